This is an optimization exercise on Yosys and OpenROAD, whose aim is small area and a short achievable clock period, not a production implementation.
In this exercise RTL edits were held to simulation tests only and were not proved equivalent to the original.
Order is by start time. A run may have started before the one above it ended, and the first run may already hold edits.
Some runs may be left out. An edit can pass the tests and still lose a function that they never use.

[design.v]
module multihead_attention #(
    parameter HEADS = 1,   
    parameter DIM = 4      
)(
    input clk,
    input reset,
    input [HEADS*DIM*32-1:0] query,
    input [HEADS*DIM*32-1:0] key,
    input [HEADS*DIM*32-1:0] value,
    output reg [HEADS*DIM*32-1:0] attention_output
);
    reg [31:0] scores [0:HEADS-1][0:DIM-1];
    reg [31:0] sum [0:HEADS-1];
    reg [31:0] weighted;
    reg [HEADS*DIM*32-1:0] next_output;
    integer i, j;
    always @* begin
        next_output = {HEADS*DIM*32{1'b0}};
        for (i = 0; i < HEADS; i = i + 1) begin
            sum[i] = 0;
            for (j = 0; j < DIM; j = j + 1) begin
                scores[i][j] = query[(i*DIM+j)*32 +: 32] * key[(i*DIM+j)*32 +: 32];  
                sum[i] = sum[i] + scores[i][j];
            end
            for (j = 0; j < DIM; j = j + 1) begin
                weighted = scores[i][j] * value[(i*DIM+j)*32 +: 32];
                next_output[(i*DIM+j)*32 +: 32] = (sum[i] == 32'd0) ? 32'd0 : weighted / sum[i];  
            end
        end
    end
    always @(posedge clk or posedge reset) begin
        if (reset)
            attention_output <= {HEADS*DIM*32{1'b0}};
        else
            attention_output <= next_output;
    end
endmodule
[run.sh]
#!/bin/bash
# synth_recipe.tcl (not shown) runs the flow's synth.tcl, then flattens the netlist and writes it again
# the make line also repeats each setting of config.mk as NAME=value (left out here)
make -C /OpenROAD-flow-scripts/flow DESIGN_CONFIG=/design/flow/config.mk WORK_HOME=/design/flow/orfs CLKGATE_MAP_FILE= SYNTH_SCRIPT=/design/flow/synth_recipe.tcl finish
[config.mk]
export PLATFORM = sky130hd
export DESIGN_NAME = multihead_attention
export DESIGN_NICKNAME = multihead_attention
export VERILOG_FILES = /design/flow/design.v
export SDC_FILE = /design/flow/constraint.sdc
export NUM_CORES = 4
export LEC_CHECK = 0
export CAP_MARGIN = 20
export CORE_MARGIN = 2
export CORE_UTILIZATION = 40
export SLEW_MARGIN = 20
[constraint.sdc]
create_clock -name core_clock -period 170.0 [get_ports {clk}]
set_input_delay 34.0000 -clock core_clock [delete_from_list [all_inputs] [get_ports {clk}]]
set_output_delay 34.0000 -clock core_clock [all_outputs]
set_load 0.01 [all_outputs]
==> run summary, run 1 <==
Layout Area Growth over Synthesis - 7.13%
sequential area share after synthesis - 0.0137
initial antenna violation count - 134
# fillers - 59.2k
max frequency - 6.24 MHz
largest net degree at the start of global routing - 77
Top Registers - attention_output (128)
# Max-Cap Violations - 0
largest register by flop count - attention_output
total CTS buffers - 25
Hold/Removal Path Class - in -> async
synth warn - 3
Mapped Cells - 29.7k
Synth Register Bits - 128
first-pass GRT wire length - 1290 mm
DR WL/cell - 22.4 µm
Worst Path Required - 170420 ps
largest cells by area after synthesis - fa_1 29%, ha_1 17%, inv_1 7.2%, nand2_1 6.4%, and2_1 3.9%
RePlAce Congestion - 0.955
EDFF count, synth - 0
vias in the first global route - 214k
final hold violations - 0
actual slew at the worst max-slew pin - 1350 ps
Die Width - 767 µm
share of the synthesized area in the top cell type - 0.286
GRT Overall Usage - 0.281
hold slack - 33910 ps
I/O pin cnt - 514
CTS Hold Bufs - 0
CTS tree - yes
crit path max-delay cell type - clkdlybuf4s50_1
Detail Placement HPWL - 672 mm
Primary FF master, synth - dfrtp_1
worst-path fanout max - 40
Final Setup Violations - 0
Routed Antenna Nets - 0
core area - 581000 µm²
top post-synthesis cells by count - 4443 x inv_1, 3997 x nand2_1, 3326 x fa_1
1st-pass router iterations - 8
Tmin final - 160240 ps
Clock transition at path regs - 60 ps
unrepaired setup endpoints after global routing - false
post-synthesis cell area - 233000 µm²
CTS max path bufs - 3
Slew headroom - 0.0987
htree depth - 4
most common cell in the netlist - inv_1
Unique masters post-synth - 107
total grt overflow - 0
Starting Density - 0.401
Vias - 212k
startpoint types - input port
clk sinks - 128
Root Driver - clkbuf_16
crit-path most repeated cell - o21a_1
Site Rows - 280
final setup TNS - 0 ps
asr flop ratio synth - 1.00
area of the die - 589000 µm²
Max Slew Vio Count - 0
Post-Route WL - 842 mm
postcts setup bufs - 0
worst setup path class - in -> reg
most area-hungry cell type in the Yosys netlist - fa_1
Final period util - 0.943
DRT iter0 DRCs - 16.3k
WP data arrival - 160660 ps
Mean Syn Cell Area - 7.84 µm²
CTS resizes - 0
vias per cell - 5.64
status - finished clean
layout cells sized above 1 - 0.0509
Layout Nets - 36.5k
Die Y - 767 µm
DRC viols - 0
CP Capture Type - flip-flop
port bufs - 513
max reg flops - 128
crit-path max cell delay - 1030 ps
stage by stage:
step                setup slack (ps)  instances  utilization  instance area [µm²]
floorplan                      30170      29720            -               233000
global placement               11630      37336        0.428               249000
detailed placement             10880      37337        0.428               249000
CTS                            11040      37370        0.429               249000
global route                     278      37467        0.430               250000
finish                          9760      37519        0.430               250000
cells in the final DEF (no fill, tap or decap), drive strengths merged, types with 486 or more instances in the layout:
| master | synthesis | layout |
|---|---|---|
| a21o | 537 | 537 |
| a21oi | 1115 | 1115 |
| and2 | 1468 | 1468 |
| buf | 106 | 553 |
| clkdlybuf4s50 | 0 | 499 |
| fa | 3326 | 3326 |
| ha | 3131 | 3131 |
| inv | 4445 | 4445 |
| mux2 | 494 | 494 |
| nand2 | 3997 | 3997 |
| nor2 | 1888 | 1888 |
| nor3 | 965 | 965 |
| o21a | 913 | 913 |
| o21ai | 958 | 958 |
| xnor2 | 1030 | 1030 |
| xor2 | 486 | 486 |
cell type report:
cell class                      instances  area (µm²)  share of cell area
Clock buffer                           29         671             0.00269
Sequential cell                       128        3200              0.0128
Multi-Input combinational cell      23956      210000               0.840
Inverter                             4446       16700              0.0670
Tap cell                             7755        9700              0.0389
Antenna cell                          149         373             0.00149
Timing Repair Buffer                 1052        9110              0.0365
Clock inverter                          4        45.0            0.000180
per-layer routing:
metal  global-route usage  wire, µm  up-vias
met3               0.0487     68800     1476
met5             0.000325       251        -
met2                0.443    371000     8008
li1                     -         -    97448
met1                0.378    358000   104732
met4                0.124     43200       42
final timing paths:
check | startpoint | cells after the start | endpoint
min in group core_clock | value[5] | 9 | attention_output[31]
hold / removal | reset | 2 | attention_output[72]
max in group asynchronous | reset | 3 | attention_output[123]
setup / recovery | key[9] | 497 | attention_output[0]
worst max-delay path, delay by kind of cell:
| family | cells | cell delay [ps] |
|---|---|---|
| AO/OA/AOI/OAI | 338 | 77210 |
| XOR/XNOR | 12 | 4270 |
| adder cells (fa/ha/maj) | 49 | 18530 |
| buffers and inverters | 21 | 5880 |
| multiplexers | 9 | 3670 |
| AND/OR/NAND/NOR | 68 | 16870 |
kinds of logic after synthesis:
family	count (synthesis)	share of synthesized area
compound gates	5071	0.145
xor+xnor	1552	0.0605
fa+ha+maj	6457	0.454
buf+inv	5636	0.0910
flops	128	0.0137
mux	608	0.0288
simple gates	10268	0.207
Power of run 1 is not shown: default switching activity piles up to over one toggle a cycle in this logic, so the estimate is an artifact.
--- run 2: outline of the changes from run 1 ---
design.v: 37 -> 8438 lines; modules unchanged: 0
  multihead_attention: edited, 37 -> 37 lines
  mul32lo: new, 1353 lines, not shown
  mul32lo_b: new, 896 lines, not shown
  sum4: new, 340 lines
  udiv32: new, 5385 lines, shown in part
  dprep: new, 404 lines, not shown
  bpp_c: new, 5 lines
  fa_c: new, 6 lines
  ha_c: new, 6 lines
  hai_c: new, 6 lines
==> module multihead_attention as of run 2 <==
module multihead_attention #(
    parameter HEADS = 1,
    parameter DIM = 4
)(
    input clk,
    input reset,
    input [HEADS*DIM*32-1:0] query,
    input [HEADS*DIM*32-1:0] key,
    input [HEADS*DIM*32-1:0] value,
    output reg [HEADS*DIM*32-1:0] attention_output
);
    wire [31:0] s0, s1, s2, s3, w0, w1, w2, w3, sum, q0, q1, q2, q3;
    mul32lo m0 (.a(query[31:0]),   .b(key[31:0]),   .y(s0));
    mul32lo m1 (.a(query[63:32]),  .b(key[63:32]),  .y(s1));
    mul32lo m2 (.a(query[95:64]),  .b(key[95:64]),  .y(s2));
    mul32lo m3 (.a(query[127:96]), .b(key[127:96]), .y(s3));
    sum4 ad (.a(s0), .b(s1), .c(s2), .d(s3), .y(sum));
    mul32lo_b m4 (.a(s0), .b(value[31:0]),   .y(w0));
    mul32lo_b m5 (.a(s1), .b(value[63:32]),  .y(w1));
    mul32lo_b m6 (.a(s2), .b(value[95:64]),  .y(w2));
    mul32lo_b m7 (.a(s3), .b(value[127:96]), .y(w3));
    wire [31:0] m1n;
    wire [32:0] m2n;
    wire [33:0] m3n;
    wire [47:0] fit;
    dprep dp (.d(sum), .m1n(m1n), .m2n(m2n), .m3n(m3n), .fit(fit));
    udiv32 d0 (.n(w0), .m1n(m1n), .m2n(m2n), .m3n(m3n), .fit(fit), .q(q0));
    udiv32 d1 (.n(w1), .m1n(m1n), .m2n(m2n), .m3n(m3n), .fit(fit), .q(q1));
    udiv32 d2 (.n(w2), .m1n(m1n), .m2n(m2n), .m3n(m3n), .fit(fit), .q(q2));
    udiv32 d3 (.n(w3), .m1n(m1n), .m2n(m2n), .m3n(m3n), .fit(fit), .q(q3));
    always @(posedge clk or posedge reset) begin
        if (reset)
            attention_output <= {HEADS*DIM*32{1'b0}};
        else
            attention_output <= {q3, q2, q1, q0};
    end
endmodule
==> module sum4 as of run 2 <==
module sum4 (a, b, c, d, y);
    input [31:0] a;
    input [31:0] b;
    input [31:0] c;
    input [31:0] d;
    output [31:0] y;
    wire c1, c2, c4, c5, c7, c8, c10, c11, c13, c14, c16, c17, c19, c20, c22, c23;
    wire c25, c26, c28, c29, c31, c32, c34, c35, c37, c38, c40, c41, c43, c44, c46, c47;
    wire c49, c50, c52, c53, c55, c56, c58, c59, c61, c62, c64, c65, c67, c68, c70, c71;
    wire c73, c74, c76, c77, c79, c80, c82, c83, c85, c86, c88, c89, c91, c92, c94, c95;
    wire c97, c98, c100, c101, c103, c104, c106, c107, c109, c110, c112, c113, c115, c116, c118, c119;
    wire c121, c122, c124, c125, c127, c128, c130, c131, c133, c134, c136, c137, c139, c140, c142, c143;
    wire c145, c146, c148, c149, c151, c152, c154, c155, c157, c158, c160, c161, c163, c164, c166, c167;
    wire c169, c170, c172, c173, c175, c176, c178, c179, c181, c182, c184, c185, c187, c188, c190, c191;
    wire c193, c194, c196, c197, c199, c200, c202, c203, c205, c206, c208, c209, c211, c212, c214, c215;
    wire c217, c218, c220, c221, c223, c224, c226, c227, c229, c230, c232, c233, c235, c236, c238, c239;
    wire c241, c242, c244, c245, c247, c248, c250, c251, c253, c254, c256, c257, c259, c260, c262, c263;
    wire c265, c266, c268, c269, c271, c272, c274, c275, c277, c278, c280, c281, c283, c284, c286, c287;
    wire n289, n290, n291, n292, n293, n294, n295, n296, n297, n298, n299, n300, n301, n302, n303, n304;
    wire n305, n306, n307, n308, n309, n310, n311, n312, n313, n314, n315, n316, n317, n318, n319, n320;
    wire n321, n322, n323, n324, n325, n326, n327, n328, n329, n330, n331, n332, n333, n334, n335, n336;
    wire n337, n338, n339, n340, n341, n342, n343, n344, n345, n346, n347, n348, n349, n350, n351, n352;
    wire n353, n354, n355, n356, n357, n358, n359, n360, n361, n362, n363, n364, n365, n366, n367, n368;
    wire n369, n370, n371, n372, n373, n374, n375, n376, n377, n378, n379, n380, n381, n382, n383, n384;
    wire n385, n386, n387, n388, n389, n390, n391, n392, n393, n394, n395, n396, n397, n398, n399, n400;
    wire n401, n402, n403, n404, n405, n406, n407, n408, n409, n410, n411, n412, n413, n414, n415, n416;
    wire n417, n418, n419, n420, n421, n422, n423, n424, n425, n426, n427, n428, n429, n430, n431, n432;
    wire n433, n434, n435, n436, n437, n438, n439, n440, n441, n442, n443, n444, n445, n446, n447, n448;
    wire n449, n450, n451, n452, n453, n454, n455, n456, n457, n458, n459, n460, n461, n462, n463, n464;
    wire n465, n466, n467, n468, n469;
    ha_c u3 (.a(a[0]), .b(b[0]), .s(c1), .co(c2));
    fa_c u6 (.a(a[1]), .b(b[1]), .c(c[1]), .s(c4), .co(c5));
    fa_c u9 (.a(a[2]), .b(b[2]), .c(c[2]), .s(c7), .co(c8));
    fa_c u12 (.a(a[3]), .b(b[3]), .c(c[3]), .s(c10), .co(c11));
    fa_c u15 (.a(a[4]), .b(b[4]), .c(c[4]), .s(c13), .co(c14));
    fa_c u18 (.a(a[5]), .b(b[5]), .c(c[5]), .s(c16), .co(c17));
    fa_c u21 (.a(a[6]), .b(b[6]), .c(c[6]), .s(c19), .co(c20));
    fa_c u24 (.a(a[7]), .b(b[7]), .c(c[7]), .s(c22), .co(c23));
    fa_c u27 (.a(a[8]), .b(b[8]), .c(c[8]), .s(c25), .co(c26));
    fa_c u30 (.a(a[9]), .b(b[9]), .c(c[9]), .s(c28), .co(c29));
    fa_c u33 (.a(a[10]), .b(b[10]), .c(c[10]), .s(c31), .co(c32));
    fa_c u36 (.a(a[11]), .b(b[11]), .c(c[11]), .s(c34), .co(c35));
    fa_c u39 (.a(a[12]), .b(b[12]), .c(c[12]), .s(c37), .co(c38));
    fa_c u42 (.a(a[13]), .b(b[13]), .c(c[13]), .s(c40), .co(c41));
    fa_c u45 (.a(a[14]), .b(b[14]), .c(c[14]), .s(c43), .co(c44));
    fa_c u48 (.a(a[15]), .b(b[15]), .c(c[15]), .s(c46), .co(c47));
    fa_c u51 (.a(a[16]), .b(b[16]), .c(c[16]), .s(c49), .co(c50));
    fa_c u54 (.a(a[17]), .b(b[17]), .c(c[17]), .s(c52), .co(c53));
    fa_c u57 (.a(a[18]), .b(b[18]), .c(c[18]), .s(c55), .co(c56));
    fa_c u60 (.a(a[19]), .b(b[19]), .c(c[19]), .s(c58), .co(c59));
    fa_c u63 (.a(a[20]), .b(b[20]), .c(c[20]), .s(c61), .co(c62));
    fa_c u66 (.a(a[21]), .b(b[21]), .c(c[21]), .s(c64), .co(c65));
    fa_c u69 (.a(a[22]), .b(b[22]), .c(c[22]), .s(c67), .co(c68));
    fa_c u72 (.a(a[23]), .b(b[23]), .c(c[23]), .s(c70), .co(c71));
    fa_c u75 (.a(a[24]), .b(b[24]), .c(c[24]), .s(c73), .co(c74));
    fa_c u78 (.a(a[25]), .b(b[25]), .c(c[25]), .s(c76), .co(c77));
    fa_c u81 (.a(a[26]), .b(b[26]), .c(c[26]), .s(c79), .co(c80));
    fa_c u84 (.a(a[27]), .b(b[27]), .c(c[27]), .s(c82), .co(c83));
    fa_c u87 (.a(a[28]), .b(b[28]), .c(c[28]), .s(c85), .co(c86));
    fa_c u90 (.a(a[29]), .b(b[29]), .c(c[29]), .s(c88), .co(c89));
    fa_c u93 (.a(a[30]), .b(b[30]), .c(c[30]), .s(c91), .co(c92));
    fa_c u96 (.a(a[31]), .b(b[31]), .c(c[31]), .s(c94), .co(c95));
    ha_c u99 (.a(c1), .b(c[0]), .s(c97), .co(c98));
    fa_c u102 (.a(c2), .b(c4), .c(d[1]), .s(c100), .co(c101));
    fa_c u105 (.a(c5), .b(c7), .c(d[2]), .s(c103), .co(c104));
    fa_c u108 (.a(c8), .b(c10), .c(d[3]), .s(c106), .co(c107));
    fa_c u111 (.a(c11), .b(c13), .c(d[4]), .s(c109), .co(c110));
    fa_c u114 (.a(c14), .b(c16), .c(d[5]), .s(c112), .co(c113));
    fa_c u117 (.a(c17), .b(c19), .c(d[6]), .s(c115), .co(c116));
    fa_c u120 (.a(c20), .b(c22), .c(d[7]), .s(c118), .co(c119));
    fa_c u123 (.a(c23), .b(c25), .c(d[8]), .s(c121), .co(c122));
    fa_c u126 (.a(c26), .b(c28), .c(d[9]), .s(c124), .co(c125));
    fa_c u129 (.a(c29), .b(c31), .c(d[10]), .s(c127), .co(c128));
    fa_c u132 (.a(c32), .b(c34), .c(d[11]), .s(c130), .co(c131));
    fa_c u135 (.a(c35), .b(c37), .c(d[12]), .s(c133), .co(c134));
    fa_c u138 (.a(c38), .b(c40), .c(d[13]), .s(c136), .co(c137));
    fa_c u141 (.a(c41), .b(c43), .c(d[14]), .s(c139), .co(c140));
    fa_c u144 (.a(c44), .b(c46), .c(d[15]), .s(c142), .co(c143));
    fa_c u147 (.a(c47), .b(c49), .c(d[16]), .s(c145), .co(c146));
    fa_c u150 (.a(c50), .b(c52), .c(d[17]), .s(c148), .co(c149));
    fa_c u153 (.a(c53), .b(c55), .c(d[18]), .s(c151), .co(c152));
    fa_c u156 (.a(c56), .b(c58), .c(d[19]), .s(c154), .co(c155));
    fa_c u159 (.a(c59), .b(c61), .c(d[20]), .s(c157), .co(c158));
    fa_c u162 (.a(c62), .b(c64), .c(d[21]), .s(c160), .co(c161));
    fa_c u165 (.a(c65), .b(c67), .c(d[22]), .s(c163), .co(c164));
    fa_c u168 (.a(c68), .b(c70), .c(d[23]), .s(c166), .co(c167));
    fa_c u171 (.a(c71), .b(c73), .c(d[24]), .s(c169), .co(c170));
    fa_c u174 (.a(c74), .b(c76), .c(d[25]), .s(c172), .co(c173));
    fa_c u177 (.a(c77), .b(c79), .c(d[26]), .s(c175), .co(c176));
    fa_c u180 (.a(c80), .b(c82), .c(d[27]), .s(c178), .co(c179));
    fa_c u183 (.a(c83), .b(c85), .c(d[28]), .s(c181), .co(c182));
    fa_c u186 (.a(c86), .b(c88), .c(d[29]), .s(c184), .co(c185));
    fa_c u189 (.a(c89), .b(c91), .c(d[30]), .s(c187), .co(c188));
    fa_c u192 (.a(c92), .b(c94), .c(d[31]), .s(c190), .co(c191));
    ha_c u195 (.a(c97), .b(d[0]), .s(c193), .co(c194));
    ha_c u198 (.a(c98), .b(c100), .s(c196), .co(c197));
    ha_c u201 (.a(c101), .b(c103), .s(c199), .co(c200));
    ha_c u204 (.a(c104), .b(c106), .s(c202), .co(c203));
    ha_c u207 (.a(c107), .b(c109), .s(c205), .co(c206));
    ha_c u210 (.a(c110), .b(c112), .s(c208), .co(c209));
    ha_c u213 (.a(c113), .b(c115), .s(c211), .co(c212));
    ha_c u216 (.a(c116), .b(c118), .s(c214), .co(c215));
    ha_c u219 (.a(c119), .b(c121), .s(c217), .co(c218));
    ha_c u222 (.a(c122), .b(c124), .s(c220), .co(c221));
    ha_c u225 (.a(c125), .b(c127), .s(c223), .co(c224));
    ha_c u228 (.a(c128), .b(c130), .s(c226), .co(c227));
    ha_c u231 (.a(c131), .b(c133), .s(c229), .co(c230));
    ha_c u234 (.a(c134), .b(c136), .s(c232), .co(c233));
    ha_c u237 (.a(c137), .b(c139), .s(c235), .co(c236));
    ha_c u240 (.a(c140), .b(c142), .s(c238), .co(c239));
    ha_c u243 (.a(c143), .b(c145), .s(c241), .co(c242));
    ha_c u246 (.a(c146), .b(c148), .s(c244), .co(c245));
    ha_c u249 (.a(c149), .b(c151), .s(c247), .co(c248));
    ha_c u252 (.a(c152), .b(c154), .s(c250), .co(c251));
    ha_c u255 (.a(c155), .b(c157), .s(c253), .co(c254));
    ha_c u258 (.a(c158), .b(c160), .s(c256), .co(c257));
    ha_c u261 (.a(c161), .b(c163), .s(c259), .co(c260));
    ha_c u264 (.a(c164), .b(c166), .s(c262), .co(c263));
    ha_c u267 (.a(c167), .b(c169), .s(c265), .co(c266));
    ha_c u270 (.a(c170), .b(c172), .s(c268), .co(c269));
    ha_c u273 (.a(c173), .b(c175), .s(c271), .co(c272));
    ha_c u276 (.a(c176), .b(c178), .s(c274), .co(c275));
    ha_c u279 (.a(c179), .b(c181), .s(c277), .co(c278));
    ha_c u282 (.a(c182), .b(c184), .s(c280), .co(c281));
    ha_c u285 (.a(c185), .b(c187), .s(c283), .co(c284));
    ha_c u288 (.a(c188), .b(c190), .s(c286), .co(c287));
    assign n289 = c197 | (c196 & c194);
    assign n290 = c196 & c193;
    assign n291 = c203 | (c202 & c200);
    assign n292 = c202 & c199;
    assign n293 = c209 | (c208 & c206);
    assign n294 = c208 & c205;
    assign n295 = c215 | (c214 & c212);
    assign n296 = c214 & c211;
    assign n297 = c221 | (c220 & c218);
    assign n298 = c220 & c217;
    assign n299 = c227 | (c226 & c224);
    assign n300 = c226 & c223;
    assign n301 = c233 | (c232 & c230);
    assign n302 = c232 & c229;
    assign n303 = c239 | (c238 & c236);
    assign n304 = c238 & c235;
    assign n305 = c245 | (c244 & c242);
    assign n306 = c244 & c241;
    assign n307 = c251 | (c250 & c248);
    assign n308 = c250 & c247;
    assign n309 = c257 | (c256 & c254);
    assign n310 = c256 & c253;
    assign n311 = c263 | (c262 & c260);
    assign n312 = c262 & c259;
    assign n313 = c269 | (c268 & c266);
    assign n314 = c268 & c265;
    assign n315 = c275 | (c274 & c272);
    assign n316 = c274 & c271;
    assign n317 = c281 | (c280 & c278);
    assign n318 = c280 & c277;
    assign n319 = c200 | (c199 & n289);
    assign n320 = c199 & n290;
    assign n321 = n291 | (n292 & n289);
    assign n322 = n292 & n290;
    assign n323 = c212 | (c211 & n293);
    assign n324 = c211 & n294;
    assign n325 = n295 | (n296 & n293);
    assign n326 = n296 & n294;
    assign n327 = c224 | (c223 & n297);
    assign n328 = c223 & n298;
    assign n329 = n299 | (n300 & n297);
    assign n330 = n300 & n298;
    assign n331 = c236 | (c235 & n301);
    assign n332 = c235 & n302;
    assign n333 = n303 | (n304 & n301);
    assign n334 = n304 & n302;
    assign n335 = c248 | (c247 & n305);
    assign n336 = c247 & n306;
    assign n337 = n307 | (n308 & n305);
    assign n338 = n308 & n306;
    assign n339 = c260 | (c259 & n309);
    assign n340 = c259 & n310;
    assign n341 = n311 | (n312 & n309);
    assign n342 = n312 & n310;
    assign n343 = c272 | (c271 & n313);
    assign n344 = c271 & n314;
    assign n345 = n315 | (n316 & n313);
    assign n346 = n316 & n314;
    assign n347 = c284 | (c283 & n317);
    assign n348 = c283 & n318;
    assign n349 = c206 | (c205 & n321);
    assign n350 = c205 & n322;
    assign n351 = n293 | (n294 & n321);
    assign n352 = n294 & n322;
    assign n353 = n323 | (n324 & n321);
    assign n354 = n324 & n322;
    assign n355 = n325 | (n326 & n321);
    assign n356 = n326 & n322;
    assign n357 = c230 | (c229 & n329);
    assign n358 = c229 & n330;
    assign n359 = n301 | (n302 & n329);
    assign n360 = n302 & n330;
    assign n361 = n331 | (n332 & n329);
    assign n362 = n332 & n330;
    assign n363 = n333 | (n334 & n329);
    assign n364 = n334 & n330;
    assign n365 = c254 | (c253 & n337);
    assign n366 = c253 & n338;
    assign n367 = n309 | (n310 & n337);
    assign n368 = n310 & n338;
    assign n369 = n339 | (n340 & n337);
    assign n370 = n340 & n338;
    assign n371 = n341 | (n342 & n337);
    assign n372 = n342 & n338;
    assign n373 = c278 | (c277 & n345);
    assign n374 = c277 & n346;
    assign n375 = n317 | (n318 & n345);
    assign n376 = n318 & n346;
    assign n377 = n347 | (n348 & n345);
    assign n378 = n348 & n346;
    assign n379 = c218 | (c217 & n355);
    assign n380 = c217 & n356;
    assign n381 = n297 | (n298 & n355);
    assign n382 = n298 & n356;
    assign n383 = n327 | (n328 & n355);
    assign n384 = n328 & n356;
    assign n385 = n329 | (n330 & n355);
    assign n386 = n330 & n356;
    assign n387 = n357 | (n358 & n355);
    assign n388 = n358 & n356;
    assign n389 = n359 | (n360 & n355);
    assign n390 = n360 & n356;
    assign n391 = n361 | (n362 & n355);
    assign n392 = n362 & n356;
    assign n393 = n363 | (n364 & n355);
    assign n394 = n364 & n356;
    assign n395 = c266 | (c265 & n371);
    assign n396 = c265 & n372;
    assign n397 = n313 | (n314 & n371);
    assign n398 = n314 & n372;
    assign n399 = n343 | (n344 & n371);
    assign n400 = n344 & n372;
    assign n401 = n345 | (n346 & n371);
    assign n402 = n346 & n372;
    assign n403 = n373 | (n374 & n371);
    assign n404 = n374 & n372;
    assign n405 = n375 | (n376 & n371);
    assign n406 = n376 & n372;
    assign n407 = n377 | (n378 & n371);
    assign n408 = n378 & n372;
    assign n409 = c242 | (c241 & n393);
    assign n410 = c241 & n394;
    assign n411 = n305 | (n306 & n393);
    assign n412 = n306 & n394;
    assign n413 = n335 | (n336 & n393);
    assign n414 = n336 & n394;
    assign n415 = n337 | (n338 & n393);
    assign n416 = n338 & n394;
    assign n417 = n365 | (n366 & n393);
    assign n418 = n366 & n394;
    assign n419 = n367 | (n368 & n393);
    assign n420 = n368 & n394;
    assign n421 = n369 | (n370 & n393);
    assign n422 = n370 & n394;
    assign n423 = n371 | (n372 & n393);
    assign n424 = n372 & n394;
    assign n425 = n395 | (n396 & n393);
    assign n426 = n396 & n394;
    assign n427 = n397 | (n398 & n393);
    assign n428 = n398 & n394;
    assign n429 = n399 | (n400 & n393);
    assign n430 = n400 & n394;
    assign n431 = n401 | (n402 & n393);
    assign n432 = n402 & n394;
    assign n433 = n403 | (n404 & n393);
    assign n434 = n404 & n394;
    assign n435 = n405 | (n406 & n393);
    assign n436 = n406 & n394;
    assign n437 = n407 | (n408 & n393);
    assign n438 = n408 & n394;
    assign n439 = c196 ^ c194;
    assign n440 = c199 ^ n289;
    assign n441 = c202 ^ n319;
    assign n442 = c205 ^ n321;
    assign n443 = c208 ^ n349;
    assign n444 = c211 ^ n351;
    assign n445 = c214 ^ n353;
    assign n446 = c217 ^ n355;
    assign n447 = c220 ^ n379;
    assign n448 = c223 ^ n381;
    assign n449 = c226 ^ n383;
    assign n450 = c229 ^ n385;
    assign n451 = c232 ^ n387;
    assign n452 = c235 ^ n389;
    assign n453 = c238 ^ n391;
    assign n454 = c241 ^ n393;
    assign n455 = c244 ^ n409;
    assign n456 = c247 ^ n411;
    assign n457 = c250 ^ n413;
    assign n458 = c253 ^ n415;
    assign n459 = c256 ^ n417;
    assign n460 = c259 ^ n419;
    assign n461 = c262 ^ n421;
    assign n462 = c265 ^ n423;
    assign n463 = c268 ^ n425;
    assign n464 = c271 ^ n427;
    assign n465 = c274 ^ n429;
    assign n466 = c277 ^ n431;
    assign n467 = c280 ^ n433;
    assign n468 = c283 ^ n435;
    assign n469 = c286 ^ n437;
    assign y[0] = c193;
    assign y[1] = n439;
    assign y[2] = n440;
    assign y[3] = n441;
    assign y[4] = n442;
    assign y[5] = n443;
    assign y[6] = n444;
    assign y[7] = n445;
    assign y[8] = n446;
    assign y[9] = n447;
    assign y[10] = n448;
    assign y[11] = n449;
    assign y[12] = n450;
    assign y[13] = n451;
    assign y[14] = n452;
    assign y[15] = n453;
    assign y[16] = n454;
    assign y[17] = n455;
    assign y[18] = n456;
    assign y[19] = n457;
    assign y[20] = n458;
    assign y[21] = n459;
    assign y[22] = n460;
    assign y[23] = n461;
    assign y[24] = n462;
    assign y[25] = n463;
    assign y[26] = n464;
    assign y[27] = n465;
    assign y[28] = n466;
    assign y[29] = n467;
    assign y[30] = n468;
    assign y[31] = n469;
endmodule
==> module udiv32 as of run 2, first 22 of 5385 lines <==
module udiv32 (n, m1n, m2n, m3n, fit, q);
    input [31:0] n;
    input [31:0] m1n;
    input [32:0] m2n;
    input [33:0] m3n;
    input [47:0] fit;
    output [31:0] q;
    wire c1, c2, c4, c5, n7, n8, n9, n10, n11, ge1_12, n13, c14, c15, n17, n18, n19;
    wire n20, n21, ge2_22, c23, c24, c26, c27, n29, n30, n31, n32, n33, ge3_34, s0_35, s1_36, s2_37;
    wire n38, n39, c40, c41, c43, c44, c46, c47, c49, c50, n52, n53, n54, n55, n56, n57;
    wire n58, n59, n60, n61, n62, n63, n64, ge1_65, n66, c67, c68, c70, c71, c73, c74, n76;
    wire n77, n78, n79, n80, n81, n82, n83, n84, n85, n86, n87, n88, ge2_89, c90, c91, c93;
    wire c94, c96, c97, c99, c100, n102, n103, n104, n105, n106, n107, n108, n109, n110, n111, n112;
    wire n113, n114, ge3_115, s0_116, s1_117, s2_118, n119, n120, n121, n122, c123, c124, c126, c127, c129, c130;
    wire c132, c133, c135, c136, c138, c139, n141, n142, n143, n144, n145, n146, n147, n148, n149, n150;
    wire n151, n152, n153, n154, n155, n156, n157, n158, n159, n160, n161, ge1_162, n163, c164, c165, c167;
    wire c168, c170, c171, c173, c174, c176, c177, n179, n180, n181, n182, n183, n184, n185, n186, n187;
    wire n188, n189, n190, n191, n192, n193, n194, n195, n196, n197, n198, n199, ge2_200, c201, c202, c204;
    wire c205, c207, c208, c210, c211, c213, c214, c216, c217, n219, n220, n221, n222, n223, n224, n225;
    wire n226, n227, n228, n229, n230, n231, n232, n233, n234, n235, n236, n237, n238, n239, ge3_240, s0_241;
    wire s1_242, s2_243, n244, n245, n246, n247, n248, n249, c250, c251, c253, c254, c256, c257, c259, c260;
    wire c262, c263, c265, c266, c268, c269, c271, c272, n274, n275, n276, n277, n278, n279, n280, n281;
==> module bpp_c as of run 2 <==
module bpp_c (one, two, neg, x1, x0, y);
    input one, two, neg, x1, x0;
    output y;
    assign y = ~(((one & x1) | (two & x0)) ^ neg);
endmodule
==> module fa_c as of run 2 <==
module fa_c (a, b, c, s, co);
    input a, b, c;
    output s, co;
    assign s = a ^ b ^ c;
    assign co = (a & b) | (a & c) | (b & c);
endmodule
==> module ha_c as of run 2 <==
module ha_c (a, b, s, co);
    input a, b;
    output s, co;
    assign s = a ^ b;
    assign co = a & b;
endmodule
==> module hai_c as of run 2 <==
module hai_c (a, b, s, co);
    input a, b;
    output s, co;
    assign s = ~(a ^ b);
    assign co = a | b;
endmodule
--- a/config.mk
+++ b/config.mk
@@ -5,7 +5,11 @@
 export SDC_FILE = /design/flow/constraint.sdc
 export NUM_CORES = 4
 export LEC_CHECK = 0
+export ABC_AREA = 1
 export CAP_MARGIN = 20
 export CORE_MARGIN = 2
 export CORE_UTILIZATION = 40
+export CTS_CLUSTER_DIAMETER = 60
+export CTS_CLUSTER_SIZE = 10
 export SLEW_MARGIN = 20
+export SYNTH_HIERARCHICAL = 1
==> run summary, run 2 <==
status - finished clean
Mean Syn Cell Area - 6.56 µm²
largest net degree at the start of global routing - 91
1st-pass router iterations - 10
Final Setup Violations - 0
DRC viols - 0
max frequency - 11.7 MHz
core area - 654000 µm²
postcts setup bufs - 0
Worst path depth - 284
delay-heaviest family, CP - simple AND/OR/NAND/NOR gates
first-pass GRT wire length - 1570 mm
Layout Nets - 47.9k
RePlAce Congestion - 0.959
largest register by flop count - attention_output
port bufs - 513
Layout Area Growth over Synthesis - 6.50%
DRT iter0 DRCs - 20.9k
htree depth - 4
Hold/Removal Path Class - in -> async
clk sinks - 128
worst setup path class - in -> reg
I/O pin cnt - 514
Setup crit end - attention_output[32]
Clock transition at path regs - 80 ps
crit-path most repeated cell - nand2_1
Worst Path Required - 170530 ps
crit-path max cell delay - 1060 ps
Bufs and invs on worst path - 15
crit path max-delay cell type - clkdlybuf4s50_1
Final period util - 0.504
# Max-Cap Violations - 0
Vias - 266k
CTS max path bufs - 3
total grt overflow - 0
final setup TNS - 0 ps
Final WS setup - 84350 ps
max reg flops - 128
dpl ws - 84210 ps
WP data arrival - 86190 ps
CTS tree - yes
vias in the first global route - 258k
Slew headroom - 0.188
Max Slew Vio Count - 0
area of the die - 663000 µm²
total CTS buffers - 25
Die Width - 814 µm
Mapped Cells - 40.0k
initial antenna violation count - 125
# fillers - 67.9k
most frequent cells in the layout - 14.1k x nand2_1, 5028 x inv_1, 4517 x ha_1, 2965 x nor2_1, 2642 x fa_1
Starting Density - 0.402
CP Capture Type - flip-flop
Root Driver - clkbuf_16
final hold violations - 0
unrepaired setup endpoints after global routing - false
layout cells sized above 1 - 0.0715
worst-path fanout max - 24
synth warn - 7
Die Y - 814 µm
actual slew at the worst max-slew pin - 1210 ps
Routed Antenna Nets - 0
CTS resizes - 0
post-synthesis cell area - 263000 µm²
CTS Hold Bufs - 0
most common cell after layout, fill and taps aside - nand2_1
GRT Overall Usage - 0.306
Worst Setup SP - query[47]
Post-Route WL - 1040 mm
Site Rows - 297
Top Registers - attention_output (128)
startpoint types - input port
Detail Placement HPWL - 813 mm
Tmin final - 85650 ps
DR WL/cell - 21.2 µm
vias per cell - 5.42
[run 2: per-stage QoR]
stage / instance area [µm²] / hold WS (ps) / cells / utilization
global route: 280000 / 33830 / 49059 / 0.428
floorplan: 263000 / 34350 / 40046 / -
detailed placement: 279000 / 34520 / 48987 / 0.426
CTS: 280000 / 33800 / 49020 / 0.427
finish: 280000 / 33770 / 49080 / 0.428
global placement: 279000 / 34520 / 48987 / 0.426
[run 2: layer usage]
metal / GRT usage / vias up / share of wire
met2: 0.505 / 10116 / 0.45
met4: 0.163 / 64 / 0.064
met3: 0.0502 / 2357 / 0.080
met5: 0 / - / 0.00044
li1: - / 127664 / -
met1: 0.382 / 125669 / 0.41
[run 2: worst min-delay path by stage]
| stage | slack [ps] | end | from |
|---|---|---|---|
| floorplan | 34350 | attention_output[0] | attention_output[0] |
| global placement | 34520 | attention_output[85] | reset |
| detailed placement | 34520 | attention_output[84] | reset |
| CTS | 33800 | attention_output[85] | reset |
| global route | 33830 | attention_output[85] | reset |
| finish | 33770 | attention_output[85] | reset |
[run 2: layout make-up]
| class | instances | area [µm²] | area share |
|---|---|---|---|
| Tap cell | 8671 | 10800 | 0.0388 |
| Antenna cell | 59 | 148 | 0.000528 |
| Sequential cell | 128 | 3200 | 0.0115 |
| Clock inverter | 2 | 35.0 | 0.000125 |
| Multi-Input combinational cell | 33939 | 236000 | 0.843 |
| Clock buffer | 31 | 678 | 0.00242 |
| Inverter | 5171 | 19600 | 0.0700 |
| Timing Repair Buffer | 1079 | 9390 | 0.0336 |
Power of run 2 is left out for the same reason.
==> run 3, diff against run 2 <==
--- a/config.mk
+++ b/config.mk
@@ -8,8 +8,9 @@
 export ABC_AREA = 1
 export CAP_MARGIN = 20
 export CORE_MARGIN = 2
-export CORE_UTILIZATION = 40
+export CORE_UTILIZATION = 55
 export CTS_CLUSTER_DIAMETER = 60
 export CTS_CLUSTER_SIZE = 10
+export PLACE_DENSITY = 0.7
 export SLEW_MARGIN = 20
 export SYNTH_HIERARCHICAL = 1
==> run summary, run 3 <==
post-synthesis cell area - 263000 µm²
crit-path most repeated cell - nand2_1
initial antenna violation count - 84
total grt overflow - 0
max frequency - 11.7 MHz
Top Registers - attention_output (128)
Max Slew Vio Count - 0
max reg flops - 128
Worst Path Required - 170500 ps
port bufs - 513
Routed Antenna Nets - 0
GRT Overall Usage - 0.401
final setup TNS - 0 ps
Layout Area Growth over Synthesis - 5.25%
I/O pin cnt - 514
actual slew at the worst max-slew pin - 1260 ps
Tmin final - 85120 ps
crit-path max cell delay - 1150 ps
synth warn - 7
Mean Syn Cell Area - 6.56 µm²
# fillers - 45.9k
Post-Route WL - 987 mm
Detail Placement HPWL - 769 mm
Util after Layout - 0.582
1st-pass router iterations - 8
largest register by flop count - attention_output
Die Width - 695 µm
Root Driver - clkbuf_16
WP data arrival - 85620 ps
Vias - 268k
CP Capture Type - flip-flop
Layout Nets - 47.9k
Site Rows - 253
total CTS buffers - 25
CTS tree - yes
Worst Setup SP - query[110]
first-pass GRT wire length - 1500 mm
Die Y - 695 µm
htree depth - 4
status - finished clean
layout cells sized above 1 - 0.0705
DRT iter0 DRCs - 23.6k
most common cell after layout, fill and taps aside - nand2_1
CTS max path bufs - 3
delay-heaviest family, CP - simple AND/OR/NAND/NOR gates
Starting Density - 0.553
Mapped Cells - 40.0k
area of the die - 483000 µm²
startpoint types - input port
most frequent cells in the layout - 14.1k x nand2_1, 5027 x inv_1, 4518 x ha_1, 2965 x nor2_1, 2642 x fa_1
Hold/Removal Path Class - in -> async
postcts setup bufs - 0
largest net degree at the start of global routing - 77
Final WS setup - 84880 ps
Reg area - 3200 µm²
DP Cell Count - 46.7k
RePlAce Congestion - 1.00
worst-path fanout max - 30
Final period util - 0.501
crit path max-delay cell type - clkdlybuf4s50_1
Worst path depth - 289
Slew headroom - 0.152
clk sinks - 128
dpl ws - 85310 ps
worst setup path class - in -> reg
Bufs and invs on worst path - 18
CTS resizes - 0
Final Setup Violations - 0
# Max-Cap Violations - 0
vias per cell - 5.73
unrepaired setup endpoints after global routing - false
core area - 475000 µm²
Clock transition at path regs - 90 ps
Multi-input gate area - 236000 µm²
DRC viols - 0
Cell Count, Final, Fillers Out - 46.7k
DR WL/cell - 21.1 µm
vias in the first global route - 258k
final hold violations - 0
CTS Hold Bufs - 0
## run 3: layer usage
| layer | global-route usage | wire [µm] | vias up |
|---|---|---|---|
| met5 | 0 | 257 | - |
| met4 | 0.274 | 79400 | 40 |
| met3 | 0.0827 | 96700 | 3018 |
| met2 | 0.642 | 432000 | 11847 |
| met1 | 0.486 | 379000 | 125406 |
| li1 | - | - | 127597 |
## run 3: cell type report
| class | instances | area share |
|---|---|---|
| Multi-Input combinational cell | 33939 | 0.853 |
| Inverter | 5171 | 0.0708 |
| Timing Repair Buffer | 1044 | 0.0328 |
| Tap cell | 6375 | 0.0289 |
| Sequential cell | 128 | 0.0116 |
| Clock buffer | 31 | 0.00256 |
| Antenna cell | 47 | 0.000426 |
| Clock inverter | 2 | 0.0000498 |
## run 3: metrics by stage
step | hold WS [ps] | cell area, µm²
floorplan | 34350 | 263000
global placement | 34570 | 275000
detailed placement | 34610 | 275000
CTS | 33930 | 276000
global route | 33980 | 276000
finish | 33920 | 276000
## run 3: worst max path at each step
stage | endpoint
after global placement | attention_output[32]
after detailed placement | attention_output[32]
after floorplan | attention_output[0]
after global routing | attention_output[32]
final | attention_output[96]
after CTS | attention_output[32]
Power of run 3 is left out for the same reason.
==> run 4, diff against run 3 <==
==> flow/run.sh (new file) <==
#!/bin/bash
set -uo pipefail
MARGIN=${MARGIN:-91}
bash standard.sh synth > synth.log 2>&1 || { tail -50 synth.log; exit 1; }
bash standard.sh SETUP_SLACK_MARGIN=$MARGIN SKIP_GATE_CLONING=1 SKIP_PIN_SWAP=1 finish > layout.log 2>&1 || { tail -50 layout.log; exit 1; }
tail -5 layout.log
==> standard.sh (new file) <==
#!/bin/bash
# synth_recipe.tcl (not shown) runs the flow's synth.tcl, then flattens the netlist and writes it again
# the make line also repeats each setting of config.mk as NAME=value (left out here)
make -C /OpenROAD-flow-scripts/flow DESIGN_CONFIG=/design/flow/config.mk WORK_HOME=/design/flow/orfs CLKGATE_MAP_FILE= SYNTH_SCRIPT=/design/flow/synth_recipe.tcl "${@:-finish}"
removed: run.sh
==> run summary, run 4 <==
Final period util - 0.452
total CTS buffers - 25
synth warn - 7
DRT iter0 DRCs - 23.9k
Hold/Removal Path Class - in -> async
first-pass GRT wire length - 1510 mm
Detail Placement HPWL - 769 mm
largest register by flop count - attention_output
Final Setup Violations - 0
Max Slew Vio Count - 0
crit-path max cell delay - 630 ps
Die Y - 695 µm
worst-path fanout max - 16
htree depth - 4
final setup TNS - 0 ps
1st-pass router iterations - 7
Mapped Cells - 40.0k
Layout Area Growth over Synthesis - 10.3%
port bufs - 513
Tmin final - 76850 ps
I/O pin cnt - 514
Site Rows - 253
vias in the first global route - 259k
initial antenna violation count - 80
area of the die - 483000 µm²
vias per cell - 5.74
Routed Antenna Nets - 0
Worst Path Required - 170500 ps
actual slew at the worst max-slew pin - 1200 ps
core area - 475000 µm²
Die Width - 695 µm
crit path max-delay cell type - fa_1
DR WL/cell - 21.3 µm
Clock transition at path regs - 90 ps
max frequency - 13.0 MHz
Top Registers - attention_output (128)
largest net degree at the start of global routing - 77
Mean Syn Cell Area - 6.56 µm²
CP Capture Type - flip-flop
unrepaired setup endpoints after global routing - false
most frequent cells in the layout - 13.9k x nand2_1, 4978 x inv_1, 4362 x ha_1, 2931 x nor2_1, 2619 x fa_1
post-synthesis cell area - 263000 µm²
final hold violations - 0
Post-Route WL - 1010 mm
Starting Density - 0.553
total grt overflow - 0
max reg flops - 128
# fillers - 44.6k
Layout Nets - 48.7k
most common cell after layout, fill and taps aside - nand2_1
worst setup path class - in -> reg
CTS tree - yes
Vias - 273k
GRT Overall Usage - 0.403
layout cells sized above 1 - 0.106
status - finished clean
CTS max path bufs - 3
Slew headroom - 0.196
WP data arrival - 77350 ps
Root Driver - clkbuf_16
startpoint types - input port
CTS Hold Bufs - 0
# Max-Cap Violations - 0
crit-path most repeated cell - nand2_1
clk sinks - 128
RePlAce Congestion - 1.00
DRC viols - 0
[run 4: changes by cell type in the layout (fill, tap and decap cells not counted), sizes merged, moves of 6 or more]
cell,change
dlygate4sd2,+11
dlymetal6s2s,+16
clkinvlp,+41
buf,+824
clkbuf,+45
clkdlybuf4s50,-63
inv,-46
clkdlybuf4s15,+6
[run 4: path summary, 6_finish.rpt]
| check | cells after the start | slack (ps) | end | start |
|---|---|---|---|---|
| worst max-delay path | 282 | 93150 | attention_output[96] | key[99] |
| worst min-delay path | 2 | 33920 | attention_output[78] | reset |
| max in group asynchronous | 4 | 134040 | attention_output[102] | reset |
| min in group core_clock | 18 | 35410 | attention_output[63] | value[33] |
[run 4: final cells by class]
type	instances	area, µm²	area share
multi-input combinational	33939	241000	0.833
sequential	128	3200	0.0111
inverter	5171	19900	0.0686
clock inverter	2	13.8	0.0000475
clock buffer	31	708	0.00244
antenna	49	123	0.000423
tap	6375	7980	0.0275
timing repair buffer	1883	16600	0.0574
[run 4: worst max-delay path, delay by kind of cell]
kind,cells,cell delay [ps]
simple gates,161,16170
compound gates,56,9460
fa+ha+maj,33,12460
xor+xnor,1,100
buf+inv,31,5040
[run 4: metal layers]
| metal | GRT usage | share of wire | wire length [µm] |
|---|---|---|---|
| met1 | 0.488 | 0.38 | 381000 |
| met2 | 0.642 | 0.44 | 442000 |
| met3 | 0.0844 | 0.10 | 103000 |
| met4 | 0.280 | 0.085 | 86400 |
| met5 | 0 | 0.00025 | 252 |
[run 4: stage by stage]
step,hold WS (ps),cells,setup slack [ps],cell area [µm²],utilization
5_1_grt,33980,47547,90450,290000,0.610
3_3_place_gp,34570,46654,85390,275000,0.580
2_1_floorplan,34350,40046,98480,263000,-
6_report,33920,47578,93150,290000,0.610
3_5_place_dp,34610,46654,85310,275000,0.580
4_1_cts,33930,46841,90990,279000,0.586
[run 4: repair_timing]
item / CTS / global route
pin swaps: 0 / 0
setup buffers: 154 / 685
setup endpoints to repair: 16 / 16
resized for setup: 321 / 1105
Power of run 4 is left out for the same reason.
## Run 5: large edit since run 4, in outline
design.v: 8438 -> 8884 lines; modules unchanged: 6
  mul32lo: edited, 1353 -> 1353 lines
  mul32lo_b: edited, 896 -> 1353 lines, shown in part
  removed: bpp_c, hai_c
==> module mul32lo, changes in run 5 <==
@@ -637,44 +637,44 @@
     assign pp526 = ~(a[0] & b[30]);
     assign pp527 = ~(a[1] & b[30]);
     assign pp528 = ~(a[0] & b[31]);
-    hai_c u531 (.a(pp29), .b(pp60), .s(c529), .co(c530));
+    fa_c u531 (.a(pp29), .b(pp60), .c(1'b1), .s(c529), .co(c530));
     fa_c u534 (.a(pp30), .b(pp61), .c(pp91), .s(c532), .co(c533));
-    hai_c u537 (.a(pp120), .b(pp148), .s(c535), .co(c536));
+    fa_c u537 (.a(pp120), .b(pp148), .c(1'b1), .s(c535), .co(c536));
     fa_c u540 (.a(pp31), .b(pp62), .c(pp92), .s(c538), .co(c539));
     fa_c u543 (.a(pp121), .b(pp149), .c(pp176), .s(c541), .co(c542));
-    hai_c u546 (.a(pp202), .b(pp227), .s(c544), .co(c545));
+    fa_c u546 (.a(pp202), .b(pp227), .c(1'b1), .s(c544), .co(c545));
     fa_c u549 (.a(pp32), .b(pp63), .c(pp93), .s(c547), .co(c548));
     fa_c u552 (.a(pp122), .b(pp150), .c(pp177), .s(c550), .co(c551));
     fa_c u555 (.a(pp203), .b(pp228), .c(pp252), .s(c553), .co(c554));
-    hai_c u558 (.a(pp275), .b(pp297), .s(c556), .co(c557));
-    hai_c u561 (.a(pp20), .b(pp51), .s(c559), .co(c560));
+    fa_c u558 (.a(pp275), .b(pp297), .c(1'b1), .s(c556), .co(c557));
+    fa_c u561 (.a(pp20), .b(pp51), .c(1'b1), .s(c559), .co(c560));
     fa_c u564 (.a(pp21), .b(pp52), .c(pp82), .s(c562), .co(c563));
-    hai_c u567 (.a(pp111), .b(pp139), .s(c565), .co(c566));
+    fa_c u567 (.a(pp111), .b(pp139), .c(1'b1), .s(c565), .co(c566));
     fa_c u570 (.a(pp22), .b(pp53), .c(pp83), .s(c568), .co(c569));
     fa_c u573 (.a(pp112), .b(pp140), .c(pp167), .s(c571), .co(c572));
-    hai_c u576 (.a(pp193), .b(pp218), .s(c574), .co(c575));
+    fa_c u576 (.a(pp193), .b(pp218), .c(1'b1), .s(c574), .co(c575));
     fa_c u579 (.a(pp23), .b(pp54), .c(pp84), .s(c577), .co(c578));
     fa_c u582 (.a(pp113), .b(pp141), .c(pp168), .s(c580), .co(c581));
     fa_c u585 (.a(pp194), .b(pp219), .c(pp243), .s(c583), .co(c584));
-    hai_c u588 (.a(pp266), .b(pp288), .s(c586), .co(c587));
+    fa_c u588 (.a(pp266), .b(pp288), .c(1'b1), .s(c586), .co(c587));
     fa_c u591 (.a(pp24), .b(pp55), .c(pp85), .s(c589), .co(c590));
     fa_c u594 (.a(pp114), .b(pp142), .c(pp169), .s(c592), .co(c593));
     fa_c u597 (.a(pp195), .b(pp220), .c(pp244), .s(c595), .co(c596));
     fa_c u600 (.a(pp267), .b(pp289), .c(pp310), .s(c598), .co(c599));
-    hai_c u603 (.a(pp330), .b(pp349), .s(c601), .co(c602));
+    fa_c u603 (.a(pp330), .b(pp349), .c(1'b1), .s(c601), .co(c602));
     fa_c u606 (.a(pp25), .b(pp56), .c(pp86), .s(c604), .co(c605));
     fa_c u609 (.a(pp115), .b(pp143), .c(pp170), .s(c607), .co(c608));
     fa_c u612 (.a(pp196), .b(pp221), .c(pp245), .s(c610), .co(c611));
     fa_c u615 (.a(pp268), .b(pp290), .c(pp311), .s(c613), .co(c614));
     fa_c u618 (.a(pp331), .b(pp350), .c(pp368), .s(c616), .co(c617));
-    hai_c u621 (.a(pp385), .b(pp401), .s(c619), .co(c620));
+    fa_c u621 (.a(pp385), .b(pp401), .c(1'b1), .s(c619), .co(c620));
     fa_c u624 (.a(pp26), .b(pp57), .c(pp87), .s(c622), .co(c623));
     fa_c u627 (.a(pp116), .b(pp144), .c(pp171), .s(c625), .co(c626));
     fa_c u630 (.a(pp197), .b(pp222), .c(pp246), .s(c628), .co(c629));
     fa_c u633 (.a(pp269), .b(pp291), .c(pp312), .s(c631), .co(c632));
     fa_c u636 (.a(pp332), .b(pp351), .c(pp369), .s(c634), .co(c635));
     fa_c u639 (.a(pp386), .b(pp402), .c(pp417), .s(c637), .co(c638));
-    hai_c u642 (.a(pp431), .b(pp444), .s(c640), .co(c641));
+    fa_c u642 (.a(pp431), .b(pp444), .c(1'b1), .s(c640), .co(c641));
     fa_c u645 (.a(pp27), .b(pp58), .c(pp88), .s(c643), .co(c644));
     fa_c u648 (.a(pp117), .b(pp145), .c(pp172), .s(c646), .co(c647));
     fa_c u651 (.a(pp198), .b(pp223), .c(pp247), .s(c649), .co(c650));
@@ -682,7 +682,7 @@
     fa_c u657 (.a(pp333), .b(pp352), .c(pp370), .s(c655), .co(c656));
     fa_c u660 (.a(pp387), .b(pp403), .c(pp418), .s(c658), .co(c659));
     fa_c u663 (.a(pp432), .b(pp445), .c(pp457), .s(c661), .co(c662));
-    hai_c u666 (.a(pp468), .b(pp478), .s(c664), .co(c665));
+    fa_c u666 (.a(pp468), .b(pp478), .c(1'b1), .s(c664), .co(c665));
     fa_c u669 (.a(pp28), .b(pp59), .c(pp89), .s(c667), .co(c668));
     fa_c u672 (.a(pp118), .b(pp146), .c(pp173), .s(c670), .co(c671));
     fa_c u675 (.a(pp199), .b(pp224), .c(pp248), .s(c673), .co(c674));
@@ -691,7 +691,7 @@
     fa_c u684 (.a(pp388), .b(pp404), .c(pp419), .s(c682), .co(c683));
     fa_c u687 (.a(pp433), .b(pp446), .c(pp458), .s(c685), .co(c686));
     fa_c u690 (.a(pp469), .b(pp479), .c(pp488), .s(c688), .co(c689));
-    hai_c u693 (.a(pp496), .b(pp503), .s(c691), .co(c692));
+    fa_c u693 (.a(pp496), .b(pp503), .c(1'b1), .s(c691), .co(c692));
     fa_c u696 (.a(c529), .b(pp90), .c(pp119), .s(c694), .co(c695));
     fa_c u699 (.a(pp147), .b(pp174), .c(pp200), .s(c697), .co(c698));
     fa_c u702 (.a(pp225), .b(pp249), .c(pp272), .s(c700), .co(c701));
@@ -728,27 +728,27 @@
     fa_c u795 (.a(pp483), .b(pp492), .c(pp500), .s(c793), .co(c794));
     fa_c u798 (.a(pp507), .b(pp513), .c(pp518), .s(c796), .co(c797));
     fa_c u801 (.a(pp522), .b(pp525), .c(pp527), .s(c799), .co(c800));
-    hai_c u804 (.a(pp14), .b(pp45), .s(c802), .co(c803));
+    fa_c u804 (.a(pp14), .b(pp45), .c(1'b1), .s(c802), .co(c803));
     fa_c u807 (.a(pp15), .b(pp46), .c(pp76), .s(c805), .co(c806));
-    hai_c u810 (.a(pp105), .b(pp133), .s(c808), .co(c809));
+    fa_c u810 (.a(pp105), .b(pp133), .c(1'b1), .s(c808), .co(c809));
     fa_c u813 (.a(pp16), .b(pp47), .c(pp77), .s(c811), .co(c812));
     fa_c u816 (.a(pp106), .b(pp134), .c(pp161), .s(c814), .co(c815));
-    hai_c u819 (.a(pp187), .b(pp212), .s(c817), .co(c818));
+    fa_c u819 (.a(pp187), .b(pp212), .c(1'b1), .s(c817), .co(c818));
     fa_c u822 (.a(pp17), .b(pp48), .c(pp78), .s(c820), .co(c821));
     fa_c u825 (.a(pp107), .b(pp135), .c(pp162), .s(c823), .co(c824));
     fa_c u828 (.a(pp188), .b(pp213), .c(pp237), .s(c826), .co(c827));
-    hai_c u831 (.a(pp260), .b(pp282), .s(c829), .co(c830));
+    fa_c u831 (.a(pp260), .b(pp282), .c(1'b1), .s(c829), .co(c830));
     fa_c u834 (.a(pp18), .b(pp49), .c(pp79), .s(c832), .co(c833));
     fa_c u837 (.a(pp108), .b(pp136), .c(pp163), .s(c835), .co(c836));
     fa_c u840 (.a(pp189), .b(pp214), .c(pp238), .s(c838), .co(c839));
     fa_c u843 (.a(pp261), .b(pp283), .c(pp304), .s(c841), .co(c842));
-    hai_c u846 (.a(pp324), .b(pp343), .s(c844), .co(c845));
+    fa_c u846 (.a(pp324), .b(pp343), .c(1'b1), .s(c844), .co(c845));
     fa_c u849 (.a(pp19), .b(pp50), .c(pp80), .s(c847), .co(c848));
     fa_c u852 (.a(pp109), .b(pp137), .c(pp164), .s(c850), .co(c851));
     fa_c u855 (.a(pp190), .b(pp215), .c(pp239), .s(c853), .co(c854));
     fa_c u858 (.a(pp262), .b(pp284), .c(pp305), .s(c856), .co(c857));
     fa_c u861 (.a(pp325), .b(pp344), .c(pp362), .s(c859), .co(c860));
-    hai_c u864 (.a(pp379), .b(pp395), .s(c862), .co(c863));
+    fa_c u864 (.a(pp379), .b(pp395), .c(1'b1), .s(c862), .co(c863));
     fa_c u867 (.a(c559), .b(pp81), .c(pp110), .s(c865), .co(c866));
     fa_c u870 (.a(pp138), .b(pp165), .c(pp191), .s(c868), .co(c869));
     fa_c u873 (.a(pp216), .b(pp240), .c(pp263), .s(c871), .co(c872));
@@ -827,16 +827,16 @@
     fa_c u1092 (.a(c775), .b(c778), .c(c781), .s(c1090), .co(c1091));
     fa_c u1095 (.a(c784), .b(c787), .c(c790), .s(c1093), .co(c1094));
     fa_c u1098 (.a(c793), .b(c796), .c(c799), .s(c1096), .co(c1097));
-    hai_c u1101 (.a(pp10), .b(pp41), .s(c1099), .co(c1100));
+    fa_c u1101 (.a(pp10), .b(pp41), .c(1'b1), .s(c1099), .co(c1100));
     fa_c u1104 (.a(pp11), .b(pp42), .c(pp72), .s(c1102), .co(c1103));
-    hai_c u1107 (.a(pp101), .b(pp129), .s(c1105), .co(c1106));
+    fa_c u1107 (.a(pp101), .b(pp129), .c(1'b1), .s(c1105), .co(c1106));
     fa_c u1110 (.a(pp12), .b(pp43), .c(pp73), .s(c1108), .co(c1109));
     fa_c u1113 (.a(pp102), .b(pp130), .c(pp157), .s(c1111), .co(c1112));
-    hai_c u1116 (.a(pp183), .b(pp208), .s(c1114), .co(c1115));
+    fa_c u1116 (.a(pp183), .b(pp208), .c(1'b1), .s(c1114), .co(c1115));
     fa_c u1119 (.a(pp13), .b(pp44), .c(pp74), .s(c1117), .co(c1118));
     fa_c u1122 (.a(pp103), .b(pp131), .c(pp158), .s(c1120), .co(c1121));
     fa_c u1125 (.a(pp184), .b(pp209), .c(pp233), .s(c1123), .co(c1124));
-    hai_c u1128 (.a(pp256), .b(pp278), .s(c1126), .co(c1127));
+    fa_c u1128 (.a(pp256), .b(pp278), .c(1'b1), .s(c1126), .co(c1127));
     fa_c u1131 (.a(c802), .b(pp75), .c(pp104), .s(c1129), .co(c1130));
     fa_c u1134 (.a(pp132), .b(pp159), .c(pp185), .s(c1132), .co(c1133));
     fa_c u1137 (.a(pp210), .b(pp234), .c(pp257), .s(c1135), .co(c1136));
@@ -913,12 +913,12 @@
     fa_c u1350 (.a(c1073), .b(c1076), .c(c1079), .s(c1348), .co(c1349));
     fa_c u1353 (.a(c1081), .b(c1084), .c(c1087), .s(c1351), .co(c1352));
     fa_c u1356 (.a(c1090), .b(c1093), .c(c1096), .s(c1354), .co(c1355));
-    hai_c u1359 (.a(pp7), .b(pp38), .s(c1357), .co(c1358));
+    fa_c u1359 (.a(pp7), .b(pp38), .c(1'b1), .s(c1357), .co(c1358));
     fa_c u1362 (.a(pp8), .b(pp39), .c(pp69), .s(c1360), .co(c1361));
-    hai_c u1365 (.a(pp98), .b(pp126), .s(c1363), .co(c1364));
+    fa_c u1365 (.a(pp98), .b(pp126), .c(1'b1), .s(c1363), .co(c1364));
     fa_c u1368 (.a(pp9), .b(pp40), .c(pp70), .s(c1366), .co(c1367));
     fa_c u1371 (.a(pp99), .b(pp127), .c(pp154), .s(c1369), .co(c1370));
-    hai_c u1374 (.a(pp180), .b(pp205), .s(c1372), .co(c1373));
+    fa_c u1374 (.a(pp180), .b(pp205), .c(1'b1), .s(c1372), .co(c1373));
     fa_c u1377 (.a(c1099), .b(pp71), .c(pp100), .s(c1375), .co(c1376));
     fa_c u1380 (.a(pp128), .b(pp155), .c(pp181), .s(c1378), .co(c1379));
     fa_c u1383 (.a(pp206), .b(pp230), .c(pp253), .s(c1381), .co(c1382));
@@ -988,9 +988,9 @@
     fa_c u1575 (.a(c1334), .b(c1337), .c(c1340), .s(c1573), .co(c1574));
     fa_c u1578 (.a(c1343), .b(c1345), .c(c1348), .s(c1576), .co(c1577));
     fa_c u1581 (.a(c1351), .b(c1354), .c(pp528), .s(c1579), .co(c1580));
-    hai_c u1584 (.a(pp5), .b(pp36), .s(c1582), .co(c1583));
+    fa_c u1584 (.a(pp5), .b(pp36), .c(1'b1), .s(c1582), .co(c1583));
     fa_c u1587 (.a(pp6), .b(pp37), .c(pp67), .s(c1585), .co(c1586));
-    hai_c u1590 (.a(pp96), .b(pp124), .s(c1588), .co(c1589));
+    fa_c u1590 (.a(pp96), .b(pp124), .c(1'b1), .s(c1588), .co(c1589));
     fa_c u1593 (.a(c1357), .b(pp68), .c(pp97), .s(c1591), .co(c1592));
     fa_c u1596 (.a(pp125), .b(pp152), .c(pp178), .s(c1594), .co(c1595));
     fa_c u1599 (.a(c1358), .b(c1360), .c(c1363), .s(c1597), .co(c1598));
@@ -1043,7 +1043,7 @@
     fa_c u1740 (.a(c1564), .b(c1567), .c(c1570), .s(c1738), .co(c1739));
     fa_c u1743 (.a(c1565), .b(c1568), .c(c1571), .s(c1741), .co(c1742));
     fa_c u1746 (.a(c1573), .b(c1576), .c(c1579), .s(c1744), .co(c1745));
-    hai_c u1749 (.a(pp4), .b(pp35), .s(c1747), .co(c1748));
+    fa_c u1749 (.a(pp4), .b(pp35), .c(1'b1), .s(c1747), .co(c1748));
     fa_c u1752 (.a(c1582), .b(pp66), .c(pp95), .s(c1750), .co(c1751));
     fa_c u1755 (.a(c1583), .b(c1585), .c(c1588), .s(c1753), .co(c1754));
     fa_c u1758 (.a(c1586), .b(c1589), .c(c1591), .s(c1756), .co(c1757));
@@ -1072,7 +1072,7 @@
     fa_c u1827 (.a(c1724), .b(c1727), .c(c1729), .s(c1825), .co(c1826));
     fa_c u1830 (.a(c1730), .b(c1733), .c(c1735), .s(c1828), .co(c1829));
     fa_c u1833 (.a(c1736), .b(c1739), .c(c1741), .s(c1831), .co(c1832));
-    hai_c u1836 (.a(pp3), .b(pp34), .s(c1834), .co(c1835));
+    fa_c u1836 (.a(pp3), .b(pp34), .c(1'b1), .s(c1834), .co(c1835));
     fa_c u1839 (.a(c1747), .b(pp65), .c(pp94), .s(c1837), .co(c1838));
     fa_c u1842 (.a(c1748), .b(c1750), .c(pp123), .s(c1840), .co(c1841));
     fa_c u1845 (.a(c1751), .b(c1753), .c(pp151), .s(c1843), .co(c1844));
==> module mul32lo_b as of run 5, first 19 of 1353 lines <==
module mul32lo_b (a, b, y);
    input [31:0] a;
    input [31:0] b;
    output [31:0] y;
    wire pp1, pp2, pp3, pp4, pp5, pp6, pp7, pp8, pp9, pp10, pp11, pp12, pp13, pp14, pp15, pp16;
    wire pp17, pp18, pp19, pp20, pp21, pp22, pp23, pp24, pp25, pp26, pp27, pp28, pp29, pp30, pp31, pp32;
    wire pp33, pp34, pp35, pp36, pp37, pp38, pp39, pp40, pp41, pp42, pp43, pp44, pp45, pp46, pp47, pp48;
    wire pp49, pp50, pp51, pp52, pp53, pp54, pp55, pp56, pp57, pp58, pp59, pp60, pp61, pp62, pp63, pp64;
    wire pp65, pp66, pp67, pp68, pp69, pp70, pp71, pp72, pp73, pp74, pp75, pp76, pp77, pp78, pp79, pp80;
    wire pp81, pp82, pp83, pp84, pp85, pp86, pp87, pp88, pp89, pp90, pp91, pp92, pp93, pp94, pp95, pp96;
    wire pp97, pp98, pp99, pp100, pp101, pp102, pp103, pp104, pp105, pp106, pp107, pp108, pp109, pp110, pp111, pp112;
    wire pp113, pp114, pp115, pp116, pp117, pp118, pp119, pp120, pp121, pp122, pp123, pp124, pp125, pp126, pp127, pp128;
    wire pp129, pp130, pp131, pp132, pp133, pp134, pp135, pp136, pp137, pp138, pp139, pp140, pp141, pp142, pp143, pp144;
    wire pp145, pp146, pp147, pp148, pp149, pp150, pp151, pp152, pp153, pp154, pp155, pp156, pp157, pp158, pp159, pp160;
    wire pp161, pp162, pp163, pp164, pp165, pp166, pp167, pp168, pp169, pp170, pp171, pp172, pp173, pp174, pp175, pp176;
    wire pp177, pp178, pp179, pp180, pp181, pp182, pp183, pp184, pp185, pp186, pp187, pp188, pp189, pp190, pp191, pp192;
    wire pp193, pp194, pp195, pp196, pp197, pp198, pp199, pp200, pp201, pp202, pp203, pp204, pp205, pp206, pp207, pp208;
    wire pp209, pp210, pp211, pp212, pp213, pp214, pp215, pp216, pp217, pp218, pp219, pp220, pp221, pp222, pp223, pp224;
    wire pp225, pp226, pp227, pp228, pp229, pp230, pp231, pp232, pp233, pp234, pp235, pp236, pp237, pp238, pp239, pp240;
==> flow/run.sh (replaced) <==
#!/bin/bash
set -uo pipefail
MARGIN=${MARGIN:-95}
bash standard.sh synth > synth.log 2>&1 || { tail -50 synth.log; exit 1; }
bash standard.sh SETUP_SLACK_MARGIN=$MARGIN SKIP_GATE_CLONING=1 SKIP_PIN_SWAP=1 cts > cts.log 2>&1 || { tail -50 cts.log; exit 1; }
bash standard.sh SKIP_GATE_CLONING=1 SKIP_PIN_SWAP=1 finish > layout.log 2>&1 || { tail -50 layout.log; exit 1; }
tail -5 layout.log
--- a/config.mk
+++ b/config.mk
@@ -9,8 +9,8 @@
 export CAP_MARGIN = 20
 export CORE_MARGIN = 2
 export CORE_UTILIZATION = 55
-export CTS_CLUSTER_DIAMETER = 60
-export CTS_CLUSTER_SIZE = 10
+export CTS_CLUSTER_DIAMETER = 40
+export CTS_CLUSTER_SIZE = 8
 export PLACE_DENSITY = 0.7
 export SLEW_MARGIN = 20
 export SYNTH_HIERARCHICAL = 1
==> run summary, run 5 <==
status - finished clean
worst-path fanout max - 22
CTS Hold Bufs - 0
total CTS buffers - 25
Mean Syn Cell Area - 7.40 µm²
I/O pin cnt - 514
met3 global-route usage - 0.104
max reg flops - 128
post-synthesis cell area - 257000 µm²
Post-Route WL - 981 mm
synth warn - 7
Final period util - 0.452
vias in the first global route - 255k
htree depth - 4
Layout Nets - 44.3k
1st-pass router iterations - 9
Max Slew Vio Count - 0
actual slew at the worst max-slew pin - 1300 ps
DRC viols - 0
final hold violations - 0
Detail Placement HPWL - 723 mm
Final Setup Violations - 0
unrepaired setup endpoints after global routing - false
most common cell after layout, fill and taps aside - nand2_1
crit path max-delay cell type - fa_1
Site Rows - 250
Mapped Cells - 34.7k
Die Y - 687 µm
# Max-Cap Violations - 0
first-pass GRT wire length - 1490 mm
dpl ws - 84000 ps
Starting Density - 0.553
vias per cell - 5.97
Vias - 251k
largest net degree at the start of global routing - 58
Die Width - 687 µm
Slew headroom - 0.133
crit-path most repeated cell - nand2_1
Top Registers - attention_output (128)
CTS tree - yes
final setup TNS - 0 ps
Final WS setup - 93180 ps
most frequent cells in the layout - 10.6k x nand2_1, 3951 x ha_1, 3728 x fa_1, 2861 x inv_1, 2840 x nor2_1
Worst Path Required - 170540 ps
largest register by flop count - attention_output
crit-path max cell delay - 950 ps
port bufs - 513
Clock transition at path regs - 100 ps
Layout Area Growth over Synthesis - 11.9%
startpoint types - input port
Util after Layout - 0.619
CP Capture Type - flip-flop
area of the die - 473000 µm²
RePlAce Congestion - 1.00
max frequency - 13.0 MHz
Root Driver - clkbuf_16
worst setup path class - in -> reg
GRT Overall Usage - 0.412
Tmin final - 76820 ps
layout cells sized above 1 - 0.135
core area - 465000 µm²
met1 usage - 0.492
WP data arrival - 77350 ps
Hold/Removal Path Class - in -> async
M2 GR Usage - 0.646
total grt overflow - 0
hold slack - 33740 ps
clk sinks - 128
DR WL/cell - 23.3 µm
CTS max path bufs - 3
busiest grt layer - met2
initial antenna violation count - 95
Routed Antenna Nets - 0
DRT iter0 DRCs - 23.3k
[run 5: per-layer routing]
metal | vias to the layer above | share of wire
li1 | 113383 | -
met1 | 120155 | 0.36
met2 | 13820 | 0.43
met3 | 3940 | 0.11
met4 | 84 | 0.088
met5 | - | 0.00061
[run 5: area by class of cell]
cell class / instances / area, µm²
Multi-Input combinational cell: 30544 / 244000
Timing Repair Buffer: 2093 / 19200
Antenna cell: 73 / 183
Sequential cell: 128 / 3200
Clock inverter: 4 / 45.0
Tap cell: 6174 / 7720
Clock buffer: 28 / 657
Inverter: 3078 / 12000
Fill cell: 41307 / 177000
[run 5: what timing repair did]
item,4_1_cts,5_1_grt
gates resized for setup,1847,0
setup buffers,1111,0
endpoints found under the setup margin,26,0
[run 5: worst max-delay path: cells and delay by family]
family / cells / cell delay [ps]
compound gates: 39 / 6490
fa+ha+maj: 24 / 10040
buf+inv: 68 / 10130
simple gates: 157 / 16530
[run 5: final timing paths]
check	cells past startpoint	slack, ps	endpoint	from
max in group asynchronous	4	134250	attention_output[126]	reset
min in group core_clock	1	35410	attention_output[33]	attention_output[33]
max	288	93180	attention_output[96]	key[10]
min	2	33740	attention_output[18]	reset
[run 5: per-stage QoR]
| step | area, µm² | cells |
|---|---|---|
| after floorplan | 258000 | 34953 |
| after global placement | 268000 | 40906 |
| after detailed placement | 268000 | 40906 |
| after CTS | 287000 | 42049 |
| after global routing | 287000 | 42085 |
| final | 287000 | 42122 |
Power of run 5 is left out for the same reason.
==> run 6, diff against run 5 <==
==> flow/run.sh (replaced) <==
#!/bin/bash
set -uo pipefail
MARGIN=${MARGIN:-92}
bash standard.sh synth > synth.log 2>&1 || { tail -50 synth.log; exit 1; }
bash standard.sh SETUP_SLACK_MARGIN=$MARGIN SKIP_GATE_CLONING=1 SKIP_PIN_SWAP=1 cts > cts.log 2>&1 || { tail -50 cts.log; exit 1; }
bash standard.sh SKIP_GATE_CLONING=1 SKIP_PIN_SWAP=1 finish > layout.log 2>&1 || { tail -50 layout.log; exit 1; }
tail -5 layout.log
==> run summary, run 6 <==
final hold violations - 0
DRT iter0 DRCs - 22.3k
Die Y - 687 µm
core area - 465000 µm²
CTS Hold Bufs - 0
Post-Route WL - 947 mm
post-synthesis cell area - 257000 µm²
WP data arrival - 79730 ps
delay-heaviest family, CP - simple AND/OR/NAND/NOR gates
startpoint types - input port
Hold/Removal Path Class - in -> async
total CTS buffers - 25
Starting Density - 0.553
Layout Nets - 43.5k
Final Setup Violations - 0
Final WS setup - 90800 ps
# fillers - 43.0k
Max Used Layer - met5
max frequency - 12.6 MHz
htree depth - 4
Die Width - 687 µm
largest net degree at the start of global routing - 58
Vias - 246k
final setup TNS - 0 ps
Top Registers - attention_output (128)
Bufs and invs on worst path - 22
Max Slew Vio Count - 0
worst setup path class - in -> reg
most frequent cells in the layout - 10.8k x nand2_1, 4210 x ha_1, 3782 x fa_1, 2889 x inv_1, 2870 x nor2_1
first-pass GRT wire length - 1440 mm
Worst path depth - 295
port bufs - 513
CTS max path bufs - 3
routed length on met1 - 351 mm
vias per cell - 5.94
crit-path max cell delay - 840 ps
I/O pin cnt - 514
synth warn - 7
clk sinks - 128
unrepaired setup endpoints after global routing - false
status - finished clean
initial antenna violation count - 98
RePlAce Congestion - 1.00
crit path max-delay cell type - clkdlybuf4s15_1
Site Rows - 250
area of the die - 473000 µm²
1st-pass router iterations - 8
# Max-Cap Violations - 0
Mean Syn Cell Area - 7.40 µm²
layout cells sized above 1 - 0.0934
worst-path fanout max - 20
Slew headroom - 0.137
Worst Path Required - 170540 ps
Mapped Cells - 34.7k
GRT Overall Usage - 0.397
vias in the first global route - 247k
CTS tree - yes
Root Driver - clkbuf_16
Clock transition at path regs - 100 ps
largest register by flop count - attention_output
most common cell after layout, fill and taps aside - nand2_1
total grt overflow - 0
CP Capture Type - flip-flop
max reg flops - 128
met2 WL post-DR - 413 mm
actual slew at the worst max-slew pin - 1290 ps
DR WL/cell - 22.9 µm
Routed Antenna Nets - 0
Detail Placement HPWL - 723 mm
crit-path most repeated cell - nand2_1
dpl ws - 84000 ps
Final period util - 0.466
Tmin final - 79200 ps
DRC viols - 0
Layout Area Growth over Synthesis - 6.67%
met3 routed WL - 103 mm
run 6: metrics by stage:
| step | utilization | std cells | hold WS, ps | instance area (µm²) |
|---|---|---|---|---|
| 3_5_place_dp | 0.577 | 40906 | 34400 | 268000 |
| 4_1_cts | 0.589 | 41277 | 33740 | 274000 |
| 2_1_floorplan | - | 34953 | 34350 | 258000 |
| 6_report | 0.590 | 41363 | 33730 | 274000 |
| 5_1_grt | 0.590 | 41318 | 33790 | 274000 |
| 3_3_place_gp | 0.577 | 40906 | 34400 | 268000 |
run 6: worst max path at each step:
stage | end | slack [ps] | startpoint
after floorplan | attention_output[0] | 97910 | query[13]
after global placement | attention_output[32] | 84320 | query[38]
after detailed placement | attention_output[32] | 84000 | key[44]
after CTS | attention_output[32] | 92000 | key[32]
after global routing | attention_output[96] | 87100 | query[111]
final | attention_output[96] | 90800 | key[115]
run 6: cell type report:
cell class                      instances  area, µm²  area share
Antenna cell                           86        215    0.000785
Clock buffer                           28        657     0.00240
Clock inverter                          4       45.0    0.000164
Inverter                             3078      11900      0.0434
Multi-Input combinational cell      30544     239000       0.871
Sequential cell                       128       3200      0.0117
Tap cell                             6174       7720      0.0282
Timing Repair Buffer                 1321      11600      0.0425
run 6: timing repair:
action / in CTS / in global routing
endpoints found under the setup margin: 19 / 0
buffers inserted: 339 / 0
gates resized for setup: 538 / 0
run 6: layer usage:
layer  track usage  vias to the layer above
li1              -                   111807
met1         0.480                   117503
met2         0.629                    12683
met3        0.0958                     3525
met4         0.269                       64
met5             0                        -
Power of run 6 is left out for the same reason.

afterwards: timing with drivers on the ports:
The flow's constraints put no driver on any port. The routed layouts listed below were extracted and timed again, unchanged, in two steps.
Step 1 (the two cells are an assumption about what drives the block):
set clk [get_ports {clk}]
set_driving_cell -lib_cell sky130_fd_sc_hd__clkbuf_16 $clk
set_driving_cell -lib_cell sky130_fd_sc_hd__buf_2 [delete_from_list [all_inputs] $clk]
Step 2 adds t to the input delays and takes it off the output delays; t is the mean of the earliest and latest rising clock arrival at the registers after step 1. Input paths then give back, and output paths get back, about the clock's delay inside the block.
Three values: no drivers, after step 1, after step 2; two values: the first two.
| run | shift t [ns] | slack for setup (ns) | hold slack, ns | worst setup path at the end |
|---|---|---|---|---|
| run 1 | 0.686 | 9.763 / 9.818 / 9.132 | 33.908 / 33.850 / 34.536 | input to register |
| run 2 | 0.753 | 84.346 / 84.437 / 83.684 | 33.767 / 33.676 / 34.429 | input to register |
| run 3 | 0.732 | 84.882 / 84.957 / 84.225 | 33.917 / 33.842 / 34.574 | input to register |
| run 4 | 0.740 | 93.154 / 93.234 / 92.494 | 33.915 / 33.835 / 34.575 | input to register |
| run 5 | 0.728 | 93.184 / 93.274 / 92.546 | 33.737 / 33.642 / 34.370 | input to register |
| run 6 | 0.730 | 90.803 / 90.875 / 90.145 | 33.726 / 33.638 / 34.367 | input to register |
After both steps setup and hold are still met in every run listed. For run 2, which loses most, drivers alone change the setup slack by +0.091 ns; drivers and shift together by -0.662 ns.
